Background: an optimization exercise with open tools, aiming at small area and a short achievable clock period. Do not read the settings as production practice. RTL that was checked went through simulation tests only; none was proved equivalent to the original. Order is by start time. A run may have started before the one above it ended, and the first run may already hold edits. Not every run is shown, and edits may drop behaviour that the tests do not exercise. For runs 2 and 4, only the layout was checked, not whether the RTL still works.

**flow/design.v**
```verilog
module cpu(i_clk, i_rst, i_en,
    i_opcode, i_data, i_ready,
    o_data, o_err,
    d_index
);
parameter  DATA       = 32;  
parameter  OPCODE     = 16;  
parameter  STACK      = 16;  
localparam STACK_BITS = $clog2(STACK);
input wire i_clk;
input wire i_rst;
input wire i_en;
input wire [OPCODE-1:0] i_opcode;
input wire [DATA-1:0] i_data;
input wire i_ready;  
output reg [DATA-1:0] o_data;
output reg [2:0] o_err;
output reg [STACK_BITS:0] d_index;  
localparam OPCODE_IDLE = 0;
localparam OPCODE_PUSH = 1;
localparam OPCODE_POP = 2;
localparam OPCODE_ADD = 3;
localparam OPCODE_SUBTRACT= 4;
localparam OPCODE_MULTIPLY = 5;
localparam OPCODE_DIVIDE = 6;
localparam OPCODE_DUP = 7;
localparam OPCODE_ROT = 8;
localparam OPCODE_SWAP = 9;
localparam ERROR_OK = 0;
localparam ERROR_INVALID_OPCODE = 1;
localparam ERROR_STACK_TOO_SMALL = 2;
localparam ERROR_STACK_TOO_BIG = 3;
localparam ERROR_DIVIDE_BY_ZERO = 4;
reg [STACK*DATA-1:0] d_stack;
reg [STACK*DATA-1:0] next_stack;
reg [STACK_BITS:0] next_index;
reg [DATA-1:0] next_data;
reg [2:0] next_err;
wire [STACK_BITS-1:0] i0 = d_index[STACK_BITS-1:0];
wire [STACK_BITS-1:0] i1 = d_index[STACK_BITS-1:0] - 1'd1;
wire [STACK_BITS-1:0] i2 = d_index[STACK_BITS-1:0] - 2'd2;
wire [STACK_BITS-1:0] i3 = d_index[STACK_BITS-1:0] - 2'd3;
reg [DATA-1:0] top, second, third;
integer k;
always @(*)
begin
    top = 0;
    second = 0;
    third = 0;
    for (k = 0; k < STACK; k = k + 1)
    begin
        if (i1 == k) top    = d_stack[k*DATA +: DATA];
        if (i2 == k) second = d_stack[k*DATA +: DATA];
        if (i3 == k) third  = d_stack[k*DATA +: DATA];
    end
end
reg we0, we1, we2, we3;
reg [DATA-1:0] wv0, wv1, wv2, wv3;
always @(*)
begin
    we0 = 0; we1 = 0; we2 = 0; we3 = 0;
    wv0 = i_data; wv1 = second; wv2 = top; wv3 = top;
    next_index = d_index;
    next_data = 0;
    next_err = ERROR_OK;
    case (i_opcode)
        OPCODE_IDLE: next_err = ERROR_OK;
        OPCODE_PUSH:
        begin
            if (d_index == STACK) next_err = ERROR_STACK_TOO_BIG;
            else
            begin
                we0 = 1; wv0 = i_data;
                next_index = d_index + 1'd1;
            end
        end
        OPCODE_POP:
        begin
            if (d_index == 0) next_err = ERROR_STACK_TOO_SMALL;
            else
            begin
                next_data = top;
                next_index = d_index - 1'd1;
            end
        end
        OPCODE_ADD:
        begin
            if (d_index < 2) next_err = ERROR_STACK_TOO_SMALL;
            else
            begin
                we2 = 1; wv2 = second + top;
                next_index = d_index - 1'd1;
            end
        end
        OPCODE_SUBTRACT:
        begin
            if (d_index < 2) next_err = ERROR_STACK_TOO_SMALL;
            else
            begin
                we2 = 1; wv2 = second - top;
                next_index = d_index - 1'd1;
            end
        end
        OPCODE_MULTIPLY:
        begin
            if (d_index < 2) next_err = ERROR_STACK_TOO_SMALL;
            else
            begin
                we2 = 1; wv2 = second * top;
                next_index = d_index - 1'd1;
            end
        end
        OPCODE_DIVIDE:
        begin
            if (d_index < 2) next_err = ERROR_STACK_TOO_SMALL;
            else if (top == 0) next_err = ERROR_DIVIDE_BY_ZERO;
            else
            begin
                we2 = 1; wv2 = second / top;
                next_index = d_index - 1'd1;
            end
        end
        OPCODE_DUP:
        begin
            if (d_index == 0) next_err = ERROR_STACK_TOO_SMALL;
            else if (d_index == STACK) next_err = ERROR_STACK_TOO_BIG;
            else
            begin
                we0 = 1; wv0 = top;
                next_index = d_index + 1'd1;
            end
        end
        OPCODE_ROT:
        begin
            if (d_index < 3) next_err = ERROR_STACK_TOO_SMALL;
            else
            begin
                we1 = 1; wv1 = second;
                we2 = 1; wv2 = third;
                we3 = 1; wv3 = top;
            end
        end
        OPCODE_SWAP:
        begin
            if (d_index < 2) next_err = ERROR_STACK_TOO_SMALL;
            else
            begin
                we2 = 1; wv2 = top;
                we1 = 1; wv1 = second;
            end
        end
        default: next_err = ERROR_INVALID_OPCODE;
    endcase
end
always @(*)
begin
    next_stack = d_stack;
    for (k = 0; k < STACK; k = k + 1)
    begin
        if (we0 && i0 == k) next_stack[k*DATA +: DATA] = wv0;
        if (we1 && i1 == k) next_stack[k*DATA +: DATA] = wv1;
        if (we2 && i2 == k) next_stack[k*DATA +: DATA] = wv2;
        if (we3 && i3 == k) next_stack[k*DATA +: DATA] = wv3;
    end
end
always @(posedge i_clk or posedge i_rst)
begin
    if (1 == i_rst)
    begin
        o_data <= 0;
        o_err <= 0;
        d_index <= 0;
        d_stack <= 0;
    end
    else if (1 == i_en)
    begin
        if (1 == i_ready)
        begin
            o_data <= next_data;
            o_err <= next_err;
            d_index <= next_index;
            d_stack <= next_stack;
        end
    end
end
endmodule
```
**flow/constraint.sdc**
```tcl
create_clock -name core_clock -period 80.0 [get_ports {i_clk}]
set_input_delay 16.0000 -clock core_clock [delete_from_list [all_inputs] [get_ports {i_clk}]]
set_output_delay 16.0000 -clock core_clock [all_outputs]
set_load 0.01 [all_outputs]
```
**flow/config.mk**
```make
export PLATFORM = sky130hd
export DESIGN_NAME = cpu
export DESIGN_NICKNAME = cpu
export VERILOG_FILES = /design/flow/design.v
export SDC_FILE = /design/flow/constraint.sdc
export NUM_CORES = 4
export LEC_CHECK = 0
export CAP_MARGIN = 20
export CORE_MARGIN = 2
export CORE_UTILIZATION = 28
export PLACE_DENSITY = 0.45
export SLEW_MARGIN = 20
```
**flow/run.sh**
```bash
#!/bin/bash
# synth_recipe.tcl (not shown) runs the flow's synth.tcl, then flattens the netlist and writes it again
# the make line also repeats each setting of config.mk as NAME=value (left out here)
make -C /OpenROAD-flow-scripts/flow DESIGN_CONFIG=/design/flow/config.mk WORK_HOME=/design/flow/orfs CLKGATE_MAP_FILE= SYNTH_SCRIPT=/design/flow/synth_recipe.tcl finish
```
==> results of run 1 <==
-- worst max path at each step --
stage	start	to
after floorplan	d_index[1]	d_stack[64]
after global placement	d_index[3]	d_stack[64]
after detailed placement	d_index[2]	d_stack[64]
after CTS	d_index[1]	d_stack[416]
after global routing	d_index[1]	d_stack[256]
final	d_index[1]	d_stack[96]
-- flip-flops by register name, indices dropped and copies added (netlist names) --
| signal | flops |
|---|---|
| d_index | 5 |
| d_stack | 512 |
| o_data | 32 |
| o_err | 3 |
-- placed cells by master (no fill, tap or decap), drive strengths merged, types with 144 or more instances in the layout --
master  count
xor2      162
a22oi     188
nor2     1135
fa        411
dfrtp     552
ha        722
buf      2385
o211ai    472
xnor2     281
inv       706
nand2    1966
o21a      144
a211oi    338
a21oi    1146
nor3      365
nand3     246
a21o      161
o21ai    1376
-- cells by family (layout without fill, tap and decap cells) --
family | count (synthesis) | count (layout)
compound gates | 4804 | 4804
xor+xnor | 446 | 446
fa+ha+maj | 1133 | 1133
buf+inv | 1790 | 3341
flops | 552 | 552
mux | 164 | 164
other cells | 0 | 57
simple gates | 4415 | 4415
-- routing by layer --
| metal | up-vias | part of all wire, % | GRT usage, % |
|---|---|---|---|
| li1 | 50994 | - | - |
| met1 | 60127 | 42 | 56.0 |
| met2 | 8755 | 39 | 58.6 |
| met3 | 2160 | 12 | 12.7 |
| met4 | 16 | 6.9 | 23.8 |
| met5 | - | 0.014 | 0 |
-- area by class of cell --
cell class,count,area [µm²]
antenna,57,143
clock buffer,115,2380
clock inverter,31,414
fill,35732,213000
inverter,713,2690
multi-input combinational,10962,75900
sequential,552,13800
tap,4387,5490
timing repair buffer,2482,19500
-- synthesized netlist by cell type (all sizes together) (29+ instances only) --
cell type	number	share of area (%)
a222oi	38	0.41
xnor2	281	2.7
nor2	1135	4.5
o211ai	472	3.8
inv	698	2.8
and3	66	0.44
a21oi	1146	6.1
fa	411	8.8
and4	29	0.27
buf	160	0.83
or2	54	0.36
ha	722	9.6
a2111oi	42	0.41
nor2b	102	0.69
and2	69	0.46
nand4	82	0.55
a21o	161	1.3
a221o	67	0.71
mux2	79	0.95
mux2i	81	0.86
a221oi	98	0.93
dfrtp	552	15
o31ai	44	0.35
o21a	144	1.2
o21ai	1376	7.3
a211oi	338	2.7
or3	74	0.49
o22ai	92	0.61
a31oi	112	0.75
a22o	43	0.40
a211o	38	0.35
xor2	162	1.5
a22oi	188	1.5
nand3	246	1.3
nand2b	103	0.69
nor4	50	0.39
o221ai	39	0.36
nor3	365	2.0
o21bai	45	0.36
nand2	1966	7.9
clkbuf	917	3.7
-- per-stage QoR --
stage / util, % / setup slack, ns / hold slack [ns] / cells / TNS (ns)
2_1_floorplan: - / 0.00920 / 0.450 / 13304 / 0
3_3_place_gp: 34.5 / -0.462 / 0.464 / 19008 / -7.02
3_5_place_dp: 34.5 / -1.70 / 0.471 / 19008 / -26.49
4_1_cts: 35.5 / 0.00203 / 0.482 / 19173 / 0
5_1_grt: 36.0 / -0.462 / 0.500 / 19245 / -7.23
6_report: 36.1 / 3.45 / 0.473 / 19299 / 0
-- critical path: cells and delay by family, from the launching register on --
| kind | cells | cell delay (ns) |
|---|---|---|
| AO/OA/AOI/OAI | 186 | 34.92 |
| adder cells (fa/ha/maj) | 31 | 9.14 |
| buffers and inverters | 52 | 8.66 |
| flip-flops | 1 | 0.50 |
| multiplexers | 9 | 2.80 |
| AND/OR/NAND/NOR | 107 | 20.19 |
-- timing repair --
| action | in CTS | in global routing |
|---|---|---|
| setup buffers | 19 | 62 |
| cloned | 0 | 3 |
| gates resized for setup | 41 | 306 |
| pin swaps | 9 | 99 |
| endpoints found under the setup margin | 16 | 48 |
==> qor.yml, run 1 <==
outcome:
  status: "timing/DRC/antenna clean"
setup_path:
  crit_path_end_kind: "flop"
  cp_slowest_stage_delay_ns: 0.67
  rr_worst_depth: 385
  crit_arrival_ns: 77.18
  cp_max_fo: 40
  reg2reg_to: "d_stack[96]"
  reg2reg_from: "d_index[1]"
  crit_path_frequent_cell: "buf_4"
  ff2ff_setup_slack_ns: 3.45
  cp.required_ns: 80.63
  slowest_stage: "or4b_2"
  worst-setup-path-type: "flop to flop"
  startpoint_type: "flop"
route:
  vias: 122052
  routed_via_density: 6.32
  drt_iter0_drc: 18850
  dr.pass1.iters: 10
  drc_errors: 0
  antenna_left: 0
  routedWlPerCell_um: 38.2
  wirelength_um: 737000
grt:
  antenna_found_initial: 91
  grt_pass1_wl_um: 985000
  grt-ovfl-total: 0
  grt_pass1_vias: 112811
  track_usage_pct: 41.7
  grt_max_degree: 112
floorplanning:
  io_pins: 92
  die_h_um: 583
  core_area_um2: 334000
  num_rows: 212
  dieArea_um2: 340000
  die_width_um: 583
  start_util_pct: 28.1
synthesis:
  synthAdderAreaFrac_pct: 18.4
  synth.avg_cell_area_um2: 7.06
  synth_edf_count: 0
  synth_flop_cell: "dfrtp_1"
  ys_async_sr_fraction_pct: 100
  synth_fp_nets: 14489
  syn-instance-count: 13304
  ys_warn_count: 1
  synthesis.area_um2: 93900
  synth-simple-area-share_pct: 20.7
  ys_ff_latch: 552
  synth_compound_area_share_pct: 32.7
  muxShareOfSynthArea_pct: 1.91
  synthXorXnorAreaFrac_pct: 4.27
  synth_top_family_by_area: "compound AO/OA/AOI/OAI gates"
  yosysSeqAreaShare_pct: 14.7
  ys_types: 107
sta:
  finalSetupViolCount: 0
  period_share_pct: 95.7
  min_period_ns: 76.55
  finalHoldViolations: 0
  clock.fmax_mhz: 13.1
  tightestPinTransition_ns: 1.24
  drv_slew: 0
  skew_ns: 0.0618
  max_slew_margin_pct: 17.1
placement:
  gp_congestion: 1.08
  dpl.hpwl_um: 551000
  port_buffers: 91
  dpl_cell_area_um2: 115000
clock_network:
  clock_latency_ns: 0.82
  clock_sinks: 552
  cts-buffers-inserted: 82
  htree_levels: 3
  cts_max_path_buffers: 3
  cts_tree: "built"
  clkTransAtPathRegs_ns: 0.07
  root_buffer: "clkbuf_16"
  cts.hold.buffers_added: 0
flow_run:
  max-cap-violations: 0
min_path:
  hp-start: "o_data[8]"
  hold_depth: 2
  hp-class: "flop to flop"
  hold_end: "o_data[8]"
finish:
  final_nets: 15978
  fin_area_um2: 120000
  area_growth_syn_to_layout_pct: 28.2
  drive_gt1_share_pct: 21.7
Power of run 1 is left out: the tool's default activity adds up to more than one toggle a clock period on the data nets, which glitch-free logic cannot reach.
==> inputs of run 2 (changes only) <==
==> flow/design.v (replaced) <==
module cpu(i_clk, i_rst, i_en,
    i_opcode, i_data, i_ready,
    o_data, o_err,
    d_index
);
parameter  DATA       = 32;  
parameter  OPCODE     = 16;  
parameter  STACK      = 16;  
localparam STACK_BITS = $clog2(STACK);
input wire i_clk;
input wire i_rst;
input wire i_en;
input wire [OPCODE-1:0] i_opcode;
input wire [DATA-1:0] i_data;
input wire i_ready;  
output reg [DATA-1:0] o_data;
output reg [2:0] o_err;
output reg [STACK_BITS:0] d_index;  
localparam OPCODE_IDLE = 0;
localparam OPCODE_PUSH = 1;
localparam OPCODE_POP = 2;
localparam OPCODE_ADD = 3;
localparam OPCODE_SUBTRACT= 4;
localparam OPCODE_MULTIPLY = 5;
localparam OPCODE_DIVIDE = 6;
localparam OPCODE_DUP = 7;
localparam OPCODE_ROT = 8;
localparam OPCODE_SWAP = 9;
localparam ERROR_OK = 0;
localparam ERROR_INVALID_OPCODE = 1;
localparam ERROR_STACK_TOO_SMALL = 2;
localparam ERROR_STACK_TOO_BIG = 3;
localparam ERROR_DIVIDE_BY_ZERO = 4;
reg [STACK*DATA-1:0] stk;
wire [DATA-1:0] T = stk[0*DATA +: DATA];
wire [DATA-1:0] S = stk[1*DATA +: DATA];
wire [DATA-1:0] U = stk[2*DATA +: DATA];
wire op_idle = (i_opcode == OPCODE_IDLE);
wire op_push = (i_opcode == OPCODE_PUSH);
wire op_pop  = (i_opcode == OPCODE_POP);
wire op_add  = (i_opcode == OPCODE_ADD);
wire op_sub  = (i_opcode == OPCODE_SUBTRACT);
wire op_mul  = (i_opcode == OPCODE_MULTIPLY);
wire op_div  = (i_opcode == OPCODE_DIVIDE);
wire op_dup  = (i_opcode == OPCODE_DUP);
wire op_rot  = (i_opcode == OPCODE_ROT);
wire op_swap = (i_opcode == OPCODE_SWAP);
wire n_full = d_index[STACK_BITS];                   
wire n_ge1  = |d_index;                              
wire n_ge2  = n_full | (|d_index[STACK_BITS-1:1]);   
wire n_ge3  = n_full | (|d_index[STACK_BITS-1:2]) | (&d_index[1:0]);
wire t_zero = ~|T;
wire ok_push = op_push & ~n_full;
wire ok_pop  = op_pop & n_ge1;
wire ok_bin  = (op_add | op_sub | op_mul) & n_ge2 | op_div & n_ge2 & ~t_zero;
wire ok_dup  = op_dup & n_ge1 & ~n_full;
wire ok_rot  = op_rot & n_ge3;
wire ok_swap = op_swap & n_ge2;
reg [2:0] next_err;
always @(*)
begin
    next_err = ERROR_OK;
    if (op_push & n_full) next_err = ERROR_STACK_TOO_BIG;
    if (op_pop & ~n_ge1) next_err = ERROR_STACK_TOO_SMALL;
    if ((op_add | op_sub | op_mul | op_div | op_swap) & ~n_ge2) next_err = ERROR_STACK_TOO_SMALL;
    if (op_div & n_ge2 & t_zero) next_err = ERROR_DIVIDE_BY_ZERO;
    if (op_dup & ~n_ge1) next_err = ERROR_STACK_TOO_SMALL;
    if (op_dup & n_full) next_err = ERROR_STACK_TOO_BIG;
    if (op_rot & ~n_ge3) next_err = ERROR_STACK_TOO_SMALL;
    if (~(op_idle | op_push | op_pop | op_add | op_sub | op_mul | op_div |
          op_dup | op_rot | op_swap)) next_err = ERROR_INVALID_OPCODE;
end
localparam DIVR = 20;
wire m_sub = op_div | op_sub;           
wire [DATA-1:0] Bp = T ^ {DATA{m_sub}};
wire [DATA:0] tz;
assign tz[DATA] = 1'b1;
genvar gi;
generate
    for (gi = DATA-1; gi >= 0; gi = gi - 1)
    begin : tzc
        assign tz[gi] = tz[gi+1] & ~T[gi];
    end
endgenerate
wire [DATA*(DATA+1)-1:0] Xf;
wire [DATA-1:0] q;
assign Xf[DATA*DATA +: DATA] = S;
wire [DATA-DIVR-1:0] mh = S[DATA-1:DIVR] * T[DATA-DIVR-1:0];
generate
    for (gi = DATA-1; gi >= 0; gi = gi - 1)
    begin : row
        localparam W = DATA - gi;
        localparam SHARED = (gi < DIVR);
        wire [DATA-1:0] xr = Xf[(gi+1)*DATA +: DATA];
        wire [DATA-1:0] xin;
        if (gi == DIVR - 1)
        begin : init
            assign xin = op_div ? xr :
                         op_mul ? {mh, {DIVR{1'b0}}} :
                         (op_add | op_sub) ? S : {DATA{1'b0}};
        end
        else
        begin : pass
            assign xin = xr;
        end
        wire [W-1:0] a = xin[DATA-1:gi];
        wire [W-1:0] b = SHARED ? Bp[W-1:0] : ~T[W-1:0];
        wire cin = SHARED ? m_sub : 1'b1;
        reg  [W-1:0] G, P, Gn, Pn;
        reg  [W:0] c;
        integer j, l, kk;
        always @(*)
        begin
            G = a & b;
            P = a ^ b;
            G[0] = G[0] | (P[0] & cin);
            for (l = 0; (1 << l) < W; l = l + 1)
            begin
                Gn = G; Pn = P;
                for (j = 0; j < W; j = j + 1)
                    if ((j >> l) & 1)
                    begin
                        kk = ((j >> l) << l) - 1;
                        Gn[j] = G[j] | (P[j] & G[kk]);
                        Pn[j] = P[j] & P[kk];
                    end
                G = Gn; P = Pn;
            end
            c = {G, cin};
        end
        wire [W-1:0] s = a ^ b ^ c[W-1:0];
        assign q[gi] = c[W] & tz[W];
        wire sel;
        if (SHARED)
        begin : shr
            assign sel = op_div ? q[gi] : (op_mul ? S[gi] : (gi == 0));
        end
        else
        begin : dvr
            assign sel = q[gi];
        end
        if (gi > 0)
            assign Xf[gi*DATA +: DATA] = {sel ? s : a, xin[gi-1:0]};
        else
            assign Xf[gi*DATA +: DATA] = sel ? s : a;
    end
endgenerate
wire [DATA-1:0] alu = op_div ? q : Xf[DATA-1:0];
wire exec = i_en & i_ready;
wire sh_dn = ok_push | ok_dup;   
wire sh_up = ok_pop | ok_bin;    
wire c_dn   = exec & sh_dn;
wire c_up   = exec & sh_up;
wire c_hold = ~(c_dn | c_up);
wire t_push = exec & ok_push;
wire t_s    = exec & (ok_pop | ok_rot | ok_swap);
wire t_alu  = exec & ok_bin;
wire t_hold = ~(t_push | t_s | t_alu);
wire s_t    = exec & (sh_dn | ok_swap);
wire s_u    = exec & (sh_up | ok_rot);
wire s_hold = ~(s_t | s_u);
wire u_rot  = exec & ok_rot;
wire u_hold = ~(c_dn | c_up | u_rot);
reg [STACK*DATA-1:0] stk_d;
integer k;
always @(*)
begin
    stk_d[0*DATA +: DATA] = ({DATA{t_hold}} & T) | ({DATA{t_push}} & i_data) |
                            ({DATA{t_s}} & S) | ({DATA{t_alu}} & alu);
    stk_d[1*DATA +: DATA] = ({DATA{s_hold}} & S) | ({DATA{s_t}} & T) | ({DATA{s_u}} & U);
    stk_d[2*DATA +: DATA] = ({DATA{u_hold}} & U) | ({DATA{c_dn}} & S) |
                            ({DATA{c_up}} & stk[3*DATA +: DATA]) | ({DATA{u_rot}} & T);
    for (k = 3; k < STACK-1; k = k + 1)
        stk_d[k*DATA +: DATA] = ({DATA{c_hold}} & stk[k*DATA +: DATA]) |
                                ({DATA{c_dn}} & stk[(k-1)*DATA +: DATA]) |
                                ({DATA{c_up}} & stk[(k+1)*DATA +: DATA]);
    stk_d[(STACK-1)*DATA +: DATA] = ({DATA{~c_dn}} & stk[(STACK-1)*DATA +: DATA]) |
                                    ({DATA{c_dn}} & stk[(STACK-2)*DATA +: DATA]);
end
always @(posedge i_clk)
    stk <= stk_d;
always @(posedge i_clk or posedge i_rst)
begin
    if (1 == i_rst)
    begin
        o_data <= 0;
        o_err <= 0;
        d_index <= 0;
    end
    else if (exec)
    begin
        o_data <= ok_pop ? T : {DATA{1'b0}};
        o_err <= next_err;
        if (sh_dn) d_index <= d_index + 1'd1;
        else if (sh_up) d_index <= d_index - 1'd1;
    end
end
endmodule
==> run 2 against run 1 <==
Area after synthesis down 42%. First-iteration DRC count fell by 72%. Cell area decreased by 44%. Wire length fell by 64%. Register-to-register slack better by 0.16 ns. Highest routed layer unchanged. Synthesized cell count shrank 46%. Via count shrank 52%. Global-route usage decreased by 16 points.
==> qor.yml, run 2 <==
route:
  drt_iter0_drc: 5278  # -72%
  vias: 58130  # -52%
  highest_layer: "met5"
  routed_via_density: 5.55  # -12%
  wl_met1_um: 116000  # -62%
  wl_met3_um: 15600  # -82%
  routedWlPerCell_um: 25.2  # -34%
  drc_errors: 0  # unchanged
  wirelength_um: 264000  # -64%
  wl_met2_um: 118000  # -60%
  dr.pass1.iters: 8  # -2
  antenna_left: 0  # unchanged
sta:
  finalSetupViolCount: 0  # unchanged
  finalHoldViolations: 0  # unchanged
  setup_slack_ns: 3.61  # +0.162 ns
  min_period_ns: 76.39  # -0.162 ns
  drv_slew: 0  # unchanged
  tightestPinTransition_ns: 1.14  # -0.106 ns
  period_share_pct: 95.5  # -0.20 points
  clock.fmax_mhz: 13.1  # +0.21%
  skew_ns: 0.0409  # -0.0209 ns
  max_slew_margin_pct: 23.5  # +6.4 points
grt:
  grt_max_degree: 261  # +130%
  track_usage_pct: 25.7  # -16 points
  grt_pass1_vias: 55332  # -51%
  grt_pass1_wl_um: 382000  # -61%
  grt-ovfl-total: 0  # unchanged
  antenna_found_initial: 9  # -90%
synthesis:
  ys_warn_count: 1  # unchanged
  synth_top_area_share_pct: 17.6  # +2.9 points
  yosysSeqAreaShare_pct: 21.2  # +6.5 points
  yosysMostFrequentCell: "nand2_1"
  synth.avg_cell_area_um2: 7.67  # +8.7%
  synth_fp_nets: 7864  # -46%
  synthesis.area_um2: 54600  # -42%
  synth_top_cell_by_area: "dfxtp_1"
  synthTopCellsByArea: "dfxtp_1 (18%), ha_1 (12%), nand2_1 (10%)"
  synth_common_cells: "nand2_1 (1470), ha_1 (517), dfxtp_1 (480)"
  ys_ff_latch: 552  # unchanged
  synth_edf_count: 32  # +32
  ys_types: 115  # +7.5%
  synth_flop_cell: "dfxtp_1"
  ys_async_sr_fraction_pct: 7.25  # -93 points
  syn-instance-count: 7126  # -46%
outcome:
  status: "timing/DRC/antenna clean"
finish:
  layout_common_cells: "nand2_1 (1465), buf_4 (957), ha_1 (517), dfxtp_1 (476), nor2_1 (462)"
  drive_gt1_share_pct: 17.0  # -4.7 points
  final_nets: 8618  # -46%
  top_regs: "stk x480, o_data x32, d_index x5"
  area_growth_syn_to_layout_pct: 23.9
  regMostFlops: "stk"
  largest_register_ffs: 480  # -6.3%
  final_common_cell: "nand2_1"
floorplanning:
  die_h_um: 446  # -24%
  die_width_um: 446  # -24%
  core_area_um2: 194000  # -42%
  io_pins: 92  # unchanged
  start_util_pct: 28.1  # about the same
  num_rows: 162  # -24%
  dieArea_um2: 199000  # -42%
setup_path:
  crit_arrival_ns: 76.92  # -0.26 ns
  cp_max_fo: 29  # -28%
  slowest_stage: "or3_1"
  cp_slowest_stage_delay_ns: 0.60  # -0.07 ns
  crit_path_frequent_cell: "buf_4"
  crit_path_end_kind: "flop"
  startpoint_type: "flop"
  cp.required_ns: 80.53  # -0.10 ns
  worst-setup-path-type: "flop to flop"
  path_buf_inv: 48  # -7.7%
  cpLargestDelayFamily: "compound AO/OA/AOI/OAI gates"
min_path:
  hp-class: "flop to flop"
flow_run:
  max-cap-violations: 0  # unchanged
placement:
  dp_worst_setup_slack_ns: -1.15  # +0.543 ns
  dpl.hpwl_um: 202000  # -63%
  gp_congestion: 1.02  # -5.7%
  port_buffers: 91  # unchanged
clock_network:
  root_buffer: "clkbuf_16"
  clock_sinks: 552  # unchanged
  cts-buffers-inserted: 67  # -18%
  htree_levels: 3  # unchanged
  clkTransAtPathRegs_ns: 0.06  # about the same
  cts_tree: "built"
  cts_max_path_buffers: 3  # unchanged
  clock_latency_ns: 0.64  # -0.18 ns
-- run 2: cell types whose count changed after synthesis, sizes merged, moves of 396 or more --
cell / before / now
dfxtp: 0 / 480
o21ai: 1376 / 335
nand2: 1966 / 1472
dfrtp: 552 / 40
a21oi: 1146 / 399
inv: 698 / 302
nor2: 1135 / 475
o211ai: 472 / 47
clkbuf: 917 / 327
-- run 2: area by class of cell --
cell class / count / area (µm²)
inverter: 304 / 1140
fill: 20466 / 127000
sequential: 552 / 11600
clock inverter: 17 / 218
timing repair buffer: 1058 / 8290
clock buffer: 103 / 1980
multi-input combinational: 5897 / 41300
tap: 2542 / 3180
antenna: 3 / 7.51
-- run 2: cell families (layout without fill, tap and decap cells) --
group,after synthesis,after routing,synth area share [%]
xor+xnor,377,377,6.07
flops,552,552,21.2
simple gates,2569,2569,20.4
fa+ha+maj,686,686,18.0
buf+inv,677,1482,4.72
compound gates,2165,2165,27.7
mux,99,99,1.92
other cells,1,4,0.00686
-- run 2: worst paths after layout --
| check | startpoint | to | slack (ns) | depth (start not counted) |
|---|---|---|---|---|
| worst max-delay path | stk[20] | stk[26] | 3.61 | 328 |
| worst min-delay path | stk[455] | stk[455] | 0.45 | 2 |
| worst max register to register | stk[20] | stk[26] | 3.61 | 328 |
| worst min register to register | stk[455] | stk[455] | 0.45 | 2 |
| max in group asynchronous | i_rst | o_data[0] | 63.74 | 3 |
| min in group asynchronous | i_rst | o_data[29] | 15.84 | 3 |
-- run 2: worst min-delay path: stages (launching register included) --
cell	delay [ns]
dfxtp_1	0.32
nand2_1	0.05
nand2_1	0.04
-- run 2: through the flow --
step | hold slack (ns) | util [%] | cell area, µm² | instances | setup TNS [ns]
final | 0.450 | 34.8 | 67700 | 10476 | 0
after CTS | 0.453 | 34.5 | 67100 | 10452 | 0
after global routing | 0.467 | 34.8 | 67700 | 10475 | -0.126
after detailed placement | 0.446 | 33.3 | 64800 | 10332 | -20.57
after floorplan | 0.428 | - | 54600 | 7126 | 0
after global placement | 0.439 | 33.3 | 64800 | 10332 | -9.45
-- run 2: layer usage --
metal	vias up	track usage, %
met5	-	0
met2	1982	41.6
met3	547	2.92
li1	27252	-
met4	8	11.5
met1	28341	34.2
-- run 2: repair_timing --
| item | in CTS | in global routing |
|---|---|---|
| buffers inserted | 0 | 19 |
| setup endpoints to repair | 31 | 32 |
| resized for setup | 16 | 93 |
| hold buffers | 0 | 0 |
| pin swaps | 0 | 7 |
Power of run 2 is not shown: the default activity estimate is doubtful for this run.
==> inputs of run 3 (changes only) <==
--- a/flow/design.v
+++ b/flow/design.v
@@ -70,82 +70,101 @@
     if (~(op_idle | op_push | op_pop | op_add | op_sub | op_mul | op_div |
           op_dup | op_rot | op_swap)) next_err = ERROR_INVALID_OPCODE;
 end
-localparam DIVR = 20;
-wire m_sub = op_div | op_sub;           
-wire [DATA-1:0] Bp = T ^ {DATA{m_sub}};
-wire [DATA:0] tz;
-assign tz[DATA] = 1'b1;
-genvar gi;
-generate
-    for (gi = DATA-1; gi >= 0; gi = gi - 1)
-    begin : tzc
-        assign tz[gi] = tz[gi+1] & ~T[gi];
-    end
-endgenerate
+localparam DIVR = 14;
+parameter BLK = 4;
+wire [DATA+1:0] T1 = {2'b00, T};
+wire [DATA+1:0] T2 = {1'b0, T, 1'b0};
+wire [DATA+1:0] T3 = T1 + T2;
 wire [DATA*(DATA+1)-1:0] Xf;
 wire [DATA-1:0] q;
 assign Xf[DATA*DATA +: DATA] = S;
 wire [DATA-DIVR-1:0] mh = S[DATA-1:DIVR] * T[DATA-DIVR-1:0];
+genvar gi, gk;
 generate
-    for (gi = DATA-1; gi >= 0; gi = gi - 1)
+    for (gi = DATA-2; gi >= 0; gi = gi - 2)
     begin : row
         localparam W = DATA - gi;
         localparam SHARED = (gi < DIVR);
-        wire [DATA-1:0] xr = Xf[(gi+1)*DATA +: DATA];
+        wire [DATA-1:0] xr = Xf[(gi+2)*DATA +: DATA];
         wire [DATA-1:0] xin;
-        if (gi == DIVR - 1)
+        if (gi == DIVR - 2)
         begin : init
             assign xin = op_div ? xr :
-                         op_mul ? {mh, {DIVR{1'b0}}} :
-                         (op_add | op_sub) ? S : {DATA{1'b0}};
+                         op_mul ? ~{mh, {DIVR{1'b0}}} :
+                         S ^ {DATA{op_add}};
         end
         else
         begin : pass
             assign xin = xr;
         end
         wire [W-1:0] a = xin[DATA-1:gi];
-        wire [W-1:0] b = SHARED ? Bp[W-1:0] : ~T[W-1:0];
-        wire cin = SHARED ? m_sub : 1'b1;
-        reg  [W-1:0] G, P, Gn, Pn;
-        reg  [W:0] c;
-        integer j, l, kk;
-        always @(*)
-        begin
-            G = a & b;
-            P = a ^ b;
-            G[0] = G[0] | (P[0] & cin);
-            for (l = 0; (1 << l) < W; l = l + 1)
+        wire z1 = ((T >> W) == 0);
+        wire z2 = ((T >> (W-1)) == 0);
+        wire z3 = (T <= ((64'd1 << W) - 1) / 3);
+        wire [3:1] fit;
+        wire [W-1:0] d [1:3];
+        for (gk = 1; gk <= 3; gk = gk + 1)
+        begin : add
+            wire [DATA+1:0] bfull = ~((gk == 1) ? T1 : (gk == 2) ? T2 : T3);
+            wire [W-1:0] b = bfull[W-1:0];
+            wire cin = 1'b1;
+            reg  [W-1:0] G, P, Gn, Pn, g0, p0;
+            reg  [W:0] c;
+            integer j, l, kk;
+            always @(*)
             begin
-                Gn = G; Pn = P;
-                for (j = 0; j < W; j = j + 1)
-                    if ((j >> l) & 1)
-                    begin
-                        kk = ((j >> l) << l) - 1;
-                        Gn[j] = G[j] | (P[j] & G[kk]);
-                        Pn[j] = P[j] & P[kk];
-                    end
-                G = Gn; P = Pn;
+                g0 = a & b;
+                p0 = a ^ b;
+                g0[0] = g0[0] | (p0[0] & cin);
+                G = g0; P = p0;
+                for (l = 0; (1 << l) < W; l = l + 1)
+                begin
+                    Gn = G; Pn = P;
+                    for (j = 0; j < W; j = j + 1)
+                        if ((j >> l) & 1)
+                        begin
+                            kk = ((j >> l) << l) - 1;
+                            Gn[j] = G[j] | (P[j] & G[kk]);
+                            Pn[j] = P[j] & P[kk];
+                        end
+                    G = Gn; P = Pn;
+                end
+                c = {G, cin};
             end
-            c = {G, cin};
-        end
-        wire [W-1:0] s = a ^ b ^ c[W-1:0];
-        assign q[gi] = c[W] & tz[W];
-        wire sel;
+            assign d[gk] = p0 ^ c[W-1:0];
+            assign fit[gk] = c[W];
+        end
+        wire f1 = fit[1] & z1;
+        wire f2 = fit[2] & z2;
+        wire f3 = fit[3] & z3;
+        wire v0, v1, v2, v3;
         if (SHARED)
         begin : shr
-            assign sel = op_div ? q[gi] : (op_mul ? S[gi] : (gi == 0));
+            wire [1:0] md = S[gi+1:gi];
+            wire as0 = (op_add | op_sub) & (gi == 0);
+            assign v3 = op_div ? f3 : op_mul & (md == 2'd3);
+            assign v2 = op_div ? f2 & ~f3 : op_mul & (md == 2'd2);
+            assign v1 = op_div ? f1 & ~f2 : op_mul & (md == 2'd1) | as0;
+            assign v0 = ~(v1 | v2 | v3);
         end
         else
         begin : dvr
-            assign sel = q[gi];
-        end
+            assign v3 = f3;
+            assign v2 = f2 & ~f3;
+            assign v1 = f1 & ~f2;
+            assign v0 = ~f1;
+        end
+        assign q[gi+1] = f2;
+        assign q[gi] = f3 | (f1 & ~f2);
+        wire [W-1:0] nx = ({W{v0}} & a) | ({W{v1}} & d[1]) |
+                          ({W{v2}} & d[2]) | ({W{v3}} & d[3]);
         if (gi > 0)
-            assign Xf[gi*DATA +: DATA] = {sel ? s : a, xin[gi-1:0]};
+            assign Xf[gi*DATA +: DATA] = {nx, xin[gi-1:0]};
         else
-            assign Xf[gi*DATA +: DATA] = sel ? s : a;
+            assign Xf[gi*DATA +: DATA] = nx;
     end
 endgenerate
-wire [DATA-1:0] alu = op_div ? q : Xf[DATA-1:0];
+wire [DATA-1:0] alu = op_div ? q : Xf[DATA-1:0] ^ {DATA{~op_sub}};
 wire exec = i_en & i_ready;
 wire sh_dn = ok_push | ok_dup;   
 wire sh_up = ok_pop | ok_bin;    
--- a/flow/config.mk
+++ b/flow/config.mk
@@ -5,6 +5,7 @@
 export SDC_FILE = /design/flow/constraint.sdc
 export NUM_CORES = 4
 export LEC_CHECK = 0
+export ABC_AREA = 1
 export CAP_MARGIN = 20
 export CORE_MARGIN = 2
 export CORE_UTILIZATION = 28
==> run 3 against run 2 <==
Register-to-register slack improved by 27 ns. Hold slack got worse by 0.026 ns. Fmax rose by 55%. Still clean. Highest routed layer unchanged.
==> qor.yml, run 3 <==
placement:
  gp_congestion: 0.988  # -3.1%
  dpl.hpwl_um: 237000  # +17%
  port_buffers: 91  # unchanged
  dpl_cell_area_um2: 72900  # +12%
  dpl.cell_count: 12640  # +22%
finish:
  drive_gt1_share_pct: 7.74  # -9.2 points
  area_growth_syn_to_layout_pct: 10.7
  final_common_cell: "nand2_1"
  top_regs: "stk x480, o_data x32, d_index x5"
  final_nets: 10787  # +25%
  largest_register_ffs: 480  # unchanged
  regMostFlops: "stk"
  layout_common_cells: "nand2_1 (2107), inv_1 (1462), ha_1 (920), nor2_1 (605), a21oi_1 (527)"
  fin_area_um2: 75100  # +11%
  fin_cells: 12768  # +22%
sta:
  skew_ns: 0.0360  # -0.00490 ns
  tightestPinTransition_ns: 1.22  # +0.0820 ns
  max_slew_margin_pct: 17.8  # -5.6 points
  setup_tns_ns: 0  # unchanged
  clock.fmax_mhz: 20.3  # +55%
  period_share_pct: 61.7  # -34 points
  finalHoldViolations: 0  # unchanged
  drv_slew: 0  # unchanged
  rsz0062_at_grt: "false"
  min_period_ns: 49.32  # -27.07 ns
  finalSetupViolCount: 0  # unchanged
floorplanning:
  die_h_um: 496  # +11%
  num_rows: 180  # +11%
  core_area_um2: 241000  # +24%
  dieArea_um2: 246000  # +24%
  die_width_um: 496  # +11%
  io_pins: 92  # unchanged
  start_util_pct: 28.2  # +0.056 points
clock_network:
  clkTransAtPathRegs_ns: 0.06  # about the same
  clock_sinks: 552  # unchanged
  cts-buffers-inserted: 68  # +1.5%
  htree_levels: 3  # unchanged
  cts_max_path_buffers: 3  # unchanged
  clock_latency_ns: 0.62  # -0.02 ns
  cts_tree: "built"
  cts_setup_buffers: 0  # unchanged
  root_buffer: "clkbuf_16"
  cts_resized: 0  # -16
  cts.hold.buffers_added: 0  # unchanged
flow_run:
  max-cap-violations: 0  # unchanged
route:
  drc_errors: 0  # unchanged
  dr.pass1.iters: 6  # -2
  wirelength_um: 316000  # +19%
  routedWlPerCell_um: 24.7  # -2.0%
  drt_iter0_drc: 6139  # +16%
  vias: 67257  # +16%
  routed_via_density: 5.27  # -5.1%
  antenna_left: 0  # unchanged
setup_path:
  cp.required_ns: 80.49  # -0.04 ns
  cp_max_fo: 31  # +6.9%
  crit_arrival_ns: 49.81  # -27.11 ns
  slowest_stage: "nor2_4"
  crit_path_frequent_cell: "nand2_1"
  cp_slowest_stage_delay_ns: 0.90  # +0.30 ns
  reg2reg_from: "stk[10]"
  crit_path_end_kind: "flop"
  startpoint_type: "flop"
  worst-setup-path-type: "flop to flop"
  startpoint: "stk[10]"
outcome:
  status: "timing/DRC/antenna clean"
synthesis:
  synth_fp_nets: 10741  # +37%
  synth_edf_count: 32  # unchanged
  synth.avg_cell_area_um2: 7.15  # -6.7%
  yosysSeqAreaShare_pct: 17.1  # -4.1 points
  ys_warn_count: 1  # unchanged
  synth_top_cell_by_area: "ha_1"
  synth_flop_cell: "dfxtp_1"
  ys_types: 87  # -24%
  ys_ff_latch: 552  # unchanged
  syn-instance-count: 9479  # +33%
  synth_top_area_share_pct: 17.0  # -0.61 points
  ys_async_sr_fraction_pct: 7.25  # unchanged
  yosysMostFrequentCell: "nand2_1"
  synthTopCellsByArea: "ha_1 (17%), dfxtp_1 (14%), nand2_1 (12%)"
  synth_common_cells: "nand2_1 (2109), inv_1 (1478), ha_1 (920)"
  synthesis.area_um2: 67800  # +24%
grt:
  grt_max_degree: 161  # -38%
  grt-ovfl-total: 0  # unchanged
  grt_pass1_vias: 64655  # +17%
  track_usage_pct: 25.0  # -0.66 points
  grt_pass1_wl_um: 455000  # +19%
  antenna_found_initial: 15  # +6
min_path:
  hp-class: "flop to flop"
  hp-start: "stk[464]"
==> run 3: cell count changes in the layout (fill, tap and decap cells not counted), moves of 134 or more <==
cell      delta
inv_1     +1167
buf_4      -784
nand2_1    +642
o221ai_1   +462
a22oi_1    -418
ha_1       +403
nand3_1    +278
nand2_2    +175
a21oi_1    +144
nor2_1     +143
o21a_1     -134
==> run 3: stage by stage <==
step                utilization [%]  hold slack, ns  worst slack, ns
finish                         31.2           0.425            30.68
detailed placement             30.3           0.413            31.24
floorplan                         -           0.408            43.63
global placement               30.3           0.414            31.92
CTS                            31.2           0.423            31.10
global route                   31.2           0.436            25.82
==> run 3: routing by layer <==
layer / global-route usage (%) / wire, µm / vias to the layer above
met1: 33.1 / 138000 / 32538
li1: - / - / 31772
met3: 3.90 / 21400 / 546
met4: 11.6 / 17200 / 6
met5: 0 / 45 / -
met2: 39.8 / 139000 / 2395
==> run 3: area by class of cell <==
type | count | area (µm²)
Sequential cell | 552 | 11600
Inverter | 1521 | 5730
Clock buffer | 90 | 1920
Clock inverter | 32 | 265
Fill cell | 25918 | 166000
Multi-Input combinational cell | 7116 | 49300
Tap cell | 3185 | 3990
Timing Repair Buffer | 266 | 2240
Antenna cell | 6 | 15.0
==> run 3: worst max-delay path: cells and delay by family (launching register included) <==
family / cells / cell delay, ns
compound gates: 66 / 14.34
flops: 1 / 0.64
fa+ha+maj: 16 / 5.80
simple gates: 190 / 24.32
buf+inv: 20 / 3.95
==> run 3: cells by family after synthesis <==
group                      share of synthesized area (%)
adders and majority gates                           25.5
AOI/OAI and AO/OA                                   17.9
and+or+nand+nor                                     23.1
DFF                                                 17.1
buffers and inverters                               10.5
xor gates and xnor gates                            5.93
==> run 3: final timing paths <==
path	end	slack, ns	cells after the start
setup / recovery	stk[5]	30.68	292
max in group asynchronous	d_index[1]	63.78	3
hold / removal	flop	0.42	0
min in group asynchronous	d_index[2]	15.85	3
hold reg to reg	flop	0.42	0
setup reg to reg	stk[5]	30.68	292
Power of run 3 is not shown: the default activity estimate is doubtful for this run.
==> inputs of run 4 (changes only) <==
--- a/flow/design.v
+++ b/flow/design.v
@@ -70,7 +70,7 @@
     if (~(op_idle | op_push | op_pop | op_add | op_sub | op_mul | op_div |
           op_dup | op_rot | op_swap)) next_err = ERROR_INVALID_OPCODE;
 end
-localparam DIVR = 14;
+localparam DIVR = 20;
 parameter BLK = 4;
 wire [DATA+1:0] T1 = {2'b00, T};
 wire [DATA+1:0] T2 = {1'b0, T, 1'b0};
==> flow/config.mk (replaced) <==
export PLATFORM = sky130hd
export DESIGN_NAME = cpu
export DESIGN_NICKNAME = cpu
export VERILOG_FILES = /design/flow/design.v
export SDC_FILE = /design/flow/constraint.sdc
export NUM_CORES = 4
export LEC_CHECK = 0
export ABC_AREA = 1
export CAP_MARGIN = 30
export CORE_MARGIN = 2
export CORE_UTILIZATION = 55
export PLACE_DENSITY = 0.65
export SLEW_MARGIN = 30
==> run 4 against run 3 <==
Fmax is 9.7% lower. Clock skew rose by 0.0058 ns. Hold slack improved by 0.0012 ns. Wire length is 20% lower. Critical path type is now input port to flop. Critical endpoint unchanged. Synthesized cell count fell by 3.3%.
==> qor.yml, run 4 <==
finish:
  n_fill_cell: 11149  # -57%
  largest_register_ffs: 480  # unchanged
  layout_common_cells: "nand2_1 (2117), inv_1 (1368), ha_1 (887), nor2_1 (688), a21oi_1 (484)"
  final_common_cell: "nand2_1"
  top_regs: "stk x480, o_data x32, d_index x5"
  final_nets: 10339  # -4.2%
  fin_cells: 10756  # -16%
  multiInputGateArea_um2: 46500  # -5.7%
  drive_gt1_share_pct: 7.21  # -0.53 points
  area_growth_syn_to_layout_pct: 7.61
  final-seq-area_um2: 11600  # about the same
  fin_area_um2: 69300  # -7.7%
  regMostFlops: "stk"
sta:
  skew_ns: 0.0417  # +0.00576 ns
  drv_slew: 0  # unchanged
  clock.fmax_mhz: 18.3  # -9.7%
  max_slew_margin_pct: 26.7  # +8.8 points
  period_share_pct: 68.3  # +6.6 points
  rsz0062_at_grt: "false"
  setup_tns_ns: 0  # unchanged
  finalSetupViolCount: 0  # unchanged
  min_period_ns: 54.62  # +5.29 ns
  finalHoldViolations: 0  # unchanged
  tightestPinTransition_ns: 1.09  # -0.129 ns
synthesis:
  muxShareOfSynthArea_pct: 0.0311  # +0.031 points
  synth_compound_area_share_pct: 17.2  # -0.72 points
  ys_ff_latch: 552  # unchanged
  syn-instance-count: 9169  # -3.3%
  synthAdderAreaFrac_pct: 24.1  # -1.5 points
  ys_async_sr_fraction_pct: 7.25  # unchanged
  synth_fp_nets: 10328  # -3.8%
  synth_flop_cell: "dfxtp_1"
  ys_warn_count: 1  # unchanged
  synth_top_cell_by_area: "ha_1"
  synth_top_area_share_pct: 17.2  # +0.26 points
  synth-simple-area-share_pct: 25.1  # +2.0 points
  synth_edf_count: 32  # unchanged
  synth_top_family_by_area: "simple AND/OR/NAND/NOR gates"
  synth_common_cells: "nand2_1 (2118), inv_1 (1380), ha_1 (887)"
  yosysMostFrequentCell: "nand2_1"
  synthTopCellsByArea: "ha_1 (17%), dfxtp_1 (15%), nand2_1 (12%)"
  yosysSeqAreaShare_pct: 18.0  # +0.90 points
  synth.avg_cell_area_um2: 7.02  # -1.8%
  ys_types: 84  # -3.4%
  synthesis.area_um2: 64400  # -5.0%
  synthXorXnorAreaFrac_pct: 5.49  # -0.43 points
setup_path:
  cp.required_ns: 80.55  # +0.06 ns
  startpoint_type: "input port"
  path_buf_inv: 18  # -10%
  crit_path_end_kind: "flop"
  worst-setup-path-type: "input port to flop"
  cpLargestDelayFamily: "simple AND/OR/NAND/NOR gates"
  crit_arrival_ns: 55.17  # +5.36 ns
  cp_slowest_stage_delay_ns: 0.75  # -0.15 ns
  cp_max_fo: 33  # +6.5%
  crit_path_frequent_cell: "nand2_1"
  slowest_stage: "nor2_4"
route:
  vias: 65234  # -3.0%
  routed_via_density: 6.06  # +15%
  antenna_left: 0  # unchanged
  dr.pass1.iters: 8  # +2
  drt_iter0_drc: 7425  # +21%
  wirelength_um: 253000  # -20%
  drc_errors: 0  # unchanged
  routedWlPerCell_um: 23.5  # -4.9%
floorplanning:
  core_area_um2: 116000  # -52%
  io_pins: 92  # unchanged
  num_rows: 125  # -31%
  die_h_um: 346  # -30%
  die_width_um: 346  # -30%
  start_util_pct: 55.4  # +27 points
  dieArea_um2: 120000  # -51%
clock_network:
  cts-buffers-inserted: 57  # -16%
  clock_sinks: 552  # unchanged
  clkTransAtPathRegs_ns: 0.07  # about the same
  cts_setup_buffers: 0  # unchanged
  cts_max_path_buffers: 3  # unchanged
  cts.hold.buffers_added: 0  # unchanged
  htree_levels: 2  # -1
  root_buffer: "clkbuf_16"
  cts_tree: "built"
  clock_latency_ns: 0.68  # +0.06 ns
  cts_resized: 0  # unchanged
grt:
  grt_max_degree: 232  # +44%
  grt_pass1_wl_um: 377000  # -17%
  grt-ovfl-total: 0  # unchanged
  antenna_found_initial: 9  # -6
  grt_pass1_vias: 61312  # -5.2%
  track_usage_pct: 41.0  # +16 points
placement:
  dpl_cell_area_um2: 67200  # -7.7%
  port_buffers: 91  # unchanged
  dpl.hpwl_um: 187000  # -21%
  dpl.cell_count: 10644  # -16%
  gp_congestion: 1.04  # +5.3%
min_path:
  hp-class: "flop to flop"
outcome:
  status: "timing/DRC/antenna clean"
flow_run:
  max-cap-violations: 0  # unchanged
-- run 4: metrics by stage --
step,worst slack (ns),hold WS (ns),util (%)
after floorplan,37.59,0.408,-
after global placement,26.12,0.411,57.8
after detailed placement,25.95,0.417,57.9
after CTS,26.57,0.425,59.6
after global routing,21.84,0.436,59.6
final,25.38,0.426,59.6
-- run 4: worst paths after layout --
| path | start | endpoint | slack, ns | cells after the start |
|---|---|---|---|---|
| worst max register to register | stk[10] | stk[5] | 29.72 | 293 |
| worst max-delay path | i_opcode[5] | stk[5] | 25.38 | 234 |
| max in group asynchronous | i_rst | d_index[2] | 63.84 | 3 |
| min in group asynchronous | i_rst | o_data[5] | 15.79 | 3 |
| worst min-delay path | stk[473] | flop | 0.43 | 0 |
| worst min register to register | stk[473] | flop | 0.43 | 0 |
-- run 4: cells by family after synthesis --
group                    Yosys count
AO/OA/AOI/OAI                   1672
XOR/XNOR                         404
adder cells (fa/ha/maj)         1107
buffers and inverters           1682
flip-flops                       552
multiplexers                       2
AND/OR/NAND/NOR                 3750
-- run 4: final cells by class --
type	count	area share, %
Clock buffer	75	2.29
Inverter	1410	7.65
Timing Repair Buffer	224	2.85
Tap cell	1524	2.75
Sequential cell	552	16.7
Antenna cell	4	0.0144
Clock inverter	32	0.587
Multi-Input combinational cell	6935	67.1
-- run 4: routing by layer --
metal / wire, µm / vias to the layer above / GRT usage (%)
li1: - / 30585 / -
met1: 101000 / 30584 / 53.2
met2: 105000 / 3221 / 61.4
met3: 29200 / 832 / 10.1
met4: 18000 / 12 / 24.7
met5: 73 / - / 0
Power of run 4 is not shown: the default activity estimate is doubtful for this run.
==> inputs of run 5 (changes only) <==
--- a/flow/design.v
+++ b/flow/design.v
@@ -70,7 +70,7 @@
     if (~(op_idle | op_push | op_pop | op_add | op_sub | op_mul | op_div |
           op_dup | op_rot | op_swap)) next_err = ERROR_INVALID_OPCODE;
 end
-localparam DIVR = 20;
+localparam DIVR = 14;
 parameter BLK = 4;
 wire [DATA+1:0] T1 = {2'b00, T};
 wire [DATA+1:0] T2 = {1'b0, T, 1'b0};
--- a/flow/config.mk
+++ b/flow/config.mk
@@ -10,4 +10,4 @@
 export CORE_MARGIN = 2
 export CORE_UTILIZATION = 55
 export PLACE_DENSITY = 0.65
-export SLEW_MARGIN = 30
+export SLEW_MARGIN = 20
==> run 5 against run 4 <==
Register-to-register slack better by 2.5 ns. First-iteration DRC count increased by 6.1%. Via count up 5.6%. Final cell count increased by 3.8%. Critical endpoint unchanged.
==> qor.yml, run 5 <==
min_path:
  hp-class: "flop to flop"
setup_path:
  startpoint_type: "flop"
  crit_path_frequent_cell: "nand2_1"
  crit_path_end_kind: "flop"
  slowest_stage: "nor2_4"
  cp_slowest_stage_delay_ns: 0.77  # +0.02 ns
  worst-setup-path-type: "flop to flop"
  cp.required_ns: 80.55  # about the same
  crit_arrival_ns: 48.33  # -6.84 ns
  cp_max_fo: 31  # -6.1%
floorplanning:
  io_pins: 92  # unchanged
  start_util_pct: 55.6  # +0.15 points
  dieArea_um2: 126000  # +5.2%
  die_h_um: 355  # +2.6%
  num_rows: 128  # +2.4%
  die_width_um: 355  # +2.6%
  core_area_um2: 122000  # +5.0%
route:
  drt_iter0_drc: 7880  # +6.1%
  dr.pass1.iters: 7  # -1
  routedWlPerCell_um: 24.7  # +4.9%
  wirelength_um: 275000  # +8.9%
  routed_via_density: 6.17  # +1.7%
  drc_errors: 0  # unchanged
  vias: 68875  # +5.6%
  antenna_left: 0  # unchanged
synthesis:
  ys_warn_count: 1  # unchanged
  synth_top_area_share_pct: 17.0  # -0.26 points
  yosysMostFrequentCell: "nand2_1"
  ys_ff_latch: 552  # unchanged
  synth_flop_cell: "dfxtp_1"
  synth_common_cells: "nand2_1 (2109), inv_1 (1478), ha_1 (920)"
  syn-instance-count: 9479  # +3.4%
  synth_fp_nets: 10741  # +4.0%
  ys_types: 87  # +3.6%
  synth.avg_cell_area_um2: 7.15  # +1.9%
  yosysSeqAreaShare_pct: 17.1  # -0.90 points
  synth_top_cell_by_area: "ha_1"
  ys_async_sr_fraction_pct: 7.25  # unchanged
  synthesis.area_um2: 67800  # +5.3%
  synth_edf_count: 32  # unchanged
  synthTopCellsByArea: "ha_1 (17%), dfxtp_1 (14%), nand2_1 (12%)"
finish:
  final_common_cell: "nand2_1"
  layout_common_cells: "nand2_1 (2105), inv_1 (1465), ha_1 (920), nor2_1 (605), a21oi_1 (527)"
  final_nets: 10755  # +4.0%
  top_regs: "stk x480, o_data x32, d_index x5"
  regMostFlops: "stk"
  utilization_pct: 59.6  # about the same
  fin_cells: 11166  # +3.8%
  area_growth_syn_to_layout_pct: 7.22
  largest_register_ffs: 480  # unchanged
  drive_gt1_share_pct: 7.15  # -0.056 points
grt:
  antenna_found_initial: 9  # unchanged
  grt_pass1_wl_um: 405000  # +7.4%
  grt_pass1_vias: 64225  # +4.8%
  grt-ovfl-total: 0  # unchanged
  track_usage_pct: 42.5  # +1.5 points
  grt_max_degree: 252  # +8.6%
sta:
  max_slew_margin_pct: 24.5  # -2.1 points
  setup_slack_ns: 32.22  # +6.83 ns
  finalSetupViolCount: 0  # unchanged
  period_share_pct: 59.7  # -8.5 points
  drv_slew: 0  # unchanged
  tightestPinTransition_ns: 1.13  # +0.0415 ns
  clock.fmax_mhz: 20.9  # +14%
  min_period_ns: 47.78  # -6.83 ns
  setup_tns_ns: 0  # unchanged
  rsz0062_at_grt: "false"
  finalHoldViolations: 0  # unchanged
  skew_ns: 0.0283  # -0.0135 ns
placement:
  dpl.cell_count: 11058  # +3.9%
  dpl.hpwl_um: 204000  # +9.1%
  gp_congestion: 1.07  # +3.0%
  dp_worst_setup_slack_ns: 33.90  # +7.94 ns
  port_buffers: 91  # unchanged
clock_network:
  cts_setup_buffers: 0  # unchanged
  clkTransAtPathRegs_ns: 0.07  # about the same
  htree_levels: 2  # unchanged
  cts.hold.buffers_added: 0  # unchanged
  root_buffer: "clkbuf_16"
  cts_resized: 0  # unchanged
  clock_latency_ns: 0.66  # -0.02 ns
  cts_tree: "built"
  cts_max_path_buffers: 3  # unchanged
  cts-buffers-inserted: 54  # -5.3%
  clock_sinks: 552  # unchanged
outcome:
  status: "timing/DRC/antenna clean"
flow_run:
  max-cap-violations: 0  # unchanged
==> run 5: changes by cell type after synthesis, moves of 44 or more <==
cell     previous run  this run
fa_1              220       290
o22ai_1            72       138
inv_1            1380      1478
a21oi_1           484       528
xor2_1            208       252
nor2_1            691       608
==> run 5: layer usage <==
metal,vias to the layer above,wire [µm],global-route usage [%]
met4,10,20400,26.3
met3,905,32900,10.5
met1,32391,109000,55.5
met2,3873,113000,62.8
met5,-,57,0
li1,31696,-,-
==> run 5: critical path, delay by kind of cell, from the launching register on <==
kind / cells / cell delay, ns
simple gates: 184 / 23.30
fa+ha+maj: 16 / 5.49
flops: 1 / 0.31
compound gates: 69 / 13.61
buf+inv: 24 / 4.67
==> run 5: stage by stage <==
step	hold slack [ns]	area, µm²
after floorplan	0.408	67800
after global placement	0.412	70700
after detailed placement	0.418	70800
after CTS	0.434	72600
after global routing	0.437	72700
final	0.432	72700
==> run 5: final cells by class <==
cell class,count,area [µm²]
Multi-Input combinational cell,7116,49300
Clock inverter,20,211
Tap cell,1625,2030
Clock buffer,81,1600
Sequential cell,552,11600
Antenna cell,3,7.51
Fill cell,11535,49300
Timing Repair Buffer,248,2210
Inverter,1521,5730
==> run 5: cell families (layout without fill, tap and decap cells) <==
| kind of cell | count (synthesis) | in the layout | share of synthesized area (%) |
|---|---|---|---|
| AO/OA/AOI/OAI | 1842 | 1842 | 17.9 |
| XOR/XNOR | 459 | 459 | 5.93 |
| adder cells (fa/ha/maj) | 1210 | 1210 | 25.5 |
| buffers and inverters | 1811 | 1870 | 10.5 |
| flip-flops | 552 | 552 | 17.1 |
| other | 0 | 3 | 0 |
| AND/OR/NAND/NOR | 3605 | 3605 | 23.1 |
==> run 5: final timing paths <==
check	startpoint	cells after the start	slack, ns	endpoint
max in group asynchronous	i_rst	3	63.65	o_data[22]
min reg2reg	stk[461]	0	0.43	flop
min	stk[461]	0	0.43	flop
max reg2reg	stk[11]	293	32.22	stk[5]
min in group asynchronous	i_rst	3	15.84	o_data[1]
max	stk[11]	293	32.22	stk[5]
Power of run 5 is not shown: the default activity estimate is doubtful for this run.
==> inputs of run 6 (changes only) <==
--- a/flow/design.v
+++ b/flow/design.v
@@ -74,11 +74,38 @@
 parameter BLK = 4;
 wire [DATA+1:0] T1 = {2'b00, T};
 wire [DATA+1:0] T2 = {1'b0, T, 1'b0};
-wire [DATA+1:0] T3 = T1 + T2;
+reg  [DATA+1:0] T3;
+reg  t3c;
+integer m;
+always @(*)
+begin
+    t3c = 1'b0;
+    for (m = 0; m < DATA + 2; m = m + 1)
+    begin
+        T3[m] = T1[m] ^ T2[m] ^ t3c;
+        t3c = (T1[m] & T2[m]) | (t3c & (T1[m] ^ T2[m]));
+    end
+end
 wire [DATA*(DATA+1)-1:0] Xf;
 wire [DATA-1:0] q;
 assign Xf[DATA*DATA +: DATA] = S;
-wire [DATA-DIVR-1:0] mh = S[DATA-1:DIVR] * T[DATA-DIVR-1:0];
+localparam NB = DATA - DIVR;
+reg  [NB-1:0] mh;
+reg  mc, mp;
+integer mr, mj;
+always @(*)
+begin
+    mh = {NB{1'b0}};
+    for (mr = 0; mr < NB; mr = mr + 1)
+    begin
+        mc = 1'b0;
+        for (mj = mr; mj < NB; mj = mj + 1)
+        begin
+            mp = S[DIVR + mr] & T[mj - mr];
+            {mc, mh[mj]} = {(mh[mj] & mp) | (mc & (mh[mj] ^ mp)), mh[mj] ^ mp ^ mc};
+        end
+    end
+end
 genvar gi, gk;
 generate
     for (gi = DATA-2; gi >= 0; gi = gi - 2)
--- a/flow/config.mk
+++ b/flow/config.mk
@@ -8,6 +8,6 @@
 export ABC_AREA = 1
 export CAP_MARGIN = 30
 export CORE_MARGIN = 2
-export CORE_UTILIZATION = 55
-export PLACE_DENSITY = 0.65
-export SLEW_MARGIN = 20
+export CORE_UTILIZATION = 70
+export PLACE_DENSITY = 0.8
+export SLEW_MARGIN = 30
==> run 6 against run 5 <==
Synthesized cell count shrank 2.2%. Hold slack gained 0.029 ns. Still clean. Via count grew 0.71%. First-iteration DRC count grew 18%. Clock skew grew 0.014 ns. Non-clock buffer count shrank 30. Final cell count shrank 5.5%. Utilization grew 15 points. Critical endpoint is now stk[7]. Highest routed layer unchanged. Area after synthesis shrank 1.9%. Sequential share of layout area grew 0.52 points. Cell area shrank 3.2%.
==> qor.yml, run 6 <==
route:
  routedWlPerCell_um: 24.2  # -1.8%
  drt_iter0_drc: 9301  # +18%
  drc_errors: 0  # unchanged
  dr.pass1.iters: 9  # +2
  wirelength_um: 255000  # -7.2%
  wl_met2_um: 104000  # -7.5%
  vias: 69363  # +0.71%
  antenna_left: 0  # unchanged
  highest_layer: "met5"
  wl_met3_um: 37300  # +13%
  routed_via_density: 6.58  # +6.6%
  wl_met1_um: 89400  # -18%
setup_path:
  crit_arrival_ns: 49.49  # +1.16 ns
  startpoint_type: "flop"
  reg2reg_from: "stk[13]"
  cp_slowest_stage_delay_ns: 0.65  # -0.12 ns
  cp.required_ns: 80.54  # about the same
  startpoint: "stk[13]"
  crit_path_frequent_cell: "nand2_1"
  slowest_stage: "o21ai_0"
  cp_max_fo: 24  # -23%
  crit_path_end_kind: "flop"
  worst-setup-path-type: "flop to flop"
sta:
  finalHoldViolations: 0  # unchanged
  setup_tns_ns: 0  # unchanged
  finalSetupViolCount: 0  # unchanged
  rsz0062_at_grt: "false"
  skew_ns: 0.0419  # +0.0136 ns
  drv_slew: 0  # unchanged
  clock.fmax_mhz: 20.4  # -2.4%
  tightestPinTransition_ns: 1.15  # +0.0162 ns
  max_slew_margin_pct: 23.4  # -1.2 points
  period_share_pct: 61.2  # +1.5 points
  min_period_ns: 48.95  # +1.17 ns
synthesis:
  synth_common_cells: "nand2_1 (2259), inv_1 (1383), ha_1 (854)"
  syn-instance-count: 9267  # -2.2%
  ys_types: 83  # -4.6%
  ys_async_sr_fraction_pct: 7.25  # unchanged
  ys_warn_count: 1  # unchanged
  synth_fp_nets: 10502  # -2.2%
  yosysMostFrequentCell: "nand2_1"
  synthesis.area_um2: 66500  # -1.9%
  ys_ff_latch: 552  # unchanged
  synth.avg_cell_area_um2: 7.18  # +0.37%
  synth_edf_count: 32  # unchanged
  synth_top_cell_by_area: "ha_1"
  synth_flop_cell: "dfxtp_1"
  synthTopCellsByArea: "ha_1 (16%), dfxtp_1 (14%), nand2_1 (13%)"
  yosysSeqAreaShare_pct: 17.4  # +0.33 points
  synth_top_area_share_pct: 16.1  # -0.92 points
min_path:
  hp-start: "stk[471]"
  hp-class: "flop to flop"
clock_network:
  cts-buffers-inserted: 49  # -9.3%
  cts_max_path_buffers: 3  # unchanged
  htree_levels: 2  # unchanged
  clock_latency_ns: 0.64  # -0.02 ns
  cts_resized: 0  # unchanged
  root_buffer: "clkbuf_16"
  cts_setup_buffers: 0  # unchanged
  cts.hold.buffers_added: 0  # unchanged
  cts_tree: "built"
  clock_sinks: 552  # unchanged
  clkTransAtPathRegs_ns: 0.07  # about the same
grt:
  grt_pass1_vias: 66091  # +2.9%
  track_usage_pct: 50.9  # +8.5 points
  grt_max_degree: 161  # -36%
  grt_pass1_wl_um: 384000  # -5.1%
  grt-ovfl-total: 0  # unchanged
  antenna_found_initial: 12  # +3
placement:
  port_buffers: 91  # unchanged
  dpl.hpwl_um: 185000  # -9.5%
  gp_congestion: 1.11  # +3.6%
finish:
  top_regs: "stk x480, o_data x32, d_index x5"
  largest_register_ffs: 480  # unchanged
  drive_gt1_share_pct: 6.56  # -0.60 points
  layout_common_cells: "nand2_1 (2258), inv_1 (1365), ha_1 (854), nor2_1 (588), dfxtp_1 (473)"
  n_fill_cell: 7319  # -37%
  area_growth_syn_to_layout_pct: 5.81
  final_common_cell: "nand2_1"
  final_nets: 10469  # -2.7%
  regMostFlops: "stk"
floorplanning:
  num_rows: 113  # -12%
  core_area_um2: 94600  # -22%
  dieArea_um2: 97500  # -23%
  die_h_um: 312  # -12%
  die_width_um: 312  # -12%
  start_util_pct: 70.3  # +15 points
  io_pins: 92  # unchanged
outcome:
  status: "timing/DRC/antenna clean"
flow_run:
  max-cap-violations: 0  # unchanged
==> run 6: critical path: cells and delay by family, from the launching register on <==
kind,cells,cell delay (ns)
AND/OR/NAND/NOR,194,24.02
AO/OA/AOI/OAI,56,13.34
adder cells (fa/ha/maj),16,5.42
buffers and inverters,24,5.27
flip-flops,1,0.56
==> run 6: cell type report <==
type                            count  area (µm²)  area share, %
Sequential cell                   552       11600           16.4
Inverter                         1417        5340           7.58
Timing Repair Buffer              218        1890           2.68
Tap cell                         1265        1580           2.25
Clock inverter                     24         355          0.505
Multi-Input combinational cell   6996       48200           68.5
Antenna cell                        8        20.0         0.0284
Clock buffer                       68        1430           2.03
==> run 6: through the flow <==
| stage | std cells | util (%) | instance area, µm² | hold WS [ns] | setup WS (ns) |
|---|---|---|---|---|---|
| detailed placement | 10448 | 72.5 | 68600 | 0.442 | 33.25 |
| finish | 10548 | 74.4 | 70400 | 0.461 | 31.05 |
| global route | 10540 | 74.4 | 70400 | 0.478 | 27.40 |
| floorplan | 9267 | - | 66500 | 0.431 | 42.90 |
| CTS | 10540 | 74.4 | 70400 | 0.459 | 33.11 |
| global placement | 10447 | 72.5 | 68600 | 0.435 | 34.41 |
==> run 6: path summary, 6_finish.rpt <==
kind	slack (ns)	cells past startpoint	end
setup / recovery	31.05	290	stk[7]
hold / removal	0.46	0	flop
setup reg to reg	31.05	290	stk[7]
hold reg to reg	0.46	0	flop
max in group asynchronous	63.71	2	d_index[3]
min in group asynchronous	15.80	2	o_data[22]
==> run 6: cell families after synthesis <==
logic type               count (synthesis)  share of synthesized area [%]
AO/OA/AOI/OAI                         1584                           16.0
flip-flops                             552                           17.4
buffers and inverters                 1719                           10.3
AND/OR/NAND/NOR                       3811                           24.9
XOR/XNOR                               417                           5.49
multiplexers                             1                         0.0150
adder cells (fa/ha/maj)               1183                           26.0
==> run 6: per-layer routing <==
layer  global-route usage [%]  up-vias
met4                     38.4       16
met2                     75.3     4972
met3                     17.6     1579
met1                     61.0    32032
met5                    0.387        -
li1                         -    30764
Power of run 6 is not shown: the default activity estimate is doubtful for this run.
==> inputs of run 7 (changes only) <==
--- a/flow/design.v
+++ b/flow/design.v
@@ -89,6 +89,7 @@
 wire [DATA*(DATA+1)-1:0] Xf;
 wire [DATA-1:0] q;
 assign Xf[DATA*DATA +: DATA] = S;
+assign Xf[(DATA-2)*DATA +: DATA] = S;
 localparam NB = DATA - DIVR;
 reg  [NB-1:0] mh;
 reg  mc, mp;
@@ -106,9 +107,15 @@
         end
     end
 end
+wire [3:0] td4 = (T[3:0] == 4'd0) ? 4'd1 : T[3:0];
+wire t_small = ~|T[DATA-1:4];
+wire [3:0] q4 = t_small ? S[DATA-1:DATA-4] / td4 : 4'd0;
+wire [3:0] r4 = t_small ? S[DATA-1:DATA-4] % td4 : S[DATA-1:DATA-4];
+assign q[DATA-1:DATA-4] = q4;
+assign Xf[(DATA-4)*DATA +: DATA] = {r4, S[DATA-5:0]};
 genvar gi, gk;
 generate
-    for (gi = DATA-2; gi >= 0; gi = gi - 2)
+    for (gi = DATA-6; gi >= 0; gi = gi - 2)
     begin : row
         localparam W = DATA - gi;
         localparam SHARED = (gi < DIVR);
--- a/flow/config.mk
+++ b/flow/config.mk
@@ -8,6 +8,6 @@
 export ABC_AREA = 1
 export CAP_MARGIN = 30
 export CORE_MARGIN = 2
-export CORE_UTILIZATION = 70
-export PLACE_DENSITY = 0.8
+export CORE_UTILIZATION = 55
+export PLACE_DENSITY = 0.65
 export SLEW_MARGIN = 30
==> run 7 against run 6 <==
Fmax up 2.5%. Clock skew up 0.0094 ns. Final cell count up 3.7%. Critical path depth up 6. Die area up 28%. Worst setup slack better by 1.2 ns. First-iteration DRC count down 18%. Global-route usage down 9.9 points. Sequential share of layout area down 0.22 points. Synthesized cell count about the same. Critical endpoint is now stk[1]. Highest routed layer unchanged.
==> qor.yml, run 7 <==
clock_network:
  cts.hold.buffers_added: 0  # unchanged
  cts-buffers-inserted: 55  # +12%
  clkTransAtPathRegs_ns: 0.07  # about the same
  cts_tree: "built"
  cts_setup_buffers: 0  # unchanged
  clock_sinks: 552  # unchanged
  htree_levels: 2  # unchanged
  cts_resized: 0  # unchanged
  clock_latency_ns: 0.67  # +0.03 ns
  root_buffer: "clkbuf_16"
  cts_max_path_buffers: 3  # unchanged
sta:
  min_period_ns: 47.78  # -1.18 ns
  skew_ns: 0.0513  # +0.00945 ns
  rsz0062_at_grt: "false"
  finalHoldViolations: 0  # unchanged
  setup_tns_ns: 0  # unchanged
  finalSetupViolCount: 0  # unchanged
  drv_slew: 0  # unchanged
  clock.fmax_mhz: 20.9  # +2.5%
  tightestPinTransition_ns: 1.07  # -0.0748 ns
  max_slew_margin_pct: 28.2  # +4.8 points
  period_share_pct: 59.7  # -1.5 points
finish:
  drive_gt1_share_pct: 7.75  # +1.2 points
  largest_register_ffs: 480  # unchanged
  final_common_cell: "nand2_1"
  final_nets: 10475  # +0.057%
  area_growth_syn_to_layout_pct: 6.52
  regMostFlops: "stk"
  layout_common_cells: "nand2_1 (2071), inv_1 (1354), ha_1 (839), nor2_1 (535), dfxtp_1 (473)"
  top_regs: "stk x480, o_data x32, d_index x5"
  utilization_pct: 58.8  # -16 points
floorplanning:
  die_width_um: 353  # +13%
  core_area_um2: 121000  # +28%
  io_pins: 92  # unchanged
  num_rows: 128  # +13%
  dieArea_um2: 125000  # +28%
  die_h_um: 353  # +13%
  start_util_pct: 55.2  # -15 points
synthesis:
  synth_top_area_share_pct: 15.7  # -0.39 points
  synthTopCellsByArea: "ha_1 (16%), dfxtp_1 (14%), nand2_1 (12%)"
  synth_top_cell_by_area: "ha_1"
  yosysSeqAreaShare_pct: 17.3  # -0.12 points
  synth_common_cells: "nand2_1 (2074), inv_1 (1370), ha_1 (839)"
  ys_ff_latch: 552  # unchanged
  synth_fp_nets: 10488  # -0.13%
  yosysMostFrequentCell: "nand2_1"
  synth.avg_cell_area_um2: 7.22  # +0.63%
  ys_async_sr_fraction_pct: 7.25  # unchanged
  synth_flop_cell: "dfxtp_1"
  ys_types: 96  # +16%
  synth_edf_count: 32  # unchanged
  ys_warn_count: 1  # unchanged
  syn-instance-count: 9274  # +0.076%
  synthesis.area_um2: 67000  # +0.71%
grt:
  grt_max_degree: 220  # +37%
  track_usage_pct: 41.0  # -9.9 points
  grt_pass1_vias: 62895  # -4.8%
  grt_pass1_wl_um: 392000  # +2.1%
  antenna_found_initial: 10  # -2
  grt-ovfl-total: 0  # unchanged
setup_path:
  cp.required_ns: 80.52  # -0.02 ns
  slowest_stage: "nor2_4"
  crit_path_end_kind: "flop"
  startpoint_type: "flop"
  cpLargestDelayFamily: "simple AND/OR/NAND/NOR gates"
  path_buf_inv: 26  # +8.3%
  cp_slowest_stage_delay_ns: 0.74  # +0.09 ns
  cp_max_fo: 31  # +29%
  worst-setup-path-type: "flop to flop"
  crit_path_frequent_cell: "nand2_1"
  ff2ff_setup_slack_ns: 32.22  # +1.18 ns
  crit_arrival_ns: 48.29  # -1.20 ns
route:
  drc_errors: 0  # unchanged
  vias: 66537  # -4.1%
  routedWlPerCell_um: 24.1  # -0.41%
  wirelength_um: 264000  # +3.3%
  antenna_left: 0  # unchanged
  routed_via_density: 6.08  # -7.5%
  dr.pass1.iters: 6  # -3
  drt_iter0_drc: 7646  # -18%
placement:
  port_buffers: 91  # unchanged
  dpl.hpwl_um: 197000  # +6.2%
  gp_congestion: 1.06  # -4.2%
flow_run:
  max-cap-violations: 0  # unchanged
min_path:
  hp-class: "flop to flop"
outcome:
  status: "timing/DRC/antenna clean"
-- run 7: final cells by class --
cell class | count | area [µm²]
multi-input cells | 7003 | 48500
clock inverters | 18 | 179
diodes | 9 | 22.5
well taps | 1625 | 2030
fillers | 11610 | 50000
flip-flops and latches | 552 | 11600
clock buffers | 84 | 1650
repair buffers | 234 | 2040
inverters | 1415 | 5360
-- run 7: worst paths after layout --
path	start	endpoint	depth (start not counted)
worst max-delay path	stk[2]	stk[1]	296
worst max register to register	stk[2]	stk[1]	296
worst min register to register	stk[449]	flop	0
min in group asynchronous	i_rst	o_data[25]	3
max in group asynchronous	i_rst	o_data[12]	3
worst min-delay path	stk[449]	flop	0
-- run 7: kinds of logic (layout without fill, tap and decap cells) --
logic type / Yosys count / in the layout / share of synthesized area, %
adder cells (fa/ha/maj): 1162 / 1162 / 25.3
flip-flops: 552 / 552 / 17.3
other: 0 / 9 / 0
AO/OA/AOI/OAI: 1773 / 1773 / 17.4
XOR/XNOR: 427 / 427 / 5.58
buffers and inverters: 1719 / 1751 / 10.5
AND/OR/NAND/NOR: 3641 / 3641 / 24.0
-- run 7: layer usage --
metal  GRT usage, %  share of wire (%)
met4           24.5                7.3
met5              0              0.042
met3           9.07                 11
met1           52.7                 39
met2           63.2                 43
-- run 7: metrics by stage --
stage	cell area (µm²)	setup slack (ns)	instances	hold slack, ns
2_1_floorplan	67000	43.83	9274	0.408
3_3_place_gp	69500	34.80	10828	0.417
3_5_place_dp	69500	33.77	10829	0.417
4_1_cts	71300	33.64	10931	0.432
5_1_grt	71400	27.95	10932	0.451
6_report	71400	32.22	10940	0.432
Power of run 7 is not shown: the default activity estimate is doubtful for this run.
==> inputs of run 8 (changes only) <==
--- a/flow/design.v
+++ b/flow/design.v
@@ -70,7 +70,7 @@
     if (~(op_idle | op_push | op_pop | op_add | op_sub | op_mul | op_div |
           op_dup | op_rot | op_swap)) next_err = ERROR_INVALID_OPCODE;
 end
-localparam DIVR = 14;
+localparam DIVR = 12;
 parameter BLK = 4;
 wire [DATA+1:0] T1 = {2'b00, T};
 wire [DATA+1:0] T2 = {1'b0, T, 1'b0};
==> run 8 against run 7 <==
Critical endpoint is now stk[17]. Wire length grew 3.7%. Fmax fell by 0.53%. Global-route usage is 1.3 points higher. Synthesized cell count rose by 2.5%. First-iteration DRC count is 8.1% higher.
==> qor.yml, run 8 <==
clock_network:
  cts_setup_buffers: 0  # unchanged
  cts_tree: "built"
  htree_levels: 2  # unchanged
  clkTransAtPathRegs_ns: 0.07  # about the same
  root_buffer: "clkbuf_16"
  cts_max_path_buffers: 3  # unchanged
  cts-buffers-inserted: 57  # +3.6%
  clock_sinks: 552  # unchanged
  cts.hold.buffers_added: 0  # unchanged
  cts_resized: 0  # unchanged
  clock_latency_ns: 0.68  # about the same
floorplanning:
  num_rows: 128  # unchanged
  dieArea_um2: 126000  # +1.0%
  core_area_um2: 122000  # +0.40%
  io_pins: 92  # unchanged
  start_util_pct: 55.5  # +0.34 points
  die_width_um: 355  # +0.50%
  die_h_um: 355  # +0.50%
setup_path:
  path_buf_inv: 31  # +19%
  cpLargestDelayFamily: "simple AND/OR/NAND/NOR gates"
  cp_slowest_stage_delay_ns: 0.73  # about the same
  startpoint_type: "flop"
  crit_path_frequent_cell: "nand2_1"
  slowest_stage: "dfxtp_2"
  crit_arrival_ns: 48.58  # +0.29 ns
  cp_max_fo: 19  # -39%
  worst-setup-path-type: "flop to flop"
  crit_path_end_kind: "flop"
  cp.required_ns: 80.55  # +0.03 ns
sta:
  finalHoldViolations: 0  # unchanged
  skew_ns: 0.0516  # +0.000285 ns
  rsz0062_at_grt: "false"
  period_share_pct: 60.0  # +0.32 points
  finalSetupViolCount: 0  # unchanged
  min_period_ns: 48.03  # +0.257 ns
  setup_tns_ns: 0  # unchanged
  max_slew_margin_pct: 29.1  # +0.88 points
  tightestPinTransition_ns: 1.06  # -0.00929 ns
  drv_slew: 0  # unchanged
  clock.fmax_mhz: 20.8  # -0.53%
grt:
  grt_max_degree: 247  # +12%
  track_usage_pct: 42.4  # +1.3 points
  grt_pass1_wl_um: 405000  # +3.3%
  grt_pass1_vias: 64846  # +3.1%
  grt-ovfl-total: 0  # unchanged
  antenna_found_initial: 8  # -2
route:
  wirelength_um: 274000  # +3.7%
  routed_via_density: 6.12  # +0.58%
  antenna_left: 0  # unchanged
  routedWlPerCell_um: 24.4  # +1.3%
  drt_iter0_drc: 8262  # +8.1%
  drc_errors: 0  # unchanged
  dr.pass1.iters: 7  # +1
  vias: 68482  # +2.9%
synthesis:
  ys_ff_latch: 552  # unchanged
  synth_top_cell_by_area: "ha_1"
  ys_types: 91  # -5.2%
  synthesis.area_um2: 67700  # +1.0%
  synth_top_area_share_pct: 15.6  # -0.045 points
  yosysSeqAreaShare_pct: 17.1  # -0.17 points
  synth_fp_nets: 10760  # +2.6%
  syn-instance-count: 9507  # +2.5%
  synth.avg_cell_area_um2: 7.12  # -1.5%
  ys_warn_count: 1  # unchanged
  synth_edf_count: 32  # unchanged
  yosysMostFrequentCell: "nand2_1"
  synth_flop_cell: "dfxtp_1"
  synthTopCellsByArea: "ha_1 (16%), dfxtp_1 (14%), nand2_1 (13%)"
  ys_async_sr_fraction_pct: 7.25  # unchanged
  synth_common_cells: "nand2_1 (2394), inv_1 (1402), ha_1 (845)"
flow_run:
  max-cap-violations: 0  # unchanged
placement:
  gp_congestion: 1.05  # -1.1%
  dpl.hpwl_um: 205000  # +4.5%
  port_buffers: 91  # unchanged
finish:
  regMostFlops: "stk"
  layout_common_cells: "nand2_1 (2392), inv_1 (1387), ha_1 (845), nor2_1 (530), nand3_1 (498)"
  largest_register_ffs: 480  # unchanged
  final_common_cell: "nand2_1"
  n_fill_cell: 11438  # -1.5%
  top_regs: "stk x480, o_data x32, d_index x5"
  area_growth_syn_to_layout_pct: 7.37
  drive_gt1_share_pct: 6.83  # -0.92 points
  final_nets: 10765  # +2.8%
min_path:
  hp-class: "flop to flop"
outcome:
  status: "timing/DRC/antenna clean"
-- run 8: cell types whose count changed after synthesis, sizes merged, moves of 26 or more --
cell    change
o211ai     +68
fa         +33
nand2     +243
a22oi      -35
o22ai      -26
o221ai     -26
nand3      +31
o21ai      -77
inv        +28
o31ai      -26
-- run 8: worst register-to-register path: cells and delay by family (launching register included) --
kind	cells	cell delay [ns]
flip-flops	1	0.73
AO/OA/AOI/OAI	58	12.08
adder cells (fa/ha/maj)	19	6.50
AND/OR/NAND/NOR	179	22.60
buffers and inverters	31	6.08
-- run 8: logic make-up (layout without fill, tap and decap cells) --
logic type,count (synthesis),count (layout),synth area share [%]
XOR/XNOR,420,420,5.44
AND/OR/NAND/NOR,3935,3935,25.1
flip-flops,552,552,17.1
buffers and inverters,1741,1795,10.0
other,0,9,0
multiplexers,1,1,0.0166
adder cells (fa/ha/maj),1201,1201,26.2
AO/OA/AOI/OAI,1657,1657,16.2
-- run 8: routing by layer --
metal  track usage [%]  vias to the layer above  share of wire [%]
met3              10.5                      898                 12
met1              55.0                    32160                 40
li1                  -                    31630                  -
met4              24.1                        4                7.0
met5                 0                        -             0.0099
met2              64.1                     3790                 42
-- run 8: path summary, 6_finish.rpt --
check	slack, ns	startpoint	to	cells after the start
max	31.97	stk[1]	stk[17]	287
min	0.45	stk[457]	flop	0
max reg2reg	31.97	stk[1]	stk[17]	287
min reg2reg	0.45	stk[457]	flop	0
max in group asynchronous	63.70	i_rst	o_err[0]	2
min in group asynchronous	15.79	i_rst	o_data[15]	2
-- run 8: metrics by stage --
stage	hold slack [ns]	worst slack [ns]	cells	instance area (µm²)	utilization, %
after global routing	0.465	28.08	11186	72600	59.6
after global placement	0.438	34.57	11073	70500	57.8
after detailed placement	0.443	33.62	11076	70500	57.9
final	0.455	31.97	11195	72700	59.6
after CTS	0.446	33.57	11184	72600	59.6
after floorplan	0.431	44.11	9507	67700	-
-- run 8: layout make-up --
| cell class | count | area (µm²) | share of cell area, % |
|---|---|---|---|
| multi-input cells | 7214 | 49400 | 68.0 |
| flip-flops and latches | 552 | 11600 | 15.9 |
| inverters | 1448 | 5440 | 7.49 |
| repair buffers | 239 | 2100 | 2.89 |
| well taps | 1625 | 2030 | 2.80 |
| clock buffers | 82 | 1740 | 2.39 |
| clock inverters | 26 | 327 | 0.449 |
| diodes | 9 | 22.5 | 0.0310 |
Power of run 8 is not shown: the default activity estimate is doubtful for this run.
==> inputs of run 9 (changes only) <==
--- a/flow/design.v
+++ b/flow/design.v
@@ -70,7 +70,7 @@
     if (~(op_idle | op_push | op_pop | op_add | op_sub | op_mul | op_div |
           op_dup | op_rot | op_swap)) next_err = ERROR_INVALID_OPCODE;
 end
-localparam DIVR = 12;
+localparam DIVR = 14;
 parameter BLK = 4;
 wire [DATA+1:0] T1 = {2'b00, T};
 wire [DATA+1:0] T2 = {1'b0, T, 1'b0};
--- a/flow/config.mk
+++ b/flow/config.mk
@@ -8,6 +8,6 @@
 export ABC_AREA = 1
 export CAP_MARGIN = 30
 export CORE_MARGIN = 2
-export CORE_UTILIZATION = 55
-export PLACE_DENSITY = 0.65
+export CORE_UTILIZATION = 62
+export PLACE_DENSITY = 0.72
 export SLEW_MARGIN = 30
==> run 9 against run 8 <==
Critical endpoint is now stk[15]. Area after synthesis down 1.0%. Non-clock buffer count shrank 18. Final cell count decreased by 4.4%. Fmax down 1.4%. Global-route usage increased by 2.6 points. Critical path depth is 11 lower. Register-to-register slack lost 0.69 ns. Clock skew is 0.010 ns lower. Sequential share of layout area up 0.40 points. Utilization is 6.5 points higher. Worst setup slack lost 0.69 ns. Cell area shrank 2.4%.
==> qor.yml, run 9 <==
synthesis:
  synth_edf_count: 32  # unchanged
  synthesis.area_um2: 67000  # -1.0%
  synth_top_area_share_pct: 15.7  # +0.045 points
  synth_common_cells: "nand2_1 (2074), inv_1 (1370), ha_1 (839)"
  synth_flop_cell: "dfxtp_1"
  synth.avg_cell_area_um2: 7.22  # +1.5%
  ys_types: 96  # +5.5%
  syn-instance-count: 9274  # -2.5%
  yosysMostFrequentCell: "nand2_1"
  synth_top_cell_by_area: "ha_1"
  yosysSeqAreaShare_pct: 17.3  # +0.17 points
  synthTopCellsByArea: "ha_1 (16%), dfxtp_1 (14%), nand2_1 (12%)"
  ys_warn_count: 1  # unchanged
  ys_ff_latch: 552  # unchanged
  synth_fp_nets: 10488  # -2.5%
  ys_async_sr_fraction_pct: 7.25  # unchanged
grt:
  antenna_found_initial: 10  # +2
  grt_pass1_wl_um: 382000  # -5.6%
  grt_max_degree: 248  # +0.40%
  grt-ovfl-total: 0  # unchanged
  grt_pass1_vias: 63572  # -2.0%
  track_usage_pct: 45.0  # +2.6 points
floorplanning:
  start_util_pct: 62.5  # +7.0 points
  die_h_um: 333  # -6.2%
  num_rows: 120  # -6.3%
  core_area_um2: 107000  # -12%
  io_pins: 92  # unchanged
  dieArea_um2: 111000  # -12%
  die_width_um: 333  # -6.2%
sta:
  clock.fmax_mhz: 20.5  # -1.4%
  period_share_pct: 60.9  # +0.86 points
  finalHoldViolations: 0  # unchanged
  skew_ns: 0.0412  # -0.0104 ns
  rsz0062_at_grt: "false"
  min_period_ns: 48.72  # +0.686 ns
  tightestPinTransition_ns: 1.15  # +0.0811 ns
  setup_tns_ns: 0  # unchanged
  finalSetupViolCount: 0  # unchanged
  drv_slew: 0  # unchanged
  max_slew_margin_pct: 23.0  # -6.1 points
  worst_hold_slack_ns: 0.438  # -0.0166 ns
route:
  vias: 67311  # -1.7%
  antenna_left: 0  # unchanged
  routedWlPerCell_um: 24.0  # -2.0%
  dr.pass1.iters: 9  # +2
  routed_via_density: 6.29  # +2.9%
  wirelength_um: 256000  # -6.3%
  drt_iter0_drc: 8045  # -2.6%
  drc_errors: 0  # unchanged
finish:
  fin_area_um2: 70900  # -2.4%
  utilization_pct: 66.1  # +6.5 points
  top_regs: "stk x480, o_data x32, d_index x5"
  final_common_cell: "nand2_1"
  largest_register_ffs: 480  # unchanged
  multiInputGateArea_um2: 48500  # -1.9%
  drive_gt1_share_pct: 7.55  # +0.72 points
  area_growth_syn_to_layout_pct: 5.84
  regMostFlops: "stk"
  n_fill_cell: 9498  # -17%
  layout_common_cells: "nand2_1 (2072), inv_1 (1357), ha_1 (839), nor2_1 (535), dfxtp_1 (471)"
  final-seq-area_um2: 11600  # about the same
  final_nets: 10460  # -2.8%
setup_path:
  cp.required_ns: 80.53  # -0.02 ns
  startpoint_type: "flop"
  ff2ff_setup_slack_ns: 31.28  # -0.69 ns
  reg2reg_to: "stk[15]"
  crit_arrival_ns: 49.25  # +0.67 ns
  endpoint: "stk[15]"
  rr_worst_depth: 276  # -3.8%
  cp_max_fo: 31  # +12
  cp_slowest_stage_delay_ns: 0.74  # about the same
  crit_path_end_kind: "flop"
  crit_path_frequent_cell: "nand2_1"
  reg2reg_from: "stk[3]"
  worst-setup-path-type: "flop to flop"
  startpoint: "stk[3]"
  slowest_stage: "and2_1"
placement:
  dpl_cell_area_um2: 69100  # -2.0%
  gp_congestion: 1.06  # +0.91%
  port_buffers: 91  # unchanged
  dpl.hpwl_um: 190000  # -7.5%
clock_network:
  clkTransAtPathRegs_ns: 0.07  # about the same
  cts-buffers-inserted: 53  # -7.0%
  cts_setup_buffers: 0  # unchanged
  root_buffer: "clkbuf_16"
  cts_resized: 0  # unchanged
  clock_latency_ns: 0.64  # -0.04 ns
  cts.hold.buffers_added: 0  # unchanged
  htree_levels: 2  # unchanged
  cts_tree: "built"
  cts_max_path_buffers: 3  # unchanged
  clock_sinks: 552  # unchanged
flow_run:
  max-cap-violations: 0  # unchanged
min_path:
  hp-class: "flop to flop"
outcome:
  status: "timing/DRC/antenna clean"
-- run 9: area by class of cell --
type | instances | area share [%]
multi-input cells | 7003 | 68.4
flip-flops and latches | 552 | 16.3
inverters | 1415 | 7.56
repair buffers | 221 | 2.75
well taps | 1403 | 2.48
clock buffers | 72 | 2.11
clock inverters | 26 | 0.371
diodes | 6 | 0.0212
-- run 9: cell families (layout without fill, tap and decap cells) --
logic type,count (synthesis),count (layout),synth area share (%)
simple gates,3641,3641,24.0
xor+xnor,427,427,5.58
compound gates,1773,1773,17.4
flops,552,552,17.3
buf+inv,1719,1734,10.5
other cells,0,6,0
fa+ha+maj,1162,1162,25.3
-- run 9: critical path: cells and delay by family, from the launching register on --
kind / cells / cell delay (ns)
buf+inv: 21 / 5.21
xor+xnor: 1 / 0.16
fa+ha+maj: 20 / 7.09
compound gates: 55 / 12.75
flops: 1 / 0.33
simple gates: 179 / 22.90
-- run 9: how the worst min path moves through the flow --
stage	start	end	slack [ns]	depth (start not counted)
6_report	stk[449]	flop	0.44	0
5_1_grt	stk[451]	flop	0.45	0
4_1_cts	stk[449]	flop	0.44	0
3_5_place_dp	stk[448]	flop	0.42	0
3_3_place_gp	stk[451]	flop	0.41	0
2_1_floorplan	stk[451]	flop	0.41	0
-- run 9: through the flow --
step / instances / worst slack, ns
floorplan: 9274 / 43.83
global placement: 10592 / 34.20
detailed placement: 10592 / 33.26
CTS: 10690 / 33.08
global route: 10692 / 27.86
finish: 10698 / 31.28
-- run 9: metal layers --
metal | track usage (%) | routed length [µm] | up-vias
met4 | 30.7 | 21200 | 10
met3 | 11.5 | 31400 | 1005
met1 | 56.3 | 96800 | 31430
met5 | 0 | 57 | -
met2 | 68.1 | 107000 | 3871
li1 | - | - | 30995
Power of run 9 is not shown: the default activity estimate is doubtful for this run.
==> inputs of run 10 (changes only) <==
--- a/flow/design.v
+++ b/flow/design.v
@@ -70,7 +70,7 @@
     if (~(op_idle | op_push | op_pop | op_add | op_sub | op_mul | op_div |
           op_dup | op_rot | op_swap)) next_err = ERROR_INVALID_OPCODE;
 end
-localparam DIVR = 14;
+localparam DIVR = 16;
 parameter BLK = 4;
 wire [DATA+1:0] T1 = {2'b00, T};
 wire [DATA+1:0] T2 = {1'b0, T, 1'b0};
--- a/flow/config.mk
+++ b/flow/config.mk
@@ -8,6 +8,6 @@
 export ABC_AREA = 1
 export CAP_MARGIN = 30
 export CORE_MARGIN = 2
-export CORE_UTILIZATION = 62
-export PLACE_DENSITY = 0.72
+export CORE_UTILIZATION = 55
+export PLACE_DENSITY = 0.65
 export SLEW_MARGIN = 30
==> run 10 against run 9 <==
Still clean on timing, DRC and antenna. Synthesized cell count fell by 1.4%. Count of clock-buffer cells in the layout increased by 3. Register-to-register slack improved by 0.32 ns. Worst setup slack better by 0.32 ns. Critical endpoint is now stk[17].
==> qor.yml, run 10 <==
synthesis:
  ys_async_sr_fraction_pct: 7.25  # unchanged
  syn-instance-count: 9144  # -1.4%
  synth_fp_nets: 10325  # -1.6%
  yosysSeqAreaShare_pct: 17.7  # +0.41 points
  ys_ff_latch: 552  # unchanged
  synthTopCellsByArea: "ha_1 (16%), dfxtp_1 (15%), nand2_1 (12%)"
  synth_common_cells: "nand2_1 (2048), inv_1 (1324), ha_1 (835)"
  yosysMostFrequentCell: "nand2_1"
  synth_top_cell_by_area: "ha_1"
  synthesis.area_um2: 65500  # -2.3%
  synth.avg_cell_area_um2: 7.16  # -0.93%
  ys_types: 89  # -7.3%
  synth_edf_count: 32  # unchanged
  ys_warn_count: 1  # unchanged
  synth_flop_cell: "dfxtp_1"
  synth_top_area_share_pct: 16.0  # +0.29 points
flow_run:
  max-cap-violations: 0  # unchanged
finish:
  top_regs: "stk x480, o_data x32, d_index x5"
  regMostFlops: "stk"
  area_growth_syn_to_layout_pct: 7.03
  final_common_cell: "nand2_1"
  largest_register_ffs: 480  # unchanged
  layout_common_cells: "nand2_1 (2046), inv_1 (1305), ha_1 (835), nor2_1 (567), dfxtp_1 (473)"
  fin_cells: 10729  # +0.29%
  final_nets: 10319  # -1.3%
  drive_gt1_share_pct: 7.31  # -0.24 points
sta:
  clock.fmax_mhz: 20.7  # +0.67%
  setup_tns_ns: 0  # unchanged
  drv_slew: 0  # unchanged
  worst_hold_slack_ns: 0.459  # +0.0213 ns
  rsz0062_at_grt: "false"
  skew_ns: 0.0751  # +0.0339 ns
  min_period_ns: 48.40  # -0.323 ns
  max_slew_margin_pct: 28.2  # +5.3 points
  finalSetupViolCount: 0  # unchanged
  finalHoldViolations: 0  # unchanged
  tightestPinTransition_ns: 1.07  # -0.0706 ns
  period_share_pct: 60.5  # -0.40 points
min_path:
  hold_depth: 0  # unchanged
  hp-class: "flop to flop"
clock_network:
  cts_max_path_buffers: 3  # unchanged
  root_buffer: "clkbuf_16"
  cts-buffers-inserted: 53  # unchanged
  cts_tree: "built"
  clock_latency_ns: 0.67  # +0.03 ns
  clock_sinks: 552  # unchanged
  cts_resized: 0  # unchanged
  cts.hold.buffers_added: 0  # unchanged
  htree_levels: 2  # unchanged
  cts_setup_buffers: 0  # unchanged
  clkTransAtPathRegs_ns: 0.07  # about the same
grt:
  met3_usage_pct: 11.2  # -0.33 points
  grt_use_met1_pct: 55.1  # -1.2 points
  grtUsageMet2_pct: 62.1  # -6.0 points
  grt_max_degree: 238  # -4.0%
  grt-ovfl-total: 0  # unchanged
  antenna_found_initial: 7  # -3
  grt_pass1_vias: 61159  # -3.8%
  track_usage_pct: 41.8  # -3.1 points
  grt_pass1_wl_um: 386000  # +0.92%
  grt_busiest_layer: "met2"
setup_path:
  reg2reg_to: "stk[17]"
  path_buf_inv: 16  # -24%
  rr_worst_depth: 284  # +2.9%
  cp_max_fo: 19  # -39%
  worst-setup-path-type: "flop to flop"
  ff2ff_setup_slack_ns: 31.60  # +0.32 ns
  slowest_stage: "nor3_4"
  crit_path_end_kind: "flop"
  startpoint_type: "flop"
  crit_arrival_ns: 48.96  # -0.29 ns
  cp.required_ns: 80.56  # +0.03 ns
  reg2reg_from: "stk[2]"
  cp_slowest_stage_delay_ns: 0.81  # +0.07 ns
  startpoint: "stk[2]"
  cpLargestDelayFamily: "simple AND/OR/NAND/NOR gates"
  endpoint: "stk[17]"
  crit_path_frequent_cell: "nand2_1"
  path_depth: 284  # +2.9%
route:
  routedWlPerCell_um: 24.4  # +2.0%
  vias: 66248  # -1.6%
  drc_errors: 0  # unchanged
  wirelength_um: 262000  # +2.3%
  routed_via_density: 6.17  # -1.9%
  dr.pass1.iters: 6  # -3
  drt_iter0_drc: 7773  # -3.4%
  antenna_left: 0  # unchanged
placement:
  gp_congestion: 1.06  # +0.43%
  dpl.hpwl_um: 196000  # +3.2%
  port_buffers: 91  # unchanged
  dpl.cell_count: 10617  # +0.24%
floorplanning:
  die_width_um: 349  # +4.9%
  io_pins: 92  # unchanged
  die_h_um: 349  # +4.9%
  start_util_pct: 55.4  # -7.1 points
  num_rows: 126  # +5.0%
  dieArea_um2: 122000  # +10%
  core_area_um2: 118000  # +10%
outcome:
  status: "timing/DRC/antenna clean"
-- run 10: changes by cell type in the layout (fill, tap and decap cells not counted), sizes merged, moves of 13 or more --
cell and delta:
o211ai -22, inv -63, nor2 +40, fa -29
a21o -13, a22oi +34, nand2 -58, xnor2 -23
o22ai -19, nand4 +41
-- run 10: routing by layer --
metal  up-vias  share of wire [%]
met3       760                 12
met5         -              0.058
met2      3507                 41
met4         8                6.5
met1     31224                 40
li1      30749                  -
-- run 10: kinds of logic (layout without fill, tap and decap cells) --
kind of cell | Yosys count | in the layout | share of synthesized area [%]
flip-flops | 552 | 552 | 17.7
AND/OR/NAND/NOR | 3666 | 3666 | 24.6
XOR/XNOR | 412 | 412 | 5.51
other | 0 | 11 | 0
adder cells (fa/ha/maj) | 1129 | 1129 | 25.0
multiplexers | 1 | 1 | 0.0153
AO/OA/AOI/OAI | 1738 | 1738 | 17.4
buffers and inverters | 1646 | 1684 | 9.82
-- run 10: stage by stage --
step	area [µm²]	setup slack, ns	util, %
floorplan	65500	41.04	-
global placement	68100	33.20	57.7
detailed placement	68100	32.69	57.7
CTS	69900	33.27	59.2
global route	70000	27.92	59.3
finish	70100	31.60	59.3
-- run 10: area by class of cell --
class                           instances  area [µm²]
Fill cell                           11132       48000
Multi-Input combinational cell       6946       47600
Sequential cell                       552       11600
Inverter                             1361        5110
Timing Repair Buffer                  224        1990
Tap cell                             1536        1920
Clock buffer                           75        1560
Clock inverter                         24         280
Antenna cell                           11        27.5
-- run 10: worst min path at each step --
stage | endpoint | slack (ns) | from
2_1_floorplan | flop | 0.43 | stk[461]
3_3_place_gp | flop | 0.44 | stk[463]
3_5_place_dp | flop | 0.45 | stk[461]
4_1_cts | flop | 0.46 | stk[461]
5_1_grt | flop | 0.47 | stk[472]
6_report | flop | 0.46 | stk[462]
Power of run 10 is not shown: the default activity estimate is doubtful for this run.
==> inputs of run 11 (changes only) <==
--- a/flow/config.mk
+++ b/flow/config.mk
@@ -8,6 +8,6 @@
 export ABC_AREA = 1
 export CAP_MARGIN = 30
 export CORE_MARGIN = 2
-export CORE_UTILIZATION = 55
-export PLACE_DENSITY = 0.65
+export CORE_UTILIZATION = 50
+export PLACE_DENSITY = 0.6
 export SLEW_MARGIN = 30
==> run 11 against run 10 <==
Area after synthesis is the same. Utilization shrank 5.1 points. Synthesized cell count is the same. Sequential share of layout area shrank 0.066 points. Non-clock buffer count grew 6. Clock skew shrank 0.050 ns. Critical path type is now input port to flop. Flip-flop and latch count is the same. Critical endpoint is now stk[20]. Critical path depth shrank 93.
==> qor.yml, run 11 <==
finish:
  layout_common_cells: "nand2_1 (2043), inv_1 (1304), ha_1 (835), nor2_1 (567), dfxtp_1 (473)"
  regMostFlops: "stk"
  area_growth_syn_to_layout_pct: 7.45
  top_regs: "stk x480, o_data x32, d_index x5"
  largest_register_ffs: 480  # unchanged
  final_nets: 10327  # +0.078%
  n_fill_cell: 12778  # +15%
  final_common_cell: "nand2_1"
  drive_gt1_share_pct: 7.33  # +0.025 points
sta:
  setup_tns_ns: 0  # unchanged
  rsz0062_at_grt: "false"
  clock.fmax_mhz: 20.8  # +0.59%
  skew_ns: 0.0248  # -0.0503 ns
  finalHoldViolations: 0  # unchanged
  max_slew_margin_pct: 26.2  # -2.1 points
  tightestPinTransition_ns: 1.10  # +0.0244 ns
  drv_slew: 0  # unchanged
  finalSetupViolCount: 0  # unchanged
  min_period_ns: 48.11  # -0.282 ns
  period_share_pct: 60.1  # -0.35 points
clock_network:
  htree_levels: 2  # unchanged
  cts_max_path_buffers: 3  # unchanged
  root_buffer: "clkbuf_16"
  cts_resized: 0  # unchanged
  cts_tree: "built"
  clock_sinks: 552  # unchanged
  cts-buffers-inserted: 55  # +3.8%
  cts_setup_buffers: 0  # unchanged
  cts.hold.buffers_added: 0  # unchanged
  clkTransAtPathRegs_ns: 0.06  # about the same
  clock_latency_ns: 0.65  # -0.02 ns
placement:
  gp_congestion: 1.04  # -2.2%
  dpl.hpwl_um: 202000  # +2.8%
  port_buffers: 91  # unchanged
floorplanning:
  io_pins: 92  # unchanged
  start_util_pct: 50.5  # -4.9 points
  die_h_um: 366  # +4.8%
  core_area_um2: 130000  # +9.8%
  num_rows: 132  # +4.8%
  dieArea_um2: 134000  # +9.9%
  die_width_um: 366  # +4.8%
grt:
  grtUsageMet2_pct: 58.8  # -3.3 points
  antenna_found_initial: 8  # +1
  grt_pass1_vias: 61035  # -0.20%
  grt_use_met1_pct: 51.3  # -3.8 points
  grt_max_degree: 228  # -4.2%
  grt-ovfl-total: 0  # unchanged
  track_usage_pct: 38.7  # -3.1 points
  met3_usage_pct: 8.94  # -2.3 points
  grt_busiest_layer: "met2"
  grt_pass1_wl_um: 395000  # +2.2%
setup_path:
  cp_max_fo: 23  # +4
  cp_slowest_stage_delay_ns: 0.82  # about the same
  crit_path_frequent_cell: "nand2_1"
  cp.required_ns: 80.53  # -0.03 ns
  worst-setup-path-type: "input port to flop"
  path_buf_inv: 14  # -2
  crit_arrival_ns: 48.64  # -0.32 ns
  cpLargestDelayFamily: "simple AND/OR/NAND/NOR gates"
  startpoint_type: "input port"
  slowest_stage: "clkdlybuf4s50_1"
  crit_path_end_kind: "flop"
route:
  antenna_left: 0  # unchanged
  vias: 65885  # -0.55%
  drc_errors: 0  # unchanged
  drt_iter0_drc: 7079  # -8.9%
  routedWlPerCell_um: 24.6  # +0.71%
  dr.pass1.iters: 7  # +1
  wirelength_um: 269000  # +2.6%
  routed_via_density: 6.03  # -2.4%
synthesis:
  synth_edf_count: 32  # unchanged
  synth_top_cell_by_area: "ha_1"
  ys_ff_latch: 552  # unchanged
  synth_common_cells: "nand2_1 (2048), inv_1 (1324), ha_1 (835)"
  synth_flop_cell: "dfxtp_1"
  synthesis.area_um2: 65500  # unchanged
  synth_fp_nets: 10325  # unchanged
  ys_types: 89  # unchanged
  ys_warn_count: 1  # unchanged
  syn-instance-count: 9144  # unchanged
  yosysSeqAreaShare_pct: 17.7  # unchanged
  synth_top_area_share_pct: 16.0  # unchanged
  yosysMostFrequentCell: "nand2_1"
  ys_async_sr_fraction_pct: 7.25  # unchanged
  synth.avg_cell_area_um2: 7.16  # unchanged
  synthTopCellsByArea: "ha_1 (16%), dfxtp_1 (15%), nand2_1 (12%)"
outcome:
  status: "timing/DRC/antenna clean"
min_path:
  hp-class: "flop to flop"
flow_run:
  max-cap-violations: 0  # unchanged
==> run 11: cell types whose count changed in the layout (fill, tap and decap cells not counted), sizes merged <==
cell and change:
buf +6, diode -10, clkbuf +5, bufinv -1
inv -1
==> run 11: worst paths after layout <==
| check | start | endpoint | slack [ns] | cells past startpoint |
|---|---|---|---|---|
| worst max-delay path | i_opcode[8] | stk[20] | 31.89 | 191 |
| worst min-delay path | stk[471] | flop | 0.46 | 0 |
| worst max register to register | stk[2] | stk[20] | 32.26 | 283 |
| worst min register to register | stk[471] | flop | 0.46 | 0 |
| max in group asynchronous | i_rst | d_index[3] | 63.73 | 2 |
| min in group asynchronous | i_rst | o_data[14] | 15.78 | 2 |
==> run 11: cell type report <==
cell class                      instances  area, µm²  area share [%]
Inverter                             1361       5110            7.27
Tap cell                             1742       2180            3.10
Clock buffer                           80       1570            2.23
Timing Repair Buffer                  230       2020            2.87
Multi-Input combinational cell       6946      47600            67.7
Sequential cell                       552      11600            16.5
Clock inverter                         22        259           0.368
Antenna cell                            1       2.50         0.00356
==> run 11: cell families (layout without fill, tap and decap cells) <==
group | count (synthesis) | in the layout | synth area share, %
flops | 552 | 552 | 17.7
simple gates | 3666 | 3666 | 24.6
fa+ha+maj | 1129 | 1129 | 25.0
other cells | 0 | 1 | 0
mux | 1 | 1 | 0.0153
xor+xnor | 412 | 412 | 5.51
buf+inv | 1646 | 1693 | 9.82
compound gates | 1738 | 1738 | 17.4
==> run 11: through the flow <==
stage	util [%]	cells	hold slack, ns	setup slack, ns	instance area [µm²]
floorplan	-	9144	0.431	41.04	65500
global placement	52.8	10829	0.438	32.59	68400
detailed placement	52.8	10830	0.445	32.12	68500
CTS	54.2	10932	0.460	32.68	70300
global route	54.2	10933	0.468	28.30	70300
finish	54.2	10934	0.462	31.89	70300
==> run 11: routing by layer <==
metal	vias to the layer above	routed length (µm)
met5	-	50
met1	31147	111000
li1	30756	-
met3	754	28300
met2	3220	113000
met4	8	17200
Power of run 11 is not shown: the default activity estimate is doubtful for this run.

[afterwards: timing with drivers on the ports]
No port has a modelled driver above. Below, the same layouts with a new extraction and two added sets of constraints.
Step 1: set_driving_cell puts a clkbuf_16 on i_clk and a buf_2 on each other input, an assumption about the parent block.
Step 2 moves the port delays by t, midway between the first and last clock arrival at a register: inputs arrive t later, outputs are due t later. That takes back most of the time a late clock gives input paths.
Three values: no drivers, after step 1, after step 2; two values: the first two.
run	t (ns)	setup WS [ns]	worst register clock-pin slew, ns	worst slew at a driven data input, ns	cell pins on the clock port's net
run 1	0.886	3.447 / 3.447 / 3.447	0.08 / 0.08	0.14	1
run 2	0.684	3.609 / 3.609 / 3.609	0.07 / 0.07	0.28	1
run 3	0.663	30.676 / 30.676 / 30.676	0.07 / 0.07	0.09	1
run 4	0.730	25.383 / 25.433 / 24.703	0.08 / 0.08	0.07	1
run 5	0.720	32.217 / 32.217 / 32.217	0.07 / 0.07	0.09	1
run 6	0.696	31.048 / 31.047 / 31.047	0.08 / 0.08	0.10	1
run 7	0.720	32.223 / 32.223 / 32.223	0.07 / 0.07	0.10	1
run 8	0.721	31.966 / 31.966 / 31.966	0.07 / 0.07	0.05	1
run 9	0.691	31.281 / 31.281 / 31.281	0.08 / 0.08	0.12	1
run 10	0.713	31.603 / 31.603 / 31.294	0.08 / 0.08	0.05	1
run 11	0.706	31.885 / 31.921 / 31.216	0.07 / 0.07	0.04	1
After both steps every run listed still meets setup and hold. For run 4, which loses most, drivers alone change the setup slack by +0.050 ns; drivers and shift together by -0.680 ns.
